Context: an optimization exercise on an open-source flow, tuned for small area and a short achievable clock period. The choices shown serve that exercise and are no tape-out recipe. Only simulation tests tie the RTL to the original design; equivalence was not proved. Order is by start time. A run may have started before the one above it ended, and the first run may already hold edits. The series may have gaps, and a smaller design here may also do less where the tests do not look. No activity file was given, so power comes from the tool's default toggle rates.

File: flow/run.sh
#!/bin/bash
# synth_recipe.tcl (not shown) runs the flow's synth.tcl, then flattens the netlist and writes it again
# the make line also repeats each setting of config.mk as NAME=value (left out here)
make -C /OpenROAD-flow-scripts/flow DESIGN_CONFIG=/design/flow/config.mk WORK_HOME=/design/flow/orfs CLKGATE_MAP_FILE= SYNTH_SCRIPT=/design/flow/synth_recipe.tcl finish
File: flow/config.mk
export PLATFORM = sky130hd
export DESIGN_NAME = rv32i_top
export DESIGN_NICKNAME = rv32i_top
export VERILOG_FILES = /design/flow/design.v
export SDC_FILE = /design/flow/constraint.sdc
export NUM_CORES = 4
export LEC_CHECK = 0
export ABC_CLOCK_PERIOD_IN_PS = 9000
export CAP_MARGIN = 20
export CORE_MARGIN = 2
export CORE_UTILIZATION = 30
export PLACE_DENSITY = 0.5
export SETUP_SLACK_MARGIN = 0.3
export SLEW_MARGIN = 20
File: flow/constraint.sdc
create_clock -name core_clock -period 11.5 [get_ports {clk}]
set_input_delay 2.3000 -clock core_clock [delete_from_list [all_inputs] [get_ports {clk}]]
set_output_delay 2.3000 -clock core_clock [all_outputs]
set_load 0.01 [all_outputs]
File: flow/design.v
module alu #(parameter WIDTH=32) (
    input  logic [WIDTH-1:0] op1, op2,       
    input  logic [3:0] alu_ctrl,             
    output logic [WIDTH-1:0] alu_result,     
    output logic zero,  
    output logic lessSigend,
    output logic lessUnsigend                     
);
    always @(*) begin
        case (alu_ctrl)
            4'b0000: alu_result = op1 + op2;                 
            4'b1000: alu_result = op1 - op2;                 
            4'b0111: alu_result = op1 & op2;                 
            4'b0110: alu_result = op1 | op2;                 
            4'b0100: alu_result = op1 ^ op2;                 
            4'b0001: alu_result = op1 << op2[4:0];                
            4'b0101: alu_result = op1 >> op2[4:0];                
            4'b1101: alu_result = $signed(op1) >>> op2[4:0];      
            4'b0010: alu_result = ($signed(op1) < $signed(op2)) ? 1 : 0;  
            4'b0011: alu_result = (op1 < op2) ? 1 : 0;        
            default: alu_result = '0;                        
        endcase
        if ($unsigned(op1) < $unsigned(op2)) begin
            lessUnsigend = 1;
        end else begin
            lessUnsigend = 0;
        end
        if ($signed(op1) < $signed(op2))
            lessSigend = 1;
        else 
            lessSigend = 0;
        zero = (alu_result == 0) ? 1'b1 : 1'b0;
    end
endmodule
module alu_control (
    input  logic [1:0] alu_op,      
    input  logic func7,   
    input  logic [2:0] func3,     
    output logic [3:0] alu_ctrl   
);
always @(*) begin
    case (alu_op)
        2'b00: begin  
            alu_ctrl = 4'b0000;  
        end
        2'b01: begin  
            alu_ctrl = 4'b1000;  
        end
        2'b10: begin  
            case ({func7, func3})
                4'b0000: alu_ctrl = 4'b0000;  
                4'b1000: alu_ctrl = 4'b1000;  
                4'b0111: alu_ctrl = 4'b0111;  
                4'b0110: alu_ctrl = 4'b0110;  
                default: alu_ctrl = {((func3 == 3'b000) | (func3 == 3'b101)) & func7, func3};  
            endcase
        end
        2'b11: begin  
            case (func3)
                3'b000: alu_ctrl = 4'b0000;                    
                3'b010: alu_ctrl = 4'b0010;                    
                3'b011: alu_ctrl = 4'b0011;                    
                3'b100: alu_ctrl = 4'b0100;                    
                3'b110: alu_ctrl = 4'b0110;                    
                3'b111: alu_ctrl = 4'b0111;                    
                3'b001: alu_ctrl = 4'b0001;                    
                3'b101: alu_ctrl = func7 ? 4'b1101 : 4'b0101;  
                default: alu_ctrl = 4'b0000;
            endcase
        end
        default: alu_ctrl = 4'b0000;
    endcase
end
endmodule
module main_control(
    input logic [6:0] opcode,
    output logic reg_write,
    output logic mem_write,
    output logic mem_to_reg,
    output logic [1:0] alu_op,
    output logic alu_src,
    output logic branch
);
    always @(*) begin
        case (opcode)
            7'b0110011: begin  
                reg_write = 1'b1; 
                mem_write = 1'b0; 
                mem_to_reg = 1'b0;
                alu_op = 2'b10;
                alu_src = 1'b0;
                branch = 1'b0;
            end 
            7'b0010011: begin  
                reg_write = 1'b1; 
                mem_write = 1'b0; 
                mem_to_reg = 1'b0;
                alu_op = 2'b11;
                alu_src = 1'b1;
                branch = 1'b0;
            end 
            7'b0000011: begin  
                reg_write = 1'b1; 
                mem_write = 1'b0; 
                mem_to_reg = 1'b1;
                alu_op = 2'b00;
                alu_src = 1'b1;
                branch = 1'b0;
            end 
            7'b0100011: begin  
                reg_write = 1'b0; 
                mem_write = 1'b1; 
                mem_to_reg = 1'b0;
                alu_op = 2'b00;
                alu_src = 1'b1;
                branch = 1'b0;
            end 
            7'b1100011: begin  
                reg_write = 1'b0; 
                mem_write = 1'b0; 
                mem_to_reg = 1'b0;
                alu_op = 2'b01;
                alu_src = 1'b0;
                branch = 1'b1;
            end 
            7'b1101111: begin  
                reg_write = 1'b1; 
                mem_write = 1'b0; 
                mem_to_reg = 1'b0;
                alu_op = 2'b00;
                alu_src = 1'b1;
                branch = 1'b1;
            end 
            7'b1100111: begin  
                reg_write = 1'b1; 
                mem_write = 1'b0; 
                mem_to_reg = 1'b0;
                alu_op = 2'b00;
                alu_src = 1'b1;
                branch = 1'b0;
            end
            7'b0010111: begin  
                reg_write = 1'b1; 
                mem_write = 1'b0; 
                mem_to_reg = 1'b0;
                alu_op = 2'b00;
                alu_src = 1'b1;
                branch = 1'b0;
            end
            7'b0110111: begin  
                reg_write = 1'b1; 
                mem_write = 1'b0; 
                mem_to_reg = 1'b0;
                alu_op = 2'b00;
                alu_src = 1'b1;
                branch = 1'b0;
            end 
            default: begin      
                reg_write = 1'b0; 
                mem_write = 1'b0; 
                mem_to_reg = 1'b0;
                alu_op = 2'b00;
                alu_src = 1'b0;
                branch = 1'b0;
            end            
        endcase
    end
endmodule
module branch_controller #(parameter WIDTH=32) (
    input logic zero,
    input logic lessUnsigend,
    input logic lessSigend,
    input logic [2:0]func3,
    input logic branch,   
    output logic pc_sel                 
);
    always_comb begin
        case (func3)
            3'b000: pc_sel = (zero & branch) ? 1 : 0;    
            3'b001: pc_sel = (!zero & branch) ? 1 : 0;   
            3'b100: pc_sel = (lessSigend & branch) ? 1 : 0;    
            3'b101: pc_sel = (!lessSigend & branch) ? 1 : 0;   
            3'b110: pc_sel = (lessUnsigend & branch) ? 1 : 0;    
            3'b111: pc_sel = (!lessUnsigend & branch) ? 1 : 0;   
        default: pc_sel = 0 ; 
        endcase
    end
endmodule
module control_unit #(parameter WIDTH = 32)
    (
    input logic [ WIDTH - 1 : 0 ] inst,
    input logic zero,
    input logic lessUnsigend,
    input logic lessSigend,  
    output logic reg_write,
    output logic mem_write,
    output logic mem_to_reg,
    output logic alu_src,
    output logic [3:0] alu_ctrl,
    output logic pc_sel    
);
    logic [2:0]func3;
    logic [6:0]func7;
    logic branch;
    assign func3 = inst[14:12];
    assign func7 = inst[31:25];
    logic [1:0] alu_op;
    main_control mc(
                .opcode(inst[6:0]),
                .reg_write(reg_write),
                .mem_write(mem_write),
                .mem_to_reg(mem_to_reg),
                .alu_op(alu_op),
                .alu_src(alu_src),
                .branch(branch)
    );
    alu_control aluctrl(
                .func3(func3),
                .func7(func7[5]),
                .alu_op(alu_op),
                .alu_ctrl(alu_ctrl)
    );
    branch_controller #(WIDTH) bctrl(
        .zero(zero),
        .lessUnsigend(lessUnsigend),
        .lessSigend(lessSigend),
        .func3(func3),
        .branch(branch),   
        .pc_sel(pc_sel)                 
    );
endmodule
module imm_gen #(parameter WIDTH = 32)(
    input [ WIDTH - 1 : 0 ] inst,
    output logic [ WIDTH - 1 : 0 ] imm
    );
    logic [6:0] opcode;
    assign opcode = inst[6:0]; 
    always @ (*) begin
    case(opcode)
        7'b0010011 : imm = {{20{inst[31]}},inst[31:20]};  
        7'b0000011 : imm = {{20{inst[31]}},inst[31:20]};  
        7'b1100111 : imm = {{20{inst[31]}},inst[31:20]};  
        7'b0100011 : imm = {{20{inst[31]}},inst[31:25],inst[11:7]};  
        7'b1100011 : imm = {{20{inst[31]}},inst[7],inst[30:25],inst[11:8],1'b0};  
        7'b1101111 : imm = {{12{inst[31]}}, inst[19:12], inst[20], inst[30:21], 1'b0};  
        7'b0110111 : imm = {inst[31:12],{12{1'b0}}};  
        7'b0010111 : imm = {inst[31:12],{12{1'b0}}};  
    default  : imm = '0;
    endcase
    end
endmodule
module alignment_unit (
    input logic [2:0] fun3,
    input logic [1:0] addr,
    input logic [31:0] raw_data,
    output logic [31:0] aligned_data
);
    logic [7:0] byte_data;
    logic [15:0] halfword_data;
    assign byte_data = (addr == 2'b00) ? raw_data[7:0] :
                       (addr == 2'b01) ? raw_data[15:8] :
                       (addr == 2'b10) ? raw_data[23:16] : raw_data[31:24];
    assign halfword_data = (addr[1] == 1'b0) ? raw_data[15:0] : raw_data[31:16];
    always_comb begin
        case (fun3)
            3'b000: aligned_data = {{24{byte_data[7]}}, byte_data};           
            3'b001: aligned_data = {{16{halfword_data[15]}}, halfword_data};  
            3'b100: aligned_data = {{24{1'b0}}, byte_data};                   
            3'b101: aligned_data = {{16{1'b0}}, halfword_data};               
            default: aligned_data = raw_data;                                 
        endcase
    end
endmodule
module data_mem #(parameter WIDTH = 32) (
    input logic mem_write,
    input logic [2:0] fun3,
    input logic [WIDTH-1:0] addr, wdata,
    input logic [WIDTH-1:0] raw_data,
    output logic [3:0] wstrb,
    output logic [WIDTH-1:0] wdata_o,
    output logic [WIDTH-1:0] rdata
);
    logic [3:0] wsel;
    always_comb begin
        case (fun3[1:0])
            2'b00: wsel = (addr[1:0] == 2'b00) ? 4'b0001 :
                          (addr[1:0] == 2'b01) ? 4'b0010 :
                          (addr[1:0] == 2'b10) ? 4'b0100 : 4'b1000;
            2'b01: wsel = (addr[1] == 1'b0) ? 4'b0011 : 4'b1100;
            default: wsel = 4'b1111;
        endcase
    end
    assign wstrb = mem_write ? wsel : 4'b0000;
    always_comb begin
        case (fun3[1:0])
            2'b00: wdata_o = {4{wdata[7:0]}};
            2'b01: wdata_o = {2{wdata[15:0]}};
            default: wdata_o = wdata;
        endcase
    end
    alignment_unit align_unit (
        .fun3(fun3),
        .addr(addr[1:0]),
        .raw_data(raw_data),
        .aligned_data(rdata)
    );
endmodule
module reg_file#( parameter REGF_WIDTH = 32 )(
    input clk,
    input reset_n,
    input reg_write,
    input [4:0] raddr1,
    input [4:0] raddr2,
    input [4:0] waddr,
    input [REGF_WIDTH-1:0] wdata,
    output logic [REGF_WIDTH - 1 : 0] rdata1,
    output logic [REGF_WIDTH - 1 : 0] rdata2
);
    logic [REGF_WIDTH -1:0] register_file [31:1];
    integer i;
    always_ff @(posedge clk, negedge reset_n) begin
        if (!reset_n) begin 
           for(i = 3; i < 32; i = i + 1)
            register_file[i] <= 0;
            register_file[1] <= 0;
            register_file[2] <= 4096;
        end
        else if (reg_write & (waddr !=0)) begin
        register_file[waddr] <= wdata;
        end
    end
    assign rdata1 = (raddr1 == 0) ? '0 : register_file[raddr1];
    assign rdata2 = (raddr2 == 0) ? '0 : register_file[raddr2];
endmodule
module program_counter #(
                         parameter n = 32 
                        )(
                        input logic clk,
                        input logic reset_n,
                        input logic [n-1:0] data_in,
                        output logic [n-1:0] data_o
                        );
        always@(posedge clk, negedge reset_n) begin
            if(!reset_n) begin
                data_o <= 0;
            end
            else begin
                data_o <= data_in;
            end
        end
endmodule                        
module data_path#(parameter n = 32)
                (                    
                    input logic clk,
                    input logic reset_n,
                    input logic ALUsrc,
                    input logic memToReg,
                    input logic mem_write,
                    input logic reg_write,
                    input logic [3:0] alu_ctrl,
                    output logic [n-1:0] inst,
                    output logic zero,
                    output logic lessUnsigend,
                    output logic lessSigend,
                    input logic pc_sel,
                    output logic [n-1:0] imem_addr,
                    input logic [n-1:0] imem_rdata,
                    output logic [n-1:0] dmem_addr,
                    output logic dmem_re,
                    output logic [3:0] dmem_wstrb,
                    output logic [n-1:0] dmem_wdata,
                    input logic [n-1:0] dmem_rdata
                );
    logic [n-1:0] data_o;
    logic [n-1:0] rdata;
    logic [n-1:0] imm;
    logic [$clog2(n)-1:0] raddr1; 
    logic [$clog2(n)-1:0] raddr2; 
    logic [$clog2(n)-1:0] waddr;
    logic [n-1:0] rdata1;
    logic [n-1:0] rdata2;
    logic [n-1:0] alu_result;
    logic [n-1:0] mux_output1;
    logic [n-1:0] mux_output2;
    logic [n-1:0] mux_output3;   
    logic [n-1:0] mux_output4; 
    logic [n-1:0] mux_output5; 
    logic [n-1:0] mux_output6;           
    logic PC_jump_sel;            
    logic PC_jalr_sel;
    logic aupic_sel;
    logic lui_sel;
    logic [n-1:0] mux_output7;
    assign lui_sel =      (~inst[6] &  inst[5] & 
                            inst[4] & ~inst[3] & 
                            inst[2] & inst[1] & inst[0]);
    assign aupic_sel =    (~inst[6] &  ~inst[5] & 
                            inst[4] & ~inst[3] & 
                            inst[2] & inst[1] & inst[0]);
    assign PC_jalr_sel =    (inst[6] &  inst[5] & 
                            ~inst[4] & ~inst[3] & 
                            inst[2] & inst[1] & inst[0]);
    assign PC_jump_sel =  (inst[6] &  inst[5] & 
                            ~inst[4] & inst[3] & 
                            inst[2] & inst[1] & inst[0]) ;
    assign mux_output7 =  (lui_sel) ? 
    imm : mux_output6;
    assign mux_output6 =  (aupic_sel) ? 
    (data_o + imm) : mux_output5;
    assign mux_output5 = (PC_jalr_sel | PC_jump_sel) ? 
    data_o + 4 : mux_output2;
    assign mux_output4 = (PC_jalr_sel) ? 
    ((imm + rdata1) & ~32'd1) : mux_output3;
    assign raddr1 = inst[19:15];
    assign raddr2 = inst[24:20];
    assign waddr = inst[11:7];
    assign mux_output1 = (ALUsrc)? imm: rdata2;
    assign mux_output2 = (memToReg)? rdata: alu_result;
    assign mux_output3 = (pc_sel | PC_jump_sel)? data_o + imm: data_o + 4;
    assign inst = imem_rdata;
    assign imem_addr = data_o;
    assign dmem_addr = alu_result;
    assign dmem_re = memToReg;
    data_mem #(n) d(
    .mem_write(mem_write),
    .addr(alu_result),
    .fun3(inst [14:12]),
    .wdata(rdata2),
    .raw_data(dmem_rdata),
    .wstrb(dmem_wstrb),
    .wdata_o(dmem_wdata),
    .rdata(rdata)
    );
    imm_gen #(n) i(
     .inst(inst),
     .imm(imm)
    );
    reg_file #(n) f(
    .clk(clk),
    .reset_n(reset_n),
    .reg_write(reg_write),
    .raddr1(raddr1),
    .raddr2(raddr2),
    .waddr(waddr),
    .wdata(mux_output7),
    .rdata1(rdata1),
    .rdata2(rdata2)
    );
    alu #(n) u(
    .op1(rdata1),
    .op2(mux_output1),
    .alu_ctrl(alu_ctrl),
    .alu_result(alu_result),
    .zero(zero),
    .lessSigend(lessSigend),
    .lessUnsigend(lessUnsigend)
    );
    program_counter #(n) p(
    .clk(clk),
    .reset_n(reset_n),
    .data_in(mux_output4),
    .data_o(data_o)
    );
endmodule
module rv32i_top #(parameter n = 32)
                (
                input logic clk,
                input logic reset_n,
                output logic [n-1:0] imem_addr,
                input logic [n-1:0] imem_rdata,
                output logic [n-1:0] dmem_addr,
                output logic dmem_re,
                output logic [3:0] dmem_wstrb,
                output logic [n-1:0] dmem_wdata,
                input logic [n-1:0] dmem_rdata
                );
                 logic zero;
                 logic lessUnsigend;
                 logic lessSigend;     
                 logic pc_sel;    
                 logic ALUsrc;
                 logic memToReg;
                 logic mem_write;
                 logic reg_write;
                 logic [3:0] alu_ctrl;
                 logic [n-1:0] inst;
    data_path#(n)
                dp(
                    .clk(clk),
                    .reset_n(reset_n),
                    .ALUsrc(ALUsrc),
                    .memToReg(memToReg),
                    .mem_write(mem_write),
                    .reg_write(reg_write),
                    .alu_ctrl(alu_ctrl),
                    .inst(inst),
                    .pc_sel(pc_sel),
                    .zero(zero),
                    .lessUnsigend(lessUnsigend),
                    .lessSigend(lessSigend),
                    .imem_addr(imem_addr),
                    .imem_rdata(imem_rdata),
                    .dmem_addr(dmem_addr),
                    .dmem_re(dmem_re),
                    .dmem_wstrb(dmem_wstrb),
                    .dmem_wdata(dmem_wdata),
                    .dmem_rdata(dmem_rdata)
                );
    control_unit #( n )cu(
                .inst(inst),
                .reg_write(reg_write),
                .mem_write(mem_write),
                .mem_to_reg(memToReg),
                .alu_src(ALUsrc),                
                .alu_ctrl(alu_ctrl),
                .zero(zero),
                .lessUnsigend(lessUnsigend),
                .lessSigend(lessSigend),
                .pc_sel(pc_sel)
    );
endmodule
==> results of run 1 <==
[flip-flops by register name, summed over array words and instances (netlist names)]
signal,flops
dp.p.data_o,32
dp.f.register_file,992
[cell usage in the layout, fill, tap and decap left out, drive strengths merged, types with 32 or more instances in the layout]
cell,instances
nand2,1250
dfrtp,1023
o21ai,974
buf,837
a22oi,442
nand3,442
and3,376
nor2,376
a21oi,348
mux2,181
clkbuf,169
nand4,163
ha,161
clkdlybuf4s50,151
inv,147
nor3,129
a2111oi,125
a211oi,91
mux2i,88
a221oi,69
o211ai,67
xnor2,61
o31ai,51
a31oi,50
o22ai,48
a222oi,41
nand2b,40
a21o,38
o21a,38
nor4,35
clkinv,35
or3,34
nor2b,32
[critical path: stages]
cell,delay [ps]
buf_2,250
buf_6,290
nor2_4,200
buf_4,310
and3_1,210
a2111oi_0,510
nand4_1,160
o221a_2,320
buf_12,150
buf_4,180
ha_1,200
or3_1,400
o211ai_1,410
a2111oi_4,150
o31a_1,350
a41o_1,280
o41a_1,360
a41oi_2,220
buf_4,160
nand3_2,130
a2111oi_2,350
nor4b_1,120
a31oi_2,450
buf_4,200
dlygate4sd2_1,270
[repair_timing]
item	in CTS	in global routing
cloned	1	0
setup buffers	29	24
pin swaps	26	26
setup endpoints to repair	23	19
resized for setup	96	62
[worst max-delay path by stage]
stage                        start       endpoint  slack [ps]  cells after the start
floorplan            imem_rdata[5]  dmem_wstrb[0]         490                     30
global placement    imem_rdata[24]  dmem_addr[29]        -710                     28
detailed placement  imem_rdata[24]  dmem_addr[29]        -710                     28
CTS                 imem_rdata[24]  dmem_addr[23]         300                     30
global route        imem_rdata[24]  dmem_addr[29]         170                     31
finish              imem_rdata[15]  dmem_addr[29]         210                     25
[per-stage QoR]
stage / utilization [%] / std cells
after global placement: 34.77 / 11350
after detailed placement: 34.77 / 11350
after floorplan: - / 8202
after CTS: 37.05 / 11600
final: 37.29 / 11650
after global routing: 37.27 / 11630
[power groups by stage]
stage / logic [uW] / clock network, uW / registers (uW)
after floorplan: 932 / 0 / 3920
after global placement: 2020 / 0 / 3990
after detailed placement: 2020 / 0 / 3990
after CTS: 2050 / 4360 / 3930
after global routing: 2210 / 4490 / 3940
final: 2120 / 4330 / 3930
[metal layers]
metal	global-route usage, %	up-vias	wire [um]
met5	0	-	258
li1	-	31160	-
met2	54.63	5747	184100
met3	10.99	1602	50780
met1	47.74	37620	172100
met4	25.41	32	36920
[logic make-up (layout without fill, tap and decap cells)]
kind of cell    count (synthesis)  count (layout)
simple gates                 3034            3034
compound gates               2699            2699
flops                        1024            1024
buf+inv                       917            1369
mux                           274             274
fa+ha+maj                     165             165
xor+xnor                       89              89
other cells                     0              24
[final cells by class]
class                      instances  share of cell area [%]
inverter                         144                  0.6514
clock inverter                    63                   1.148
clock buffer                     165                   4.139
multi-input combinational       6261                   47.53
tap                             2975                   4.486
sequential                      1024                   30.88
timing repair buffer             997                   11.09
antenna                           24                 0.07238
==> impl_metrics.yaml, run 1 <==
cts:
  ctsRootBufferMaster: "clkbuf_16"
  cts_hold_buf: 0
  tritoncts: "built"
  clk_pin_slew_worst_paths_ps: 70
  cts_sinks: 1024
  insertion_delay_ps: 850
  cts.path.max_buffers: 3
  cts_buffers: 121
  htreeDepth: 3
floorplanning:
  die_width_um: 477.5
  die_h_um: 477.5
  io_pins: 167
  core.rowCount: 173
  start_util_pct: 30.22
  coreArea_um2: 222500
  dieArea_um2: 228000
synth:
  synth_cell_types: 103
  synth.most_common_cell: "nand2_1"
  synth_top_family_by_area: "compound AO/OA/AOI/OAI gates"
  synth_cells: 8202
  yosys-top-cells-area: "dfrtp_1, o21ai_0, nand2_1"
  synth_simple_gate_area_share_pct: 21.48
  synth_compound_area_share_pct: 26.35
  yosys_warnings: 10
  synth_adder_area_share_pct: 3.114
  syn_avg_cell_area_um2: 8.200
  synth.area.mux_share_pct: 4.508
  synth_xor_area_share_pct: 1.159
  synth_top_area_cell: "dfrtp_1"
  synth_edf_count: 0
  ys_top_cells_by_count: "nand2_1, dfrtp_1, o21ai_0, clkbuf_1, a22oi_1"
  yosys_register_bits: 1024
  ys_seq_area_share_pct: 38.10
  synthFlopType: "dfrtp_1"
  async_reset_ff_share_pct: 100.0
  syn_area_um2: 67260
  synth_top_cell_area_share_pct: 38.06
sta:
  timing.setup.tns_ps: 0
  finalHoldViolCount: 0
  tightest_slew_ps: 1259
  period_needed_ps: 11290
  setup-violations-final: 0
  setup_slack_ps: 213.7
  slew_violations: 0
  finalCritPeriodShare_pct: 98.14
  fmax_mhz: 88.60
  slew_headroom_pct: 15.94
  holdWs_ps: 504.8
  rsz0062_at_grt: "true"
  clock_skew_ps: 95.58
pwr:
  p_sw_uw: 3386
  switching_share_pct: 32.60
  pwr-share-comb_pct: 20.5
  power_uw: 10390
  p_seq_share_pct: 37.9
  internal-power_uw: 7001
  powerDensity_nw_per_um2: 125.2
  vdd_ir_drop_max_mv: 0.1330
  p_clk_share_pct: 41.7
  p_leak_uw: 0.03684
route:
  post_drt_via_cell_ratio: 6.535
  drtIter0Drc: 11800
  vias: 76150
  route.detailed.drc: 0
  wl_per_cell_um: 38.11
  drt_pass1_iterations: 10
  drt_wl_total_um: 444100
  ant_nets: 0
status:
  status: "no timing/DRC/antenna violations"
place:
  gp_congestion: 1.038
  place_ws_ps: -710.8
  placement.io_buffers: 166
  hpwl_um: 309300
  detailed_place.area_um2: 77370
worst_setup_path:
  rr_worst_depth: 36
  reg2reg_from: "dp.f.register_file[21][0]$_DFFE_PN0P_"
  cp.required_ps: 9200
  end_kind: "primary output"
  path_class: "input pin to primary output"
  worstSetupStartpointType: "input pin"
  worstPathArrival_ps: 8990
  cp_max_fo: 26
  r2r_setup_slack_ps: 3000
  r2r-end: "dp.f.register_file[8][23]$_DFFE_PN0P_"
min_path:
  hold_end: "dp.f.register_file[2][12]$_DFFE_PN1P_"
  min_from: "dp.f.register_file[2][12]$_DFFE_PN1P_"
  hold_path.class: "register to register"
  min_delay_path_depth: 2
global_route:
  grt_overflow_total: 0
  grt_pass1_vias: 71330
  grt_pass1_wl_um: 604800
  antenna_found_initial: 36
  grt_max_degree: 157
  grt.total_usage_pct: 37.51
final_layout:
  seqCellArea_um2: 25630
  design_area_um2: 82970
  fin_nets: 8780
  area_delta_synth_final_pct: 23.37
  fillCellCount: 22940
  multi_input_area_um2: 39440
  drive_above_1_share_pct: 17.84
run:
  maxCapViolCount: 0
==> run 2: too many edits to list; what changed since run 1 <==
flow/design.v: 521 -> 1966 lines; modules unchanged: 0
  dp_mux2i: new, 6 lines
  dp_shifter: new, 27 lines
  rf_ao222n: new, 6 lines
  rf_ao22n: new, 6 lines
  rf_nand3: new, 3 lines
  rf_nand2: new, 3 lines
  rf_nor2: new, 3 lines
  rf_and2p: new, 3 lines
  rf_and3p: new, 3 lines
  rf_decode: new, 22 lines
  rf_wmux: new, 6 lines
  rf_read: new, 35 lines
  ks_nand2: new, 3 lines
  ks_nor2: new, 3 lines
  ks_xor2: new, 3 lines
  ks_xnor2: new, 3 lines
  ks_inv: new, 3 lines
  ks_maj3: new, 3 lines
  ks_a21oi: new, 3 lines
  ks_o21ai: new, 3 lines
  ks_adder32: new, 694 lines, shown in part
  ks_addc32: new, 475 lines, not shown
  ks_adder32p: new, 472 lines, not shown
  rv32i_top: edited, 57 -> 178 lines
  removed: alu, alu_control, main_control, branch_controller, control_unit, imm_gen, alignment_unit, data_mem, reg_file, program_counter, data_path
==> module dp_mux2i as of run 2 <==
module dp_mux2i (
    input  logic a0, a1, s,
    output logic y
);
    assign y = ~(s ? a1 : a0);
endmodule
==> module dp_shifter as of run 2 <==
module dp_shifter (
    input  logic [31:0] a,
    input  logic [4:0]  sh_rs2,
    input  logic [4:0]  sh_imm,
    input  logic        use_rs2,
    input  logic        left,
    input  logic        fill,
    output logic [31:0] y
);
    logic [31:0] l0, l1, l2, l3, l4, l5;
    logic fill_n;
    logic [4:0] sh;
    assign sh = use_rs2 ? sh_rs2 : sh_imm;
    assign fill_n = ~fill;
    genvar i;
    generate
        for (i = 0; i < 32; i = i + 1) begin : g
            dp_mux2i ur (.a0(a[i]), .a1(a[31-i]), .s(left), .y(l0[i]));
            dp_mux2i u0 (.a0(l0[i]), .a1((i + 1 < 32) ? l0[i+1] : fill_n), .s(sh[0]), .y(l1[i]));
            dp_mux2i u1 (.a0(l1[i]), .a1((i + 2 < 32) ? l1[i+2] : fill), .s(sh[1]), .y(l2[i]));
            dp_mux2i u2 (.a0(l2[i]), .a1((i + 4 < 32) ? l2[i+4] : fill_n), .s(sh[2]), .y(l3[i]));
            dp_mux2i u3 (.a0(l3[i]), .a1((i + 8 < 32) ? l3[i+8] : fill), .s(sh[3]), .y(l4[i]));
            dp_mux2i u4 (.a0(l4[i]), .a1((i + 16 < 32) ? l4[i+16] : fill_n), .s(sh[4]), .y(l5[i]));
        end
    endgenerate
    assign y = l5;
endmodule
==> module rf_ao222n as of run 2 <==
module rf_ao222n (
    input  logic a1, a2, b1, b2, c1, c2,
    output logic y
);
    assign y = ~((a1 & a2) | (b1 & b2) | (c1 & c2));
endmodule
==> module rf_ao22n as of run 2 <==
module rf_ao22n (
    input  logic a1, a2, b1, b2,
    output logic y
);
    assign y = ~((a1 & a2) | (b1 & b2));
endmodule
==> module rf_nand3 as of run 2 <==
module rf_nand3 (input logic a, b, c, output logic y);
    assign y = ~(a & b & c);
endmodule
==> module rf_nand2 as of run 2 <==
module rf_nand2 (input logic a, b, output logic y);
    assign y = ~(a & b);
endmodule
==> module rf_nor2 as of run 2 <==
module rf_nor2 (input logic a, b, output logic y);
    assign y = ~(a | b);
endmodule
==> module rf_and2p as of run 2 <==
module rf_and2p #(parameter logic [1:0] INV = 2'b00) (input logic a, b, output logic y);
    assign y = (a ^ INV[0]) & (b ^ INV[1]);
endmodule
==> module rf_and3p as of run 2 <==
module rf_and3p #(parameter logic [2:0] INV = 3'b000) (input logic a, b, c, output logic y);
    assign y = (a ^ INV[0]) & (b ^ INV[1]) & (c ^ INV[2]);
endmodule
==> module rf_decode as of run 2 <==
module rf_decode (
    input  logic [4:0]  addr,
    input  logic [31:1] valid,
    output logic [31:1] sel,
    output logic        x2_rst
);
    logic [7:0] lo;
    logic [3:0] hi;
    genvar j, k;
    generate
        for (j = 0; j < 8; j = j + 1) begin : g_lo
            rf_and3p #(.INV(~j[2:0])) u (.a(addr[0]), .b(addr[1]), .c(addr[2]), .y(lo[j]));
        end
        for (j = 0; j < 4; j = j + 1) begin : g_hi
            rf_and2p #(.INV(~j[1:0])) u (.a(addr[3]), .b(addr[4]), .y(hi[j]));
        end
        for (k = 1; k < 32; k = k + 1) begin : g_sel
            rf_and3p #(.INV(3'b000)) u (.a(valid[k]), .b(lo[k % 8]), .c(hi[k / 8]), .y(sel[k]));
        end
    endgenerate
    rf_and3p #(.INV(3'b001)) ux2 (.a(valid[2]), .b(lo[2]), .c(hi[0]), .y(x2_rst));
endmodule
==> module rf_wmux as of run 2 <==
module rf_wmux (
    input  logic we, we_n, d, q,
    output logic y
);
    assign y = (we & d) | (we_n & q);
endmodule
==> module rf_read as of run 2 <==
module rf_read (
    input  logic [31:1]   sel,
    input  logic          x2_rst,
    input  logic [32*32-1:0] q,      
    output logic [31:0]   rdata
);
    genvar b, g;
    generate
        for (b = 0; b < 32; b = b + 1) begin : g_bit
            logic [10:0] y;
            for (g = 0; g < 10; g = g + 1) begin : g_grp
                rf_ao222n u (
                    .a1(sel[3*g+1]), .a2(q[32*(3*g+1) + b]),
                    .b1(sel[3*g+2]), .b2(q[32*(3*g+2) + b]),
                    .c1(sel[3*g+3]), .c2(q[32*(3*g+3) + b]),
                    .y(y[g])
                );
            end
            if (b == 12) begin : g_x2
                assign y[10] = ~((sel[31] & q[32*31 + b]) | x2_rst);
            end else begin : g_one
                assign y[10] = ~(sel[31] & q[32*31 + b]);
            end
            logic [3:0] t;
            logic [1:0] u;
            rf_nand3 n0 (.a(y[0]), .b(y[1]), .c(y[2]), .y(t[0]));
            rf_nand3 n1 (.a(y[3]), .b(y[4]), .c(y[5]), .y(t[1]));
            rf_nand3 n2 (.a(y[6]), .b(y[7]), .c(y[8]), .y(t[2]));
            rf_nand2 n3 (.a(y[9]), .b(y[10]), .y(t[3]));
            rf_nor2  o0 (.a(t[0]), .b(t[1]), .y(u[0]));
            rf_nor2  o1 (.a(t[2]), .b(t[3]), .y(u[1]));
            rf_nand2 f  (.a(u[0]), .b(u[1]), .y(rdata[b]));
        end
    endgenerate
endmodule
==> module ks_nand2 as of run 2 <==
module ks_nand2 (input logic a, b, output logic y);
    assign y = ~(a & b);
endmodule
==> module ks_nor2 as of run 2 <==
module ks_nor2 (input logic a, b, output logic y);
    assign y = ~(a | b);
endmodule
==> module ks_xor2 as of run 2 <==
module ks_xor2 (input logic a, b, output logic y);
    assign y = a ^ b;
endmodule
==> module ks_xnor2 as of run 2 <==
module ks_xnor2 (input logic a, b, output logic y);
    assign y = ~(a ^ b);
endmodule
==> module ks_inv as of run 2 <==
module ks_inv (input logic a, output logic y);
    assign y = ~a;
endmodule
==> module ks_maj3 as of run 2 <==
module ks_maj3 (input logic a, b, c, output logic y);
    assign y = (a & b) | (a & c) | (b & c);
endmodule
==> module ks_a21oi as of run 2 <==
module ks_a21oi (input logic a1, a2, b1, output logic y);
    assign y = ~((a1 & a2) | b1);
endmodule
==> module ks_o21ai as of run 2 <==
module ks_o21ai (input logic a1, a2, b1, output logic y);
    assign y = ~((a1 | a2) & b1);
endmodule
==> module ks_adder32 as of run 2, first 101 of 694 lines <==
module ks_adder32 (input logic [31:0] a, b, output logic [31:0] s);
    logic g0_0;
    logic pn0_0;
    logic g0_1;
    logic pn0_1;
    logic tn0_1;
    logic g0_2;
    logic pn0_2;
    logic tn0_2;
    logic g0_3;
    logic pn0_3;
    logic tn0_3;
    logic g0_4;
    logic pn0_4;
    logic tn0_4;
    logic g0_5;
    logic pn0_5;
    logic tn0_5;
    logic g0_6;
    logic pn0_6;
    logic tn0_6;
    logic g0_7;
    logic pn0_7;
    logic tn0_7;
    logic g0_8;
    logic pn0_8;
    logic tn0_8;
    logic g0_9;
    logic pn0_9;
    logic tn0_9;
    logic g0_10;
    logic pn0_10;
    logic tn0_10;
    logic g0_11;
    logic pn0_11;
    logic tn0_11;
    logic g0_12;
    logic pn0_12;
    logic tn0_12;
    logic g0_13;
    logic pn0_13;
    logic tn0_13;
    logic g0_14;
    logic pn0_14;
    logic tn0_14;
    logic g0_15;
    logic pn0_15;
    logic tn0_15;
    logic g0_16;
    logic pn0_16;
    logic tn0_16;
    logic g0_17;
    logic pn0_17;
    logic tn0_17;
    logic g0_18;
    logic pn0_18;
    logic tn0_18;
    logic g0_19;
    logic pn0_19;
    logic tn0_19;
    logic g0_20;
    logic pn0_20;
    logic tn0_20;
    logic g0_21;
    logic pn0_21;
    logic tn0_21;
    logic g0_22;
    logic pn0_22;
    logic tn0_22;
    logic g0_23;
    logic pn0_23;
    logic tn0_23;
    logic g0_24;
    logic pn0_24;
    logic tn0_24;
    logic g0_25;
    logic pn0_25;
    logic tn0_25;
    logic g0_26;
    logic pn0_26;
    logic tn0_26;
    logic g0_27;
    logic pn0_27;
    logic tn0_27;
    logic g0_28;
    logic pn0_28;
    logic tn0_28;
    logic g0_29;
    logic pn0_29;
    logic tn0_29;
    logic g0_30;
    logic pn0_30;
    logic tn0_30;
    logic g0_31;
    logic pn0_31;
    logic tn0_31;
    logic g1_1;
    logic g1_2;
    logic p1_2;
    logic g1_3;
    logic p1_3;
==> module rv32i_top as of run 2 <==
module rv32i_top #(parameter n = 32)
                (
                input  logic clk,
                input  logic reset_n,
                output logic [n-1:0] imem_addr,
                input  logic [n-1:0] imem_rdata,
                output logic [n-1:0] dmem_addr,
                output logic dmem_re,
                output logic [3:0] dmem_wstrb,
                output logic [n-1:0] dmem_wdata,
                input  logic [n-1:0] dmem_rdata
                );
    logic [31:0] inst;
    logic [31:0] pc;
    assign inst = imem_rdata;
    assign imem_addr = pc;
    logic [6:0] op;
    logic [2:0] f3;
    assign op = inst[6:0];
    assign f3 = inst[14:12];
    logic is_r, is_i, is_load, is_store, is_branch, is_jal, is_jalr, is_lui, is_auipc;
    assign is_r      = (op == 7'b0110011);
    assign is_i      = (op == 7'b0010011);
    assign is_load   = (op == 7'b0000011);
    assign is_store  = (op == 7'b0100011);
    assign is_branch = (op == 7'b1100011);
    assign is_jal    = (op == 7'b1101111);
    assign is_jalr   = (op == 7'b1100111);
    assign is_lui    = (op == 7'b0110111);
    assign is_auipc  = (op == 7'b0010111);
    logic reg_write;
    assign reg_write = is_r | is_i | is_load | is_jal | is_jalr | is_lui | is_auipc;
    logic [31:0] rs1v, rs2v, wdata;
    logic [4:0]  rs1, rs2, rd;
    assign rs1 = inst[19:15];
    assign rs2 = inst[24:20];
    assign rd  = inst[11:7];
    logic [32*32-1:0] rf_q, rf_d;
    logic [31:1] valid, wen, wen_n, sel1, sel2;
    assign rf_q[31:0] = '0;
    assign rf_d[31:0] = '0;
    genvar k, b;
    generate
        for (k = 1; k < 32; k = k + 1) begin : g_reg
            assign wen[k]   = reg_write & (rd == k);
            assign wen_n[k] = ~wen[k];
            for (b = 0; b < 32; b = b + 1) begin : g_bit
                rf_wmux u (.we(wen[k]), .we_n(wen_n[k]), .d(wdata[b]), .q(rf_q[32*k + b]), .y(rf_d[32*k + b]));
            end
            always_ff @(posedge clk)
                rf_q[32*k +: 32] <= rf_d[32*k +: 32];
            always_ff @(posedge clk, negedge reset_n)
                if (!reset_n) valid[k] <= 1'b0;
                else if (wen[k]) valid[k] <= 1'b1;
        end
    endgenerate
    logic x2_rst1, x2_rst2;
    rf_decode dec1 (.addr(rs1), .valid(valid), .sel(sel1), .x2_rst(x2_rst1));
    rf_decode dec2 (.addr(rs2), .valid(valid), .sel(sel2), .x2_rst(x2_rst2));
    rf_read rp1 (.sel(sel1), .x2_rst(x2_rst1), .q(rf_q), .rdata(rs1v));
    rf_read rp2 (.sel(sel2), .x2_rst(x2_rst2), .q(rf_q), .rdata(rs2v));
    logic [31:0] immI, immB, immU, immJ, imm_ls, imm_pc;
    assign immI = {{20{inst[31]}}, inst[31:20]};
    assign immB = {{20{inst[31]}}, inst[7], inst[30:25], inst[11:8], 1'b0};
    assign immU = {inst[31:12], 12'd0};
    assign immJ = {{12{inst[31]}}, inst[19:12], inst[20], inst[30:21], 1'b0};
    assign imm_ls = {{20{inst[31]}}, inst[31:25], (inst[5] & ~inst[2]) ? inst[11:7] : inst[24:20]};
    assign imm_pc = ~inst[2] ? immB : inst[3] ? immJ : immU;
    logic use_rs2, sub, cout, ltu, lts, eq;
    logic [31:0] opb, opbx, sum;
    assign use_rs2 = inst[5] & ~inst[2] & (inst[4] | inst[6]);
    assign sub  = (inst[4] & (f3[2:1] == 2'b01)) |
                  (use_rs2 & (~inst[4] | ((f3 == 3'b000) & inst[30])));
    assign opb  = use_rs2 ? rs2v : imm_ls;
    assign opbx = opb ^ {32{sub}};
    ks_addc32 alu_add (.ci(sub), .a(rs1v), .b(opbx), .s(sum), .co(cout));
    assign ltu  = ~cout;
    assign lts  = (rs1v[31] ^ opb[31]) ? rs1v[31] : ltu;
    assign eq   = (sum == 32'd0);
    logic [31:0] addr;
    ks_adder32 addr_add (.a(rs1v), .b(imm_ls), .s(addr));
    logic [31:0] op2;
    assign op2 = opb;
    logic [31:0] sh_r;
    dp_shifter shifter (
        .a(rs1v), .sh_rs2(rs2v[4:0]), .sh_imm(inst[24:20]), .use_rs2(use_rs2), .left(~f3[2]),
        .fill(inst[30] & rs1v[31] & f3[2]), .y(sh_r)
    );
    assign dmem_addr = addr;
    assign dmem_re   = is_load;
    always_comb begin
        case (f3[1:0])
            2'b00:   dmem_wstrb = {4{is_store}} & (4'b0001 << addr[1:0]);
            2'b01:   dmem_wstrb = {4{is_store}} & (addr[1] ? 4'b1100 : 4'b0011);
            default: dmem_wstrb = {4{is_store}};
        endcase
        case (f3[1:0])
            2'b00:   dmem_wdata = {4{rs2v[7:0]}};
            2'b01:   dmem_wdata = {2{rs2v[15:0]}};
            default: dmem_wdata = rs2v;
        endcase
    end
    logic [7:0]  ld_byte;
    logic [15:0] ld_half;
    logic [31:0] ld_data;
    always_comb begin
        case (addr[1:0])
            2'b00: ld_byte = dmem_rdata[7:0];
            2'b01: ld_byte = dmem_rdata[15:8];
            2'b10: ld_byte = dmem_rdata[23:16];
            default: ld_byte = dmem_rdata[31:24];
        endcase
        ld_half = addr[1] ? dmem_rdata[31:16] : dmem_rdata[15:0];
        case (f3)
            3'b000: ld_data = {{24{ld_byte[7]}}, ld_byte};
            3'b001: ld_data = {{16{ld_half[15]}}, ld_half};
            3'b100: ld_data = {24'd0, ld_byte};
            3'b101: ld_data = {16'd0, ld_half};
            default: ld_data = dmem_rdata;
        endcase
    end
    logic [31:0] pc4, pcimm, npc;
    logic taken;
    assign pc4   = pc + 32'd4;
    ks_adder32p pc_add (.a(pc), .b(imm_pc), .s(pcimm));
    always_comb begin
        case (f3)
            3'b000: taken = eq;
            3'b001: taken = ~eq;
            3'b100: taken = lts;
            3'b101: taken = ~lts;
            3'b110: taken = ltu;
            3'b111: taken = ~ltu;
            default: taken = 1'b0;
        endcase
    end
    assign npc = is_jalr ? {addr[31:1], 1'b0} :
                 ((is_branch & taken) | is_jal) ? pcimm : pc4;
    always_ff @(posedge clk, negedge reset_n)
        if (!reset_n) pc[31:1] <= 31'd0;
        else pc[31:1] <= npc[31:1];
    assign pc[0] = 1'b0;    
    logic alu_op, s_sum, s_shl, s_shr, s_and, s_xor, s_lt, s_ld, s_pc4, s_lui, s_auipc;
    assign alu_op  = inst[4] & ~inst[2];
    assign s_sum   = alu_op & (f3 == 3'b000);
    assign s_shl   = alu_op & (f3 == 3'b001);
    assign s_shr   = alu_op & (f3 == 3'b101);
    assign s_lt    = alu_op & (f3[2:1] == 2'b01);
    assign s_and   = alu_op & (f3[2:1] == 2'b11);                  
    assign s_xor   = alu_op & f3[2] & ~f3[0];                      
    assign s_ld    = ~inst[4] & ~inst[2];
    assign s_pc4   = ~inst[4] & inst[2];
    assign s_lui   = inst[4] & inst[2] & inst[5];
    assign s_auipc = inst[4] & inst[2] & ~inst[5];
    logic [31:0] t_and, t_xor, wb_y0, wb_y1, wb_y2;
    assign t_and = rs1v & op2;
    assign t_xor = rs1v ^ op2;
    genvar wb;
    generate
        for (wb = 0; wb < 32; wb = wb + 1) begin : g_wb
            rf_ao222n u0 (.a1(s_sum), .a2(sum[wb]), .b1(s_shl), .b2(sh_r[31-wb]),
                          .c1(s_shr), .c2(sh_r[wb]), .y(wb_y0[wb]));
            rf_ao222n u1 (.a1(s_and), .a2(t_and[wb]), .b1(s_xor), .b2(t_xor[wb]),
                          .c1(s_ld), .c2(ld_data[wb]), .y(wb_y1[wb]));
            if (wb >= 12) begin : g_u
                rf_ao222n u2 (.a1(s_pc4), .a2(pc4[wb]), .b1(s_auipc), .b2(pcimm[wb]),
                              .c1(s_lui), .c2(inst[wb]), .y(wb_y2[wb]));
            end else if (wb == 0) begin : g_lt
                rf_ao222n u2 (.a1(s_pc4), .a2(pc4[wb]), .b1(s_auipc), .b2(pcimm[wb]),
                              .c1(s_lt), .c2(f3[0] ? ltu : lts), .y(wb_y2[wb]));
            end else begin : g_l
                rf_ao22n u2 (.a1(s_pc4), .a2(pc4[wb]), .b1(s_auipc), .b2(pcimm[wb]),
                             .y(wb_y2[wb]));
            end
            assign wdata[wb] = ~(wb_y0[wb] & wb_y1[wb] & wb_y2[wb]);
        end
    endgenerate
endmodule
==> flow/config.mk (replaced) <==
export PLATFORM = sky130hd
export DESIGN_NAME = rv32i_top
export DESIGN_NICKNAME = rv32i_top
export VERILOG_FILES = /design/flow/design.v
export SDC_FILE = /design/flow/constraint.sdc
export NUM_CORES = 4
export LEC_CHECK = 0
export CAP_MARGIN = 20
export CORE_MARGIN = 2
export CORE_UTILIZATION = 50
export CTS_BUF_LIST = sky130_fd_sc_hd__clkbuf_16
export CTS_CLUSTER_DIAMETER = 100
export CTS_CLUSTER_SIZE = 24
export PLACE_DENSITY = 0.65
export SETUP_SLACK_MARGIN = 3.6
export SLEW_MARGIN = 20
export SYNTH_HIERARCHICAL = 1
export TNS_END_PERCENT = 5
==> run 2 against run 1 <==
Worst setup slack better by 3100 ps. Cell count is 39% lower. Count of clock-buffer cells in the layout is 113 lower. First-iteration DRC count is 8.3% higher. Design area is 25% lower. Combinational power is 8% lower. Register-to-register slack better by 2200 ps. Area after synthesis is 23% lower. Synthesized cell count is 36% lower. Fmax is 39% higher. Critical path type unchanged. Largest cell class unchanged.
==> impl_metrics.yaml, run 2 <==
worst_setup_path:
  path_class: "input pin to primary output"
  cp.required_ps: 9200
  cp_max_fo: 11
  crit_family: "simple AND/OR/NAND/NOR gates"
  path_cells: "buf_4 -> nor2b_4 -> and3_4 -> buf_4 -> a222oi_1 -> nand3_1 -> nor2_4 -> nand2_4 -> nor2_2 -> nor2_2 -> a21oi_2 -> o21ai_1 -> a21oi_2 -> o21ai_1 -> xnor2_2 -> clkdlybuf4s15_2"
  end_kind: "primary output"
  worst-path-buf-inv: 3
  worstPathArrival_ps: 5840
  slowest_delay_ps: 660
  worstSetupStartpointType: "input pin"
  cp_slowest_cell: "a222oi_1"
pwr:
  vdd_ir_drop_max_mv: 0.1501
  switching_share_pct: 34.55
  powerDensity_nw_per_um2: 130.9
  p_seq_share_pct: 50.4
  pwr-share-comb_pct: 24.1
  p_sw_uw: 2818
  p_leak_uw: 0.02451
  p_clk_share_pct: 25.5
  internal-power_uw: 5338
sta:
  clock_skew_ps: 35.22
  holdWs_ps: 486.2
  rsz0062_at_grt: "true"
  slew_headroom_pct: 11.50
  period_needed_ps: 8137
  slew_violations: 0
  finalHoldViolCount: 0
  tightest_slew_ps: 1327
  finalCritPeriodShare_pct: 70.75
  setup-violations-final: 0
  fmax_mhz: 122.9
  timing.setup.tns_ps: 0
floorplanning:
  start_util_pct: 50.36
  core.rowCount: 118
  dieArea_um2: 106800
  die_h_um: 326.9
  coreArea_um2: 103500
  io_pins: 167
  die_width_um: 326.9
final_layout:
  drive_above_1_share_pct: 18.41
  area_delta_synth_final_pct: 19.51
  fillCellCount: 8961
  top_register: "rf_q"
  fin_nets: 5863
  largest_reg_flops: 992
  top_regs: "rf_q: 992 flops, pc: 31 flops, valid: 31 flops"
  final_cell_mix: "a22o_1, dfxtp_1, a222oi_1"
route:
  vias: 56100
  wl_per_cell_um: 37.53
  drtIter0Drc: 12790
  post_drt_via_cell_ratio: 7.834
  ant_nets: 0
  drt_wl_total_um: 268800
  drt_pass1_iterations: 14
  route.detailed.drc: 0
cts:
  cts_sinks: 1054
  ctsRootBufferMaster: "clkbuf_16"
  tritoncts: "built"
  insertion_delay_ps: 720
  cts.path.max_buffers: 3
  clk_pin_slew_worst_paths_ps: 120
  cts_hold_buf: 0
  cts_buffers: 50
  htreeDepth: 2
synth:
  syn_area_um2: 52120
  synth_edf_count: 0
  synth_cell_types: 60
  ys_seq_area_share_pct: 41.08
  async_reset_ff_share_pct: 5.882
  ys_top_cells_by_count: "a22o_1, dfxtp_1, a222oi_1, nand2_1, nor2_1"
  syn_avg_cell_area_um2: 9.960
  synth_cells: 5233
  yosys_register_bits: 1054
  synth_top_cell_area_share_pct: 38.10
  yosys_warnings: 8
  yosys-top-cells-area: "dfxtp_1, a22o_1, a222oi_1"
  synthFlopType: "dfxtp_1"
  synth_top_area_cell: "dfxtp_1"
global_route:
  grt_pass1_wl_um: 375700
  grt_overflow_total: 0
  grt_max_degree: 63
  grt_pass1_vias: 50910
  grt.total_usage_pct: 47.68
  antenna_found_initial: 15
place:
  placement.io_buffers: 165
  hpwl_um: 178600
  gp_congestion: 1.084
status:
  status: "no timing/DRC/antenna violations"
min_path:
  hold_path.class: "register to register"
run:
  maxCapViolCount: 0
==> run 2: changes by cell type in the layout (fill, tap and decap cells not counted), sizes merged, moves of 684 or more <==
cell / change
dfxtp: +992
a22o: +964
dfrtp: -961
o21ai: -756
nand2: -718
a222oi: +684
==> run 2: final cells by class <==
cell class	count	area [um^2]	area share, %
repair buffers	543	5020	8.059
flip-flops and latches	1054	21410	34.37
multi-input cells	4034	32420	52.05
clock inverters	10	83.83	0.1346
well taps	1380	1727	2.772
inverters	81	307.8	0.4941
clock buffers	52	1301	2.089
diodes	7	17.52	0.02812
==> run 2: power groups by stage <==
stage / Clock, uW / Sequential (uW) / Combinational, uW
final: 2080 / 4110 / 1960
after global routing: 2190 / 4130 / 2020
after CTS: 2070 / 4100 / 1860
after detailed placement: 0 / 4170 / 1820
after global placement: 0 / 4170 / 1800
after floorplan: 0 / 4110 / 1050
==> run 2: layer usage <==
metal  track usage [%]  part of all wire [%]
met5                 0                  0.13
met4             34.24                   9.0
met3             17.82                    15
met2             67.41                    40
met1             59.41                    36
==> run 2: logic make-up after synthesis <==
| group | count (synthesis) | share of synthesized area, % |
|---|---|---|
| AO/OA/AOI/OAI | 2211 | 36.92 |
| AND/OR/NAND/NOR | 1298 | 11.12 |
| flip-flops | 1054 | 41.08 |
| adder cells (fa/ha/maj) | 34 | 0.8138 |
| XOR/XNOR | 251 | 4.218 |
| other | 1 | 0.007195 |
| multiplexers | 233 | 4.573 |
| buffers and inverters | 151 | 1.265 |
==> run 2: repair_timing <==
item / in CTS / in global routing
buffers inserted: 97 / 16
gates cloned: 10 / 1
setup endpoints to repair: 1091 / 611
pin swaps: 158 / 71
resized for setup: 610 / 110
==> run 2: worst paths after layout <==
kind                                  startpoint                    end  slack, ps  cells past startpoint
setup / recovery                  imem_rdata[19]          dmem_addr[20]       3360                     16
hold reg to reg            valid[31]$_DFFE_PN0P_  valid[31]$_DFFE_PN0P_        490                      1
min in group asynchronous                reset_n       pc[22]$_DFF_PN0_       1800                      2
max in group asynchronous                reset_n  valid[15]$_DFFE_PN0P_       9030                      2
hold / removal             valid[31]$_DFFE_PN0P_  valid[31]$_DFFE_PN0P_        490                      1
setup reg to reg           valid[18]$_DFFE_PN0P_      rf_q[749]$_DFF_P_       5210                     17
==> run 2: through the flow <==
| stage | util, % | instances | total power [uW] | setup WS [ps] | instance area (um^2) |
|---|---|---|---|---|---|
| floorplan | - | 5238 | 5163 | 4077 | 52140 |
| global placement | 55.50 | 6964 | 5975 | 1038 | 57440 |
| detailed placement | 55.50 | 6964 | 5991 | 1072 | 57440 |
| CTS | 59.55 | 7133 | 8026 | 3396 | 61630 |
| global route | 60.17 | 7154 | 8343 | 3372 | 62270 |
| finish | 60.18 | 7161 | 8156 | 3363 | 62290 |
==> run 2: Yosys stat by module, one instance, submodules excluded, a selection <==
module	cells inside	flip-flops and latches	copies in the design	area, um^2
ks_maj3	1	0	1	11.26
rf_read	35	0	2	155.1
rf_nand3	1	0	192	5.005
rv32i_top	1857	1054	1	26280
dp_shifter	6	0	1	60.06
rf_ao222n	1	0	725	10.01
ks_a21oi	1	0	114	8.758
ks_inv	1	0	63	3.754
==> run 3: changes to the inputs <==
--- a/flow/design.v
+++ b/flow/design.v
@@ -90,7 +90,9 @@
     input  logic [31:1]   sel,
     input  logic          x2_rst,
     input  logic [32*32-1:0] q,      
-    output logic [31:0]   rdata
+    output logic [31:0]   rdata,
+    output logic [31:0]   u0,        
+    output logic [31:0]   u1
 );
     genvar b, g;
     generate
@@ -118,6 +120,8 @@
             rf_nor2  o0 (.a(t[0]), .b(t[1]), .y(u[0]));
             rf_nor2  o1 (.a(t[2]), .b(t[3]), .y(u[1]));
             rf_nand2 f  (.a(u[0]), .b(u[1]), .y(rdata[b]));
+            assign u0[b] = u[0];
+            assign u1[b] = u[1];
         end
     endgenerate
 endmodule
@@ -139,13 +143,19 @@
 module ks_maj3 (input logic a, b, c, output logic y);
     assign y = (a & b) | (a & c) | (b & c);
 endmodule
+module ks_a21o (input logic a1, a2, b1, output logic y);
+    assign y = (a1 & a2) | b1;
+endmodule
+module ks_and3 (input logic a, b, c, output logic y);
+    assign y = a & b & c;
+endmodule
 module ks_a21oi (input logic a1, a2, b1, output logic y);
     assign y = ~((a1 & a2) | b1);
 endmodule
 module ks_o21ai (input logic a1, a2, b1, output logic y);
     assign y = ~((a1 | a2) & b1);
 endmodule
-module ks_adder32 (input logic [31:0] a, b, output logic [31:0] s);
+module ks_adder32 (input logic [31:0] au0, au1, bn, input logic [31:0] a, b, output logic [31:0] s);
     logic g0_0;
     logic pn0_0;
     logic g0_1;
@@ -477,100 +487,100 @@
     logic g5_30;
     logic g5_31;
     ks_xnor2 u1 (.a(a[0]), .b(b[0]), .y(pn0_0));
-    ks_nand2 u2 (.a(a[0]), .b(b[0]), .y(g0_0));
+    ks_a21o u2 (.a1(au0[0]), .a2(au1[0]), .b1(bn[0]), .y(g0_0));
     ks_xnor2 u3 (.a(a[1]), .b(b[1]), .y(pn0_1));
-    ks_nand2 u4 (.a(a[1]), .b(b[1]), .y(g0_1));
-    ks_nor2 u5 (.a(a[1]), .b(b[1]), .y(tn0_1));
+    ks_a21o u4 (.a1(au0[1]), .a2(au1[1]), .b1(bn[1]), .y(g0_1));
+    ks_and3 u5 (.a(au0[1]), .b(au1[1]), .c(bn[1]), .y(tn0_1));
     ks_xnor2 u6 (.a(a[2]), .b(b[2]), .y(pn0_2));
-    ks_nand2 u7 (.a(a[2]), .b(b[2]), .y(g0_2));
-    ks_nor2 u8 (.a(a[2]), .b(b[2]), .y(tn0_2));
+    ks_a21o u7 (.a1(au0[2]), .a2(au1[2]), .b1(bn[2]), .y(g0_2));
+    ks_and3 u8 (.a(au0[2]), .b(au1[2]), .c(bn[2]), .y(tn0_2));
     ks_xnor2 u9 (.a(a[3]), .b(b[3]), .y(pn0_3));
-    ks_nand2 u10 (.a(a[3]), .b(b[3]), .y(g0_3));
-    ks_nor2 u11 (.a(a[3]), .b(b[3]), .y(tn0_3));
+    ks_a21o u10 (.a1(au0[3]), .a2(au1[3]), .b1(bn[3]), .y(g0_3));
+    ks_and3 u11 (.a(au0[3]), .b(au1[3]), .c(bn[3]), .y(tn0_3));
     ks_xnor2 u12 (.a(a[4]), .b(b[4]), .y(pn0_4));
-    ks_nand2 u13 (.a(a[4]), .b(b[4]), .y(g0_4));
-    ks_nor2 u14 (.a(a[4]), .b(b[4]), .y(tn0_4));
+    ks_a21o u13 (.a1(au0[4]), .a2(au1[4]), .b1(bn[4]), .y(g0_4));
+    ks_and3 u14 (.a(au0[4]), .b(au1[4]), .c(bn[4]), .y(tn0_4));
     ks_xnor2 u15 (.a(a[5]), .b(b[5]), .y(pn0_5));
-    ks_nand2 u16 (.a(a[5]), .b(b[5]), .y(g0_5));
-    ks_nor2 u17 (.a(a[5]), .b(b[5]), .y(tn0_5));
+    ks_a21o u16 (.a1(au0[5]), .a2(au1[5]), .b1(bn[5]), .y(g0_5));
+    ks_and3 u17 (.a(au0[5]), .b(au1[5]), .c(bn[5]), .y(tn0_5));
     ks_xnor2 u18 (.a(a[6]), .b(b[6]), .y(pn0_6));
-    ks_nand2 u19 (.a(a[6]), .b(b[6]), .y(g0_6));
-    ks_nor2 u20 (.a(a[6]), .b(b[6]), .y(tn0_6));
+    ks_a21o u19 (.a1(au0[6]), .a2(au1[6]), .b1(bn[6]), .y(g0_6));
+    ks_and3 u20 (.a(au0[6]), .b(au1[6]), .c(bn[6]), .y(tn0_6));
     ks_xnor2 u21 (.a(a[7]), .b(b[7]), .y(pn0_7));
-    ks_nand2 u22 (.a(a[7]), .b(b[7]), .y(g0_7));
-    ks_nor2 u23 (.a(a[7]), .b(b[7]), .y(tn0_7));
+    ks_a21o u22 (.a1(au0[7]), .a2(au1[7]), .b1(bn[7]), .y(g0_7));
+    ks_and3 u23 (.a(au0[7]), .b(au1[7]), .c(bn[7]), .y(tn0_7));
     ks_xnor2 u24 (.a(a[8]), .b(b[8]), .y(pn0_8));
-    ks_nand2 u25 (.a(a[8]), .b(b[8]), .y(g0_8));
-    ks_nor2 u26 (.a(a[8]), .b(b[8]), .y(tn0_8));
+    ks_a21o u25 (.a1(au0[8]), .a2(au1[8]), .b1(bn[8]), .y(g0_8));
+    ks_and3 u26 (.a(au0[8]), .b(au1[8]), .c(bn[8]), .y(tn0_8));
     ks_xnor2 u27 (.a(a[9]), .b(b[9]), .y(pn0_9));
-    ks_nand2 u28 (.a(a[9]), .b(b[9]), .y(g0_9));
-    ks_nor2 u29 (.a(a[9]), .b(b[9]), .y(tn0_9));
+    ks_a21o u28 (.a1(au0[9]), .a2(au1[9]), .b1(bn[9]), .y(g0_9));
+    ks_and3 u29 (.a(au0[9]), .b(au1[9]), .c(bn[9]), .y(tn0_9));
     ks_xnor2 u30 (.a(a[10]), .b(b[10]), .y(pn0_10));
-    ks_nand2 u31 (.a(a[10]), .b(b[10]), .y(g0_10));
-    ks_nor2 u32 (.a(a[10]), .b(b[10]), .y(tn0_10));
+    ks_a21o u31 (.a1(au0[10]), .a2(au1[10]), .b1(bn[10]), .y(g0_10));
+    ks_and3 u32 (.a(au0[10]), .b(au1[10]), .c(bn[10]), .y(tn0_10));
     ks_xnor2 u33 (.a(a[11]), .b(b[11]), .y(pn0_11));
-    ks_nand2 u34 (.a(a[11]), .b(b[11]), .y(g0_11));
-    ks_nor2 u35 (.a(a[11]), .b(b[11]), .y(tn0_11));
+    ks_a21o u34 (.a1(au0[11]), .a2(au1[11]), .b1(bn[11]), .y(g0_11));
+    ks_and3 u35 (.a(au0[11]), .b(au1[11]), .c(bn[11]), .y(tn0_11));
     ks_xnor2 u36 (.a(a[12]), .b(b[12]), .y(pn0_12));
-    ks_nand2 u37 (.a(a[12]), .b(b[12]), .y(g0_12));
-    ks_nor2 u38 (.a(a[12]), .b(b[12]), .y(tn0_12));
+    ks_a21o u37 (.a1(au0[12]), .a2(au1[12]), .b1(bn[12]), .y(g0_12));
+    ks_and3 u38 (.a(au0[12]), .b(au1[12]), .c(bn[12]), .y(tn0_12));
     ks_xnor2 u39 (.a(a[13]), .b(b[13]), .y(pn0_13));
-    ks_nand2 u40 (.a(a[13]), .b(b[13]), .y(g0_13));
-    ks_nor2 u41 (.a(a[13]), .b(b[13]), .y(tn0_13));
+    ks_a21o u40 (.a1(au0[13]), .a2(au1[13]), .b1(bn[13]), .y(g0_13));
+    ks_and3 u41 (.a(au0[13]), .b(au1[13]), .c(bn[13]), .y(tn0_13));
     ks_xnor2 u42 (.a(a[14]), .b(b[14]), .y(pn0_14));
-    ks_nand2 u43 (.a(a[14]), .b(b[14]), .y(g0_14));
-    ks_nor2 u44 (.a(a[14]), .b(b[14]), .y(tn0_14));
+    ks_a21o u43 (.a1(au0[14]), .a2(au1[14]), .b1(bn[14]), .y(g0_14));
+    ks_and3 u44 (.a(au0[14]), .b(au1[14]), .c(bn[14]), .y(tn0_14));
     ks_xnor2 u45 (.a(a[15]), .b(b[15]), .y(pn0_15));
-    ks_nand2 u46 (.a(a[15]), .b(b[15]), .y(g0_15));
-    ks_nor2 u47 (.a(a[15]), .b(b[15]), .y(tn0_15));
+    ks_a21o u46 (.a1(au0[15]), .a2(au1[15]), .b1(bn[15]), .y(g0_15));
+    ks_and3 u47 (.a(au0[15]), .b(au1[15]), .c(bn[15]), .y(tn0_15));
     ks_xnor2 u48 (.a(a[16]), .b(b[16]), .y(pn0_16));
-    ks_nand2 u49 (.a(a[16]), .b(b[16]), .y(g0_16));
-    ks_nor2 u50 (.a(a[16]), .b(b[16]), .y(tn0_16));
+    ks_a21o u49 (.a1(au0[16]), .a2(au1[16]), .b1(bn[16]), .y(g0_16));
+    ks_and3 u50 (.a(au0[16]), .b(au1[16]), .c(bn[16]), .y(tn0_16));
     ks_xnor2 u51 (.a(a[17]), .b(b[17]), .y(pn0_17));
-    ks_nand2 u52 (.a(a[17]), .b(b[17]), .y(g0_17));
-    ks_nor2 u53 (.a(a[17]), .b(b[17]), .y(tn0_17));
+    ks_a21o u52 (.a1(au0[17]), .a2(au1[17]), .b1(bn[17]), .y(g0_17));
+    ks_and3 u53 (.a(au0[17]), .b(au1[17]), .c(bn[17]), .y(tn0_17));
     ks_xnor2 u54 (.a(a[18]), .b(b[18]), .y(pn0_18));
-    ks_nand2 u55 (.a(a[18]), .b(b[18]), .y(g0_18));
-    ks_nor2 u56 (.a(a[18]), .b(b[18]), .y(tn0_18));
+    ks_a21o u55 (.a1(au0[18]), .a2(au1[18]), .b1(bn[18]), .y(g0_18));
+    ks_and3 u56 (.a(au0[18]), .b(au1[18]), .c(bn[18]), .y(tn0_18));
     ks_xnor2 u57 (.a(a[19]), .b(b[19]), .y(pn0_19));
-    ks_nand2 u58 (.a(a[19]), .b(b[19]), .y(g0_19));
-    ks_nor2 u59 (.a(a[19]), .b(b[19]), .y(tn0_19));
+    ks_a21o u58 (.a1(au0[19]), .a2(au1[19]), .b1(bn[19]), .y(g0_19));
+    ks_and3 u59 (.a(au0[19]), .b(au1[19]), .c(bn[19]), .y(tn0_19));
     ks_xnor2 u60 (.a(a[20]), .b(b[20]), .y(pn0_20));
-    ks_nand2 u61 (.a(a[20]), .b(b[20]), .y(g0_20));
-    ks_nor2 u62 (.a(a[20]), .b(b[20]), .y(tn0_20));
+    ks_a21o u61 (.a1(au0[20]), .a2(au1[20]), .b1(bn[20]), .y(g0_20));
+    ks_and3 u62 (.a(au0[20]), .b(au1[20]), .c(bn[20]), .y(tn0_20));
     ks_xnor2 u63 (.a(a[21]), .b(b[21]), .y(pn0_21));
-    ks_nand2 u64 (.a(a[21]), .b(b[21]), .y(g0_21));
-    ks_nor2 u65 (.a(a[21]), .b(b[21]), .y(tn0_21));
+    ks_a21o u64 (.a1(au0[21]), .a2(au1[21]), .b1(bn[21]), .y(g0_21));
+    ks_and3 u65 (.a(au0[21]), .b(au1[21]), .c(bn[21]), .y(tn0_21));
     ks_xnor2 u66 (.a(a[22]), .b(b[22]), .y(pn0_22));
-    ks_nand2 u67 (.a(a[22]), .b(b[22]), .y(g0_22));
-    ks_nor2 u68 (.a(a[22]), .b(b[22]), .y(tn0_22));
+    ks_a21o u67 (.a1(au0[22]), .a2(au1[22]), .b1(bn[22]), .y(g0_22));
+    ks_and3 u68 (.a(au0[22]), .b(au1[22]), .c(bn[22]), .y(tn0_22));
     ks_xnor2 u69 (.a(a[23]), .b(b[23]), .y(pn0_23));
-    ks_nand2 u70 (.a(a[23]), .b(b[23]), .y(g0_23));
-    ks_nor2 u71 (.a(a[23]), .b(b[23]), .y(tn0_23));
+    ks_a21o u70 (.a1(au0[23]), .a2(au1[23]), .b1(bn[23]), .y(g0_23));
+    ks_and3 u71 (.a(au0[23]), .b(au1[23]), .c(bn[23]), .y(tn0_23));
     ks_xnor2 u72 (.a(a[24]), .b(b[24]), .y(pn0_24));
-    ks_nand2 u73 (.a(a[24]), .b(b[24]), .y(g0_24));
-    ks_nor2 u74 (.a(a[24]), .b(b[24]), .y(tn0_24));
+    ks_a21o u73 (.a1(au0[24]), .a2(au1[24]), .b1(bn[24]), .y(g0_24));
+    ks_and3 u74 (.a(au0[24]), .b(au1[24]), .c(bn[24]), .y(tn0_24));
     ks_xnor2 u75 (.a(a[25]), .b(b[25]), .y(pn0_25));
-    ks_nand2 u76 (.a(a[25]), .b(b[25]), .y(g0_25));
-    ks_nor2 u77 (.a(a[25]), .b(b[25]), .y(tn0_25));
+    ks_a21o u76 (.a1(au0[25]), .a2(au1[25]), .b1(bn[25]), .y(g0_25));
+    ks_and3 u77 (.a(au0[25]), .b(au1[25]), .c(bn[25]), .y(tn0_25));
     ks_xnor2 u78 (.a(a[26]), .b(b[26]), .y(pn0_26));
-    ks_nand2 u79 (.a(a[26]), .b(b[26]), .y(g0_26));
-    ks_nor2 u80 (.a(a[26]), .b(b[26]), .y(tn0_26));
+    ks_a21o u79 (.a1(au0[26]), .a2(au1[26]), .b1(bn[26]), .y(g0_26));
+    ks_and3 u80 (.a(au0[26]), .b(au1[26]), .c(bn[26]), .y(tn0_26));
     ks_xnor2 u81 (.a(a[27]), .b(b[27]), .y(pn0_27));
-    ks_nand2 u82 (.a(a[27]), .b(b[27]), .y(g0_27));
-    ks_nor2 u83 (.a(a[27]), .b(b[27]), .y(tn0_27));
+    ks_a21o u82 (.a1(au0[27]), .a2(au1[27]), .b1(bn[27]), .y(g0_27));
+    ks_and3 u83 (.a(au0[27]), .b(au1[27]), .c(bn[27]), .y(tn0_27));
     ks_xnor2 u84 (.a(a[28]), .b(b[28]), .y(pn0_28));
-    ks_nand2 u85 (.a(a[28]), .b(b[28]), .y(g0_28));
-    ks_nor2 u86 (.a(a[28]), .b(b[28]), .y(tn0_28));
+    ks_a21o u85 (.a1(au0[28]), .a2(au1[28]), .b1(bn[28]), .y(g0_28));
+    ks_and3 u86 (.a(au0[28]), .b(au1[28]), .c(bn[28]), .y(tn0_28));
     ks_xnor2 u87 (.a(a[29]), .b(b[29]), .y(pn0_29));
-    ks_nand2 u88 (.a(a[29]), .b(b[29]), .y(g0_29));
-    ks_nor2 u89 (.a(a[29]), .b(b[29]), .y(tn0_29));
+    ks_a21o u88 (.a1(au0[29]), .a2(au1[29]), .b1(bn[29]), .y(g0_29));
+    ks_and3 u89 (.a(au0[29]), .b(au1[29]), .c(bn[29]), .y(tn0_29));
     ks_xnor2 u90 (.a(a[30]), .b(b[30]), .y(pn0_30));
-    ks_nand2 u91 (.a(a[30]), .b(b[30]), .y(g0_30));
-    ks_nor2 u92 (.a(a[30]), .b(b[30]), .y(tn0_30));
+    ks_a21o u91 (.a1(au0[30]), .a2(au1[30]), .b1(bn[30]), .y(g0_30));
+    ks_and3 u92 (.a(au0[30]), .b(au1[30]), .c(bn[30]), .y(tn0_30));
     ks_xnor2 u93 (.a(a[31]), .b(b[31]), .y(pn0_31));
-    ks_nand2 u94 (.a(a[31]), .b(b[31]), .y(g0_31));
-    ks_nor2 u95 (.a(a[31]), .b(b[31]), .y(tn0_31));
+    ks_a21o u94 (.a1(au0[31]), .a2(au1[31]), .b1(bn[31]), .y(g0_31));
+    ks_and3 u95 (.a(au0[31]), .b(au1[31]), .c(bn[31]), .y(tn0_31));
     ks_o21ai u96 (.a1(tn0_1), .a2(g0_0), .b1(g0_1), .y(g1_1));
     ks_o21ai u97 (.a1(tn0_2), .a2(g0_1), .b1(g0_2), .y(g1_2));
     ks_nor2 u98 (.a(tn0_2), .b(tn0_1), .y(p1_2));
@@ -1845,8 +1855,9 @@
     logic x2_rst1, x2_rst2;
     rf_decode dec1 (.addr(rs1), .valid(valid), .sel(sel1), .x2_rst(x2_rst1));
     rf_decode dec2 (.addr(rs2), .valid(valid), .sel(sel2), .x2_rst(x2_rst2));
-    rf_read rp1 (.sel(sel1), .x2_rst(x2_rst1), .q(rf_q), .rdata(rs1v));
-    rf_read rp2 (.sel(sel2), .x2_rst(x2_rst2), .q(rf_q), .rdata(rs2v));
+    logic [31:0] rs1_u0, rs1_u1;
+    rf_read rp1 (.sel(sel1), .x2_rst(x2_rst1), .q(rf_q), .rdata(rs1v), .u0(rs1_u0), .u1(rs1_u1));
+    rf_read rp2 (.sel(sel2), .x2_rst(x2_rst2), .q(rf_q), .rdata(rs2v), .u0(), .u1());
     logic [31:0] immI, immB, immU, immJ, imm_ls, imm_pc;
     assign immI = {{20{inst[31]}}, inst[31:20]};
     assign immB = {{20{inst[31]}}, inst[7], inst[30:25], inst[11:8], 1'b0};
@@ -1866,7 +1877,7 @@
     assign lts  = (rs1v[31] ^ opb[31]) ? rs1v[31] : ltu;
     assign eq   = (sum == 32'd0);
     logic [31:0] addr;
-    ks_adder32 addr_add (.a(rs1v), .b(imm_ls), .s(addr));
+    ks_adder32 addr_add (.au0(rs1_u0), .au1(rs1_u1), .bn(~imm_ls), .a(rs1v), .b(imm_ls), .s(addr));
     logic [31:0] op2;
     assign op2 = opb;
     logic [31:0] sh_r;
==> flow/flow/run.sh (new file) <==
#!/bin/bash
# Layout flow: the standard flow (standard.sh, unchanged synthesis and
# steps), except that buffer_ports gives every input and output port a
# sky130_fd_sc_hd__buf_2 instead of its default pick (clkdlybuf4s50_1, a slow
# delay buffer). The full make output goes to standard.log in the work folder;
# ORFS keeps its per-step logs under orfs/logs.
set -euo pipefail
export BUFFER_PORTS_ARGS="-buffer_cell sky130_fd_sc_hd__buf_2"
bash standard.sh > standard.log 2>&1
==> flow/standard.sh (new file) <==
#!/bin/bash
# synth_recipe.tcl (not shown) runs the flow's synth.tcl, then flattens the netlist and writes it again
# the make line also repeats each setting of config.mk as NAME=value (left out here)
make -C /OpenROAD-flow-scripts/flow DESIGN_CONFIG=/design/flow/config.mk WORK_HOME=/design/flow/orfs CLKGATE_MAP_FILE= SYNTH_SCRIPT=/design/flow/synth_recipe.tcl "${@:-finish}"
removed: flow/run.sh
==> run 3 against run 2 <==
Combinational power decreased by 4%. Critical path depth decreased by 4. Core utilization decreased by 1.8 points. Register-to-register slack got worse by 210 ps. Global-route usage decreased by 0.72 points. First-iteration DRC count increased by 6.2%. Clock power about the same. Sequential power about the same. Area after synthesis increased by 0.45%. Fmax decreased by 0.27%. Hold slack got worse by 6.2 ps. Worst setup slack got worse by 22 ps. Largest cell class unchanged. Highest routed layer unchanged.
==> impl_metrics.yaml, run 3 <==
floorplanning:
  io_pins: 167
  coreArea_um2: 103600
  die_h_um: 327.6
  dieArea_um2: 107300
  die_width_um: 327.6
  core.rowCount: 118
  start_util_pct: 50.51
cts:
  cts_sinks: 1054
  clk_pin_slew_worst_paths_ps: 120
  cts.path.max_buffers: 3
  ctsRootBufferMaster: "clkbuf_16"
  cts_hold_buf: 0
  cts_buffers: 52
  tritoncts: "built"
  insertion_delay_ps: 710
  htreeDepth: 2
worst_setup_path:
  r2r-end: "rf_q[736]$_DFF_P_"
  path_class: "input pin to primary output"
  reg2reg_from: "valid[13]$_DFFE_PN0P_"
  end_kind: "primary output"
  r2r_setup_slack_ps: 5000
  worst-path-buf-inv: 4
  crit_family: "simple AND/OR/NAND/NOR gates"
  slowest_delay_ps: 550
  cp_max_fo: 32
  rr_worst_depth: 18
  cp_common_cell: "buf_6"
  path_cells: "buf_6 -> and3b_2 -> buf_4 -> and3_1 -> buf_6 -> a222oi_1 -> nand3_2 -> nor2_4 -> nand2_1 -> xnor2_1 -> xor2_4 -> buf_2"
  worstPathArrival_ps: 5860
  cp.required_ps: 9200
  worstSetupStartpointType: "input pin"
  cp_slowest_cell: "xnor2_1"
pwr:
  p_leak_uw: 0.02415
  vdd_ir_drop_max_mv: 0.1555
  powerDensity_nw_per_um2: 133.9
  power_uw: 8106
route:
  vias: 55830
  ant_nets: 0
  wl_per_cell_um: 37.83
  drtIter0Drc: 13580
  route.detailed.drc: 0
  drt_pass1_iterations: 17
  drt_wl_total_um: 266400
  post_drt_via_cell_ratio: 7.928
min_path:
  min_from: "valid[31]$_DFFE_PN0P_"
  min_delay_path_depth: 1
  hold_path.class: "register to register"
  hold_end: "valid[31]$_DFFE_PN0P_"
sta:
  period_needed_ps: 8159
  holdWs_ps: 480.0
  finalHoldViolCount: 0
  fmax_mhz: 122.6
  slew_headroom_pct: 18.19
  setup_slack_ps: 3341
  setup-violations-final: 0
  timing.setup.tns_ps: 0
  slew_violations: 0
  rsz0062_at_grt: "true"
  clock_skew_ps: 57.75
  tightest_slew_ps: 1224
  finalCritPeriodShare_pct: 70.95
synth:
  synth_cell_types: 66
  synth_edf_count: 0
  synth_top_area_cell: "dfxtp_1"
  syn_avg_cell_area_um2: 9.991
  syn_area_um2: 52350
  synthFlopType: "dfxtp_1"
  async_reset_ff_share_pct: 5.882
  synth_top_cell_area_share_pct: 37.93
  synth_cells: 5240
  ys_seq_area_share_pct: 40.90
  yosys-top-cells-area: "dfxtp_1, a22o_1, a222oi_1"
  yosys_warnings: 8
  ys_top_cells_by_count: "a22o_1, dfxtp_1, a222oi_1, nand2_1, nor2_1"
  yosys_register_bits: 1054
final_layout:
  fin_nets: 5747
  fin_util_pct: 58.39
  top_register: "rf_q"
  area_delta_synth_final_pct: 15.60
  seqCellArea_um2: 21410
  largest_reg_flops: 992
  fillCellCount: 9202
  top_regs: "rf_q: 992 flops, pc: 31 flops, valid: 31 flops"
  final_cell_mix: "a22o_1, dfxtp_1, a222oi_1"
  drive_above_1_share_pct: 18.13
  multi_input_area_um2: 32360
global_route:
  grt_overflow_total: 0
  grt_max_degree: 68
  grt_pass1_vias: 49580
  antenna_found_initial: 14
  grt.total_usage_pct: 46.96
  grt_pass1_wl_um: 370700
status:
  status: "no timing/DRC/antenna violations"
place:
  place_ws_ps: 1379
  hpwl_um: 173600
  gp_congestion: 1.102
  placement.io_buffers: 165
run:
  maxCapViolCount: 0
## run 3: changes by cell type after synthesis, sizes merged, moves of 25 or more
cell and delta:
a21oi -25, and3 +29, nand2 -28, nor2 -44, a21o +31, inv +26
## run 3: metrics by stage
stage | instances | cell area (um^2)
2_1_floorplan | 5245 | 52370
6_report | 7042 | 60520
5_1_grt | 7039 | 60510
4_1_cts | 7012 | 59860
3_5_place_dp | 6907 | 56460
3_3_place_gp | 6906 | 56430
## run 3: cell families after synthesis
family,after synthesis,synth area share (%)
adders and majority gates,34,0.8102
AOI/OAI and AO/OA,2226,37.28
other,1,0.007163
muxes,232,4.522
and+or+nand+nor,1263,10.88
xor gates and xnor gates,250,4.182
buffers and inverters,180,1.420
DFF,1054,40.90
## run 3: how the worst max path moves through the flow
stage	start	to	slack [ps]	cells after the start
3_5_place_dp	imem_rdata[22]	pc[19]$_DFF_PN0_	1380	26
2_1_floorplan	imem_rdata[3]	rf_q[100]$_DFF_P_	3930	8
4_1_cts	imem_rdata[17]	dmem_addr[12]	3560	15
3_3_place_gp	imem_rdata[22]	pc[18]$_DFF_PN0_	1440	26
6_report	imem_rdata[17]	dmem_addr[15]	3340	12
5_1_grt	imem_rdata[23]	pc[18]$_DFF_PN0_	3380	24
## run 3: cell type report
| class | count | area share [%] |
|---|---|---|
| clock inverter | 12 | 0.2295 |
| tap | 1380 | 2.853 |
| antenna | 4 | 0.01654 |
| clock buffer | 52 | 2.150 |
| inverter | 108 | 0.6823 |
| sequential | 1054 | 35.38 |
| multi-input combinational | 4013 | 53.47 |
| timing repair buffer | 419 | 5.218 |
## run 3: repair_timing
action	in CTS	in global routing
resized for setup	410	79
setup endpoints to repair	958	563
buffers inserted	38	21
pin swaps	102	55
cloned	3	1
## run 3: modules after synthesis, one instance, submodules excluded, a selection
module	cells	area [um^2]
dp_shifter	6	60.06
ks_a21o	1	7.507
ks_and3	1	6.256
ks_inv	1	3.754
ks_maj3	1	11.26
ks_xnor2	1	8.758
ks_xor2	1	8.758
rf_ao222n	1	10.01
rf_nand2	1	3.754
rf_nand3	1	5.005
rf_nor2	1	3.754
rf_read	35	155.1
rf_wmux	1	8.758
rv32i_top	1864	26320
## run 3: power breakdown
group | internal (uW) | leakage, uW | total [uW] | switching, uW
sequential | 3860 | 0.00882 | 4120 | 264
combinational | 585 | 0.0146 | 1890 | 1300
clock | 833 | 0.000722 | 2100 | 1270
## run 3: metal layers
| metal | vias to the layer above | GRT usage, % | wire length [um] |
|---|---|---|---|
| met5 | - | 0 | 287 |
| met4 | 14 | 32.36 | 23730 |
| met3 | 978 | 13.75 | 38820 |
| met2 | 4853 | 66.88 | 107200 |
| met1 | 27190 | 61.04 | 96370 |
| li1 | 22790 | - | - |
==> run 4: changes to the inputs <==
--- a/flow/config.mk
+++ b/flow/config.mk
@@ -9,10 +9,10 @@
 export CORE_MARGIN = 2
 export CORE_UTILIZATION = 50
 export CTS_BUF_LIST = sky130_fd_sc_hd__clkbuf_16
-export CTS_CLUSTER_DIAMETER = 100
-export CTS_CLUSTER_SIZE = 24
-export PLACE_DENSITY = 0.65
-export SETUP_SLACK_MARGIN = 3.6
+export CTS_CLUSTER_DIAMETER = 80
+export CTS_CLUSTER_SIZE = 20
+export PLACE_DENSITY = 0.75
+export SETUP_SLACK_MARGIN = 3.8
 export SLEW_MARGIN = 20
 export SYNTH_HIERARCHICAL = 1
 export TNS_END_PERCENT = 5
==> run 4 against run 3 <==
Sequential share of layout area shrank 1.2 points. Non-clock buffer count up 90. Combinational power is 2% higher. Fmax is 0.50% higher. Largest cell class unchanged. Register-to-register slack improved by 120 ps. Hold slack better by 11 ps. Routed wire length up 0.62%. Largest power group unchanged. Flip-flop and latch count is the same. Global-route usage about the same. Cell count is 1.5% higher. Die area unchanged.
==> impl_metrics.yaml, run 4 <==
status:
  status: "no timing/DRC/antenna violations"
sta:
  clock_skew_ps: 45.07
  setup-violations-final: 0
  rsz0062_at_grt: "true"
  period_needed_ps: 8118
  finalHoldViolCount: 0
  slew_headroom_pct: 19.65
  fmax_mhz: 123.2
  finalCritPeriodShare_pct: 70.59
  slew_violations: 0
  holdWs_ps: 490.9
  tightest_slew_ps: 1202
  timing.setup.tns_ps: 0
global_route:
  grt_pass1_vias: 51440
  grt.total_usage_pct: 47.01
  grt_max_degree: 69
  grt_overflow_total: 0
  grt_pass1_wl_um: 372700
  antenna_found_initial: 14
synth:
  ys_seq_area_share_pct: 40.90
  async_reset_ff_share_pct: 5.882
  yosys_warnings: 8
  yosys_register_bits: 1054
  syn_avg_cell_area_um2: 9.991
  synth_cells: 5240
  syn_area_um2: 52350
  synthFlopType: "dfxtp_1"
  synth_edf_count: 0
  yosys-top-cells-area: "dfxtp_1, a22o_1, a222oi_1"
  synth_top_cell_area_share_pct: 37.93
  synth_cell_types: 66
  synth_top_area_cell: "dfxtp_1"
  ys_top_cells_by_count: "a22o_1, dfxtp_1, a222oi_1, nand2_1, nor2_1"
min_path:
  hold_end: "valid[28]$_DFFE_PN0P_"
  hold_path.class: "register to register"
  min_from: "valid[28]$_DFFE_PN0P_"
  min_delay_path_depth: 1
route:
  drt_pass1_iterations: 22
  ant_nets: 0
  vias: 57110
  wl_per_cell_um: 37.49
  drtIter0Drc: 14200
  drt_wl_total_um: 268100
  route.detailed.drc: 0
  post_drt_via_cell_ratio: 7.987
worst_setup_path:
  reg2reg_from: "valid[16]$_DFFE_PN0P_"
  worstSetupStartpointType: "input pin"
  r2r_setup_slack_ps: 5120
  end_kind: "primary output"
  rr_worst_depth: 19
  worstPathArrival_ps: 5820
  cp.required_ps: 9200
  r2r-end: "rf_q[74]$_DFF_P_"
  cp_max_fo: 10
  path_class: "input pin to primary output"
floorplanning:
  io_pins: 167
  start_util_pct: 50.51
  die_h_um: 327.6
  core.rowCount: 118
  die_width_um: 327.6
  coreArea_um2: 103600
  dieArea_um2: 107300
place:
  detailed_place.area_um2: 56370
  placement.io_buffers: 165
  dp_cells: 6921
  hpwl_um: 170500
  gp_congestion: 1.092
final_layout:
  drive_above_1_share_pct: 21.22
  final_cell_mix: "a22o_1, dfxtp_1, a222oi_1"
  area_delta_synth_final_pct: 19.58
  fin_nets: 5850
  top_register: "rf_q"
  largest_reg_flops: 992
  design_area_um2: 62610
  top_regs: "rf_q: 992 flops, pc: 31 flops, valid: 31 flops"
  fin_cells: 7150
run:
  maxCapViolCount: 0
pwr:
  powerDensity_nw_per_um2: 132.8
  power_uw: 8316
  p_leak_uw: 0.02505
  vdd_ir_drop_max_mv: 0.1302
cts:
  insertion_delay_ps: 750
  htreeDepth: 2
  clk_pin_slew_worst_paths_ps: 80
  ctsRootBufferMaster: "clkbuf_16"
  cts.path.max_buffers: 3
  tritoncts: "built"
  cts_buffers: 61
  cts_sinks: 1054
## run 4: cell counts after synthesis
No cell type changed its count.
## run 4: cell families after synthesis
family | Yosys count | share of synthesized area [%]
DFF | 1054 | 40.90
buffers and inverters | 180 | 1.420
xor gates and xnor gates | 250 | 4.182
adders and majority gates | 34 | 0.8102
AOI/OAI and AO/OA | 2226 | 37.28
muxes | 232 | 4.522
other | 1 | 0.007163
and+or+nand+nor | 1263 | 10.88
## run 4: repair_timing
item,CTS,global route
pin swaps,189,151
setup buffers,78,43
endpoints found under the setup margin,1081,812
gates resized for setup,533,194
cloned,15,8
hold buffers,0,0
## run 4: power breakdown
| part | switching, uW | internal [uW] |
|---|---|---|
| clock network | 1300 | 960 |
| registers | 275 | 3860 |
| logic | 1300 | 622 |
## run 4: how the worst max path moves through the flow
stage	from	to	depth (start not counted)
after floorplan	imem_rdata[3]	rf_q[100]$_DFF_P_	8
after global placement	imem_rdata[21]	pc[20]$_DFF_PN0_	26
after detailed placement	imem_rdata[20]	pc[20]$_DFF_PN0_	26
after CTS	imem_rdata[16]	dmem_addr[31]	17
after global routing	imem_rdata[16]	dmem_addr[18]	17
final	imem_rdata[16]	dmem_addr[18]	17
## run 4: worst max-delay path: stages
cell and delay, ps:
buf_12 130, nor3b_4 150, buf_6 130, and3_4 190, buf_12 140, buf_16 140
a222oi_1 630, nand3_1 250, nor2_4 260, and3_4 260, nor2_2 60, a21oi_2 190
o21ai_2 130, a21oi_2 120, o21ai_1 150, xnor2_2 340, buf_2 210
## run 4: per-module statistics from Yosys, one instance, submodules excluded, excerpt
module	flip-flops and latches	times used	area (um^2)	cells
dp_mux2i	0	192	10.01	1
ks_inv	0	63	3.754	1
ks_maj3	0	1	11.26	1
ks_o21ai	0	165	5.005	1
ks_xnor2	0	138	8.758	1
rf_ao222n	0	725	10.01	1
rf_nor2	0	128	3.754	1
rv32i_top	1054	1	26320	1864
## run 4: final cells by class
type                       instances  area [um^2]
fill                            8888        41040
multi-input combinational       4017        33020
sequential                      1054        21410
timing repair buffer             509         4373
tap                             1380         1727
clock buffer                      61         1526
inverter                         108        412.9
clock inverter                    15        122.6
antenna                            6        15.01
## run 4: routing by layer
metal | global-route usage [%] | wire, um | vias up
li1 | - | - | 23030
met1 | 58.25 | 91190 | 27270
met2 | 66.16 | 106000 | 5482
met3 | 17.41 | 43150 | 1313
met4 | 35.20 | 27500 | 10
met5 | 1.642 | 263 | -
## run 4: per-stage QoR
step	worst slack (ps)	util, %
global placement	1379	54.36
floorplan	3926	-
finish	3382	60.40
global route	3439	60.39
detailed placement	1393	54.38
CTS	3658	59.03
==> run 5: changes to the inputs <==
--- a/flow/config.mk
+++ b/flow/config.mk
@@ -7,7 +7,7 @@
 export LEC_CHECK = 0
 export CAP_MARGIN = 20
 export CORE_MARGIN = 2
-export CORE_UTILIZATION = 50
+export CORE_UTILIZATION = 55
 export CTS_BUF_LIST = sky130_fd_sc_hd__clkbuf_16
 export CTS_CLUSTER_DIAMETER = 80
 export CTS_CLUSTER_SIZE = 20
==> run 5 against run 4 <==
Still clean. Non-clock buffer count is 36 lower. Sequential share of layout area grew 0.54 points. Core utilization is 4.7 points higher.
==> impl_metrics.yaml, run 5 <==
sta:
  timing.setup.tns_ps: 0
  setup-violations-final: 0
  fmax_mhz: 123.6
  tightest_slew_ps: 1210
  slew_headroom_pct: 19.16
  finalHoldViolCount: 0
  rsz0062_at_grt: "true"
  slew_violations: 0
  finalCritPeriodShare_pct: 70.36
  clock_skew_ps: 43.53
  period_needed_ps: 8092
synth:
  synth_xor_area_share_pct: 4.182
  syn_avg_cell_area_um2: 9.991
  synthFlopType: "dfxtp_1"
  synth_top_area_cell: "dfxtp_1"
  synth_compound_area_share_pct: 37.28
  ys_seq_area_share_pct: 40.90
  async_reset_ff_share_pct: 5.882
  yosys_warnings: 8
  yosys_register_bits: 1054
  syn_area_um2: 52350
  synth_top_family_by_area: "compound AO/OA/AOI/OAI gates"
  synth_adder_area_share_pct: 0.8102
  synth_simple_gate_area_share_pct: 10.88
  synth_cell_types: 66
  synth_edf_count: 0
  synth_top_cell_area_share_pct: 37.93
  yosys-top-cells-area: "dfxtp_1, a22o_1, a222oi_1"
  synth_cells: 5240
  ys_top_cells_by_count: "a22o_1, dfxtp_1, a222oi_1, nand2_1, nor2_1"
  synth.area.mux_share_pct: 4.522
status:
  status: "no timing/DRC/antenna violations"
worst_setup_path:
  r2r_setup_slack_ps: 5100
  cp_max_fo: 17
  end_kind: "primary output"
  r2r-end: "pc[21]$_DFF_PN0_"
  rr_worst_depth: 24
  path_class: "input pin to primary output"
  worstSetupStartpointType: "input pin"
  reg2reg_from: "valid[12]$_DFFE_PN0P_"
  startpoint: "imem_rdata[17]"
  cp.required_ps: 9200
  worstPathArrival_ps: 5790
min_path:
  hold_end: "valid[11]$_DFFE_PN0P_"
  min_delay_path_depth: 1
  min_from: "valid[11]$_DFFE_PN0P_"
  hold_path.class: "register to register"
global_route:
  grt.total_usage_pct: 51.03
  antenna_found_initial: 10
  grt_pass1_wl_um: 370000
  grt_pass1_vias: 50910
  grt_overflow_total: 0
  grt_max_degree: 71
floorplanning:
  io_pins: 167
  start_util_pct: 55.27
  coreArea_um2: 94730
  die_width_um: 312.5
  core.rowCount: 113
  die_h_um: 312.5
  dieArea_um2: 97670
final_layout:
  area_delta_synth_final_pct: 17.74
  fin_cells: 6991
  fin_util_pct: 65.07
  largest_reg_flops: 992
  final_cell_mix: "a22o_1, dfxtp_1, a222oi_1"
  fin_nets: 5808
  top_regs: "rf_q: 992 flops, pc: 31 flops, valid: 31 flops"
  top_register: "rf_q"
  drive_above_1_share_pct: 19.84
route:
  drt_wl_total_um: 264500
  ant_nets: 0
  drt_pass1_iterations: 14
  drtIter0Drc: 14150
  post_drt_via_cell_ratio: 8.135
  route.detailed.drc: 0
  wl_per_cell_um: 37.83
  vias: 56870
place:
  placement.io_buffers: 165
  hpwl_um: 170500
  gp_congestion: 1.104
  dp_cells: 6796
cts:
  tritoncts: "built"
  cts.path.max_buffers: 3
  cts_buffers: 59
  clk_pin_slew_worst_paths_ps: 90
  htreeDepth: 2
  cts_sinks: 1054
  cts_hold_buf: 0
  insertion_delay_ps: 740
  ctsRootBufferMaster: "clkbuf_16"
run:
  maxCapViolCount: 0
pwr:
  powerDensity_nw_per_um2: 134.4
  vdd_ir_drop_max_mv: 0.1486
  p_leak_uw: 0.02474
run 5: routing by layer:
layer / track usage, % / share of wire [%]
met1: 63.92 / 34
met2: 71.42 / 39
met3: 18.92 / 16
met4: 37.83 / 10
met5: 0.2418 / 0.028
run 5: what timing repair did:
action / in CTS / in global routing
gates resized for setup: 528 / 89
setup endpoints to repair: 849 / 257
gates cloned: 7 / 6
pin swaps: 183 / 85
setup buffers: 80 / 22
run 5: worst max-delay path, stage by stage:
cell and delay (ps):
buf_12 110, buf_4 120, nor3_4 40, buf_12 130, and3_4 210, buf_8 170, a222oi_1 530, nand3_2 270
nor2_4 320, and3_4 290, o21ai_4 100, a21oi_4 200, o21ai_2 100, a21oi_2 190, o21ai_2 140, xnor2_2 330
buf_2 200
run 5: per-module statistics from Yosys, one instance, submodules excluded, a selection:
| module | times used | area, um^2 |
|---|---|---|
| dp_shifter | 1 | 60.06 |
| ks_a21oi | 114 | 8.758 |
| ks_inv | 63 | 3.754 |
| ks_o21ai | 165 | 5.005 |
| ks_xnor2 | 138 | 8.758 |
| rf_nand2 | 128 | 3.754 |
| rf_nor2 | 128 | 3.754 |
| rf_wmux | 992 | 8.758 |
run 5: final cells by class:
cell class / instances / area (um^2)
antenna: 6 / 15.01
clock buffer: 63 / 1577
clock inverter: 9 / 67.56
fill: 7864 / 33090
inverter: 108 / 412.9
multi-input combinational: 4013 / 32740
sequential: 1054 / 21410
tap: 1265 / 1583
timing repair buffer: 473 / 3837
run 5: where the power goes:
group / total [uW] / switching [uW] / leakage (uW) / internal, uW
clock network: 2250 / 1270 / 0.000829 / 975
logic: 1910 / 1310 / 0.0151 / 599
registers: 4130 / 271 / 0.00882 / 3860
total: 8290 / 2850 / 0.0247 / 5430
run 5: cell families after synthesis:
group           Yosys count
compound gates         2226
xor+xnor                250
fa+ha+maj                34
buf+inv                 180
flops                  1054
mux                     232
other cells               1
simple gates           1263
run 5: worst max-delay path by stage:
stage / cells past startpoint / to
detailed placement: 26 / pc[20]$_DFF_PN0_
global route: 27 / pc[20]$_DFF_PN0_
global placement: 26 / pc[20]$_DFF_PN0_
CTS: 15 / dmem_addr[30]
finish: 17 / dmem_addr[29]
floorplan: 8 / rf_q[100]$_DFF_P_
run 5: metrics by stage:
step                      area [um^2]  setup WS (ps)  total power, uW  hold slack [ps]
after CTS                       60840           3624             8110            479.4
after global routing            61620           3395             8447            493.2
after detailed placement        56180           1297             5913            454.0
after floorplan                 52370           3926             5171            434.1
after global placement          56180           1403             5893            445.4
final                           61640           3408             8285            482.9
==> run 6: changes to the inputs <==
--- a/flow/design.v
+++ b/flow/design.v
@@ -1877,7 +1877,14 @@
     assign lts  = (rs1v[31] ^ opb[31]) ? rs1v[31] : ltu;
     assign eq   = (sum == 32'd0);
     logic [31:0] addr;
-    ks_adder32 addr_add (.au0(rs1_u0), .au1(rs1_u1), .bn(~imm_ls), .a(rs1v), .b(imm_ls), .s(addr));
+    logic [31:0] rs1a;
+    genvar ra;
+    generate
+        for (ra = 0; ra < 32; ra = ra + 1) begin : g_rs1a
+            rf_nand2 u (.a(rs1_u0[ra]), .b(rs1_u1[ra]), .y(rs1a[ra]));
+        end
+    endgenerate
+    ks_adder32 addr_add (.au0(rs1_u0), .au1(rs1_u1), .bn(~imm_ls), .a(rs1a), .b(imm_ls), .s(addr));
     logic [31:0] op2;
     assign op2 = opb;
     logic [31:0] sh_r;
==> flow/config.mk (replaced) <==
export PLATFORM = sky130hd
export DESIGN_NAME = rv32i_top
export DESIGN_NICKNAME = rv32i_top
export VERILOG_FILES = /design/flow/design.v
export SDC_FILE = /design/flow/constraint.sdc
export NUM_CORES = 4
export LEC_CHECK = 0
export CAP_MARGIN = 20
export CORE_MARGIN = 2
export CORE_UTILIZATION = 50
export CTS_BUF_LIST = sky130_fd_sc_hd__clkbuf_16
export CTS_CLUSTER_DIAMETER = 100
export CTS_CLUSTER_SIZE = 24
export PLACE_DENSITY = 0.65
export SETUP_SLACK_MARGIN = 3.6
export SLEW_MARGIN = 20
export SYNTH_HIERARCHICAL = 1
export TNS_END_PERCENT = 5
==> run 6 against run 5 <==
Routed wire length rose by 0.42%. Count of clock-buffer cells in the layout fell by 11. Critical path depth fell by 1. Area after synthesis rose by 0.23%.
==> impl_metrics.yaml, run 6 <==
status:
  status: "no timing/DRC/antenna violations"
route:
  drt_wl_total_um: 265600
  drtIter0Drc: 13660
  route.detailed.drc: 0
  drt_pass1_iterations: 12
  ant_nets: 0
  vias: 56230
  wl_per_cell_um: 37.36
  post_drt_via_cell_ratio: 7.910
sta:
  fmax_mhz: 121.5
  rsz0062_at_grt: "true"
  timing.setup.tns_ps: 0
  period_needed_ps: 8233
  finalCritPeriodShare_pct: 71.59
  slew_violations: 0
  setup-violations-final: 0
  slew_headroom_pct: 15.01
  clock_skew_ps: 40.87
  finalHoldViolCount: 0
  tightest_slew_ps: 1275
final_layout:
  top_register: "rf_q"
  fillCellCount: 9109
  fin_cells: 7109
  top_regs: "rf_q: 992 flops, pc: 31 flops, valid: 31 flops"
  design_area_um2: 60820
  fin_util_pct: 58.60
  drive_above_1_share_pct: 18.18
  final_cell_mix: "a22o_1, dfxtp_1, a222oi_1"
  area_delta_synth_final_pct: 15.90
  fin_nets: 5813
  largest_reg_flops: 992
global_route:
  grt_pass1_vias: 50130
  grt_max_degree: 63
  antenna_found_initial: 10
  grt_pass1_wl_um: 370600
  grt_overflow_total: 0
  grt.total_usage_pct: 46.71
cts:
  ctsRootBufferMaster: "clkbuf_16"
  clk_pin_slew_worst_paths_ps: 100
  cts.path.max_buffers: 3
  htreeDepth: 2
  cts_buffers: 51
  cts_sinks: 1054
  tritoncts: "built"
  insertion_delay_ps: 730
  cts_hold_buf: 0
synth:
  synth_cells: 5272
  synth_edf_count: 0
  yosys_warnings: 8
  ys_top_cells_by_count: "a22o_1, dfxtp_1, a222oi_1, nand2_1, nor2_1"
  ys_seq_area_share_pct: 40.80
  syn_avg_cell_area_um2: 9.953
  yosys-top-cells-area: "dfxtp_1, a22o_1, a222oi_1"
  synth_top_area_cell: "dfxtp_1"
  synthFlopType: "dfxtp_1"
  async_reset_ff_share_pct: 5.882
  syn_area_um2: 52470
  yosys_register_bits: 1054
  synth_top_cell_area_share_pct: 37.85
  synth_cell_types: 66
place:
  placement.io_buffers: 165
  detailed_place.area_um2: 56570
  hpwl_um: 174200
  gp_congestion: 1.073
  dp_cells: 6942
run:
  maxCapViolCount: 0
worst_setup_path:
  reg2reg_from: "valid[13]$_DFFE_PN0P_"
  end_kind: "primary output"
  worstSetupStartpointType: "input pin"
  worstPathArrival_ps: 5930
  r2r_setup_slack_ps: 4870
  endpoint: "dmem_addr[14]"
  cp.required_ps: 9200
  path_class: "input pin to primary output"
  r2r-end: "rf_q[449]$_DFF_P_"
  cp_max_fo: 32
  startpoint: "imem_rdata[18]"
  rr_worst_depth: 16
pwr:
  vdd_ir_drop_max_mv: 0.1534
  p_leak_uw: 0.02463
  powerDensity_nw_per_um2: 133.6
floorplanning:
  io_pins: 167
  coreArea_um2: 103800
  dieArea_um2: 107600
  die_h_um: 328.0
  start_util_pct: 50.56
  core.rowCount: 118
  die_width_um: 328.0
min_path:
  hold_path.class: "register to register"
run 6: cell count changes in the layout (fill, tap and decap cells not counted), moves of 9 or more:
cell | before | now
o21ai_1 | 111 | 157
clkbuf_16 | 68 | 52
nor2_1 | 155 | 182
and3_1 | 50 | 67
buf_4 | 255 | 246
buf_12 | 24 | 13
nand3_1 | 174 | 160
nand2_1 | 490 | 524
nor2_2 | 54 | 39
and3_4 | 51 | 30
o21ai_2 | 49 | 12
nor2_4 | 104 | 92
run 6: layer usage:
metal	wire (um)	vias to the layer above	global-route usage, %	part of all wire [%]
li1	-	22950	-	-
met3	39190	1048	14.24	15
met2	108000	4987	67.78	41
met5	65	-	0.08873	0.024
met4	23060	10	30.71	8.7
met1	95290	27240	59.82	36
run 6: cell type report:
type | count | area [um^2] | share of cell area, %
antenna | 4 | 10.01 | 0.01646
timing repair buffer | 451 | 3347 | 5.503
sequential | 1054 | 21410 | 35.20
tap | 1380 | 1727 | 2.839
clock buffer | 52 | 1301 | 2.140
inverter | 108 | 412.9 | 0.6789
multi-input combinational | 4048 | 32500 | 53.44
clock inverter | 12 | 111.4 | 0.1831
run 6: Yosys stat by module (local to each module, per instance), excerpt:
| module | times used | flip-flops and latches | area, um^2 |
|---|---|---|---|
| ks_and3 | 30 | 0 | 6.256 |
| ks_xnor2 | 138 | 0 | 8.758 |
| ks_xor2 | 52 | 0 | 8.758 |
| rf_nand3 | 192 | 0 | 5.005 |
| ks_nand2 | 136 | 0 | 3.754 |
| ks_inv | 63 | 0 | 3.754 |
| rf_nor2 | 128 | 0 | 3.754 |
| ks_a21o | 31 | 0 | 7.507 |
| rf_nand2 | 160 | 0 | 3.754 |
| dp_shifter | 1 | 0 | 60.06 |
| rf_wmux | 992 | 0 | 8.758 |
| dp_mux2i | 192 | 0 | 10.01 |
run 6: worst min path at each step:
| stage | slack, ps | cells past startpoint | start | end |
|---|---|---|---|---|
| after floorplan | 430 | 1 | valid[10]$_DFFE_PN0P_ | valid[10]$_DFFE_PN0P_ |
| after global placement | 450 | 1 | valid[12]$_DFFE_PN0P_ | valid[12]$_DFFE_PN0P_ |
| after detailed placement | 450 | 1 | valid[9]$_DFFE_PN0P_ | valid[9]$_DFFE_PN0P_ |
| after CTS | 480 | 1 | valid[28]$_DFFE_PN0P_ | valid[28]$_DFFE_PN0P_ |
| after global routing | 510 | 1 | valid[31]$_DFFE_PN0P_ | valid[31]$_DFFE_PN0P_ |
| final | 480 | 1 | valid[16]$_DFFE_PN0P_ | valid[16]$_DFFE_PN0P_ |
run 6: per-stage QoR:
stage / total power, uW / hold WS [ps] / setup WS [ps]
2_1_floorplan: 5171 / 434.1 / 3926
3_3_place_gp: 5925 / 446.8 / 992.7
3_5_place_dp: 5935 / 452.8 / 926.1
4_1_cts: 7973 / 478.4 / 3511
5_1_grt: 8321 / 506.8 / 3308
6_report: 8125 / 483.5 / 3267
run 6: cell families after synthesis:
| logic type | Yosys count | share of synthesized area (%) |
|---|---|---|
| xor gates and xnor gates | 250 | 4.173 |
| buffers and inverters | 180 | 1.416 |
| adders and majority gates | 34 | 0.8083 |
| AOI/OAI and AO/OA | 2226 | 37.20 |
| muxes | 232 | 4.511 |
| DFF | 1054 | 40.80 |
| and+or+nand+nor | 1295 | 11.09 |
| other | 1 | 0.007146 |
run 6: power by group:
| group | switching (uW) | internal [uW] | total (uW) |
|---|---|---|---|
| sequential | 267 | 3860 | 4120 |
| combinational | 1320 | 593 | 1910 |
| clock | 1260 | 827 | 2090 |
| total | 2850 | 5280 | 8130 |
run 6: repair_timing:
action | CTS | global route
gates cloned | 3 | 2
resized for setup | 301 | 146
endpoints found under the setup margin | 1064 | 501
pin swaps | 73 | 73
setup buffers | 63 | 24
hold endpoints to repair | 0 | 0
run 6: critical path, stage by stage:
cell      delay (ps)
buf_2            200
and2_2           280
and3_1           210
buf_6            220
a222oi_1         560
nand3_2          260
nor2_4           180
buf_12           140
and3_1           210
o21ai_1          120
a21oi_2          200
o21ai_1          150
a21oi_2          220
buf_4            170
xor2_2           260
buf_2            200
==> run 7: changes to the inputs <==
==> flow/config.mk (replaced) <==
export PLATFORM = sky130hd
export DESIGN_NAME = rv32i_top
export DESIGN_NICKNAME = rv32i_top
export VERILOG_FILES = /design/flow/design.v
export SDC_FILE = /design/flow/constraint.sdc
export NUM_CORES = 4
export LEC_CHECK = 0
export CAP_MARGIN = 20
export CORE_MARGIN = 2
export CORE_UTILIZATION = 55
export CTS_BUF_LIST = sky130_fd_sc_hd__clkbuf_16
export CTS_CLUSTER_DIAMETER = 80
export CTS_CLUSTER_SIZE = 20
export PLACE_DENSITY = 0.75
export SETUP_SLACK_MARGIN = 3.8
export SLEW_MARGIN = 20
export SYNTH_HIERARCHICAL = 1
export TNS_END_PERCENT = 5
==> run 7 against run 6 <==
Now fails the layout checks on slew limit. Die area down 9.0%. Via count up 2.7%. Register-to-register slack better by 200 ps. Area after synthesis unchanged. Clock power up 15%. First-iteration DRC count up 6.6%. Combinational power up 3%. Sequential share of layout area down 1.3 points. Largest power group unchanged.
==> impl_metrics.yaml, run 7 <==
run:
  maxCapViolCount: 0
route:
  wl_per_cell_um: 37.43
  met1Wirelength_um: 91160
  top_layer: "met5"
  ant_nets: 0
  vias: 57750
  wl_met3_um: 44340
  route.detailed.drc: 0
  drt_wl_total_um: 266400
  route.met2.wl_um: 103300
  drtIter0Drc: 14570
  post_drt_via_cell_ratio: 8.113
  drt_pass1_iterations: 15
floorplanning:
  die_width_um: 312.9
  dieArea_um2: 97890
  coreArea_um2: 94730
  start_util_pct: 55.39
  core.rowCount: 113
  die_h_um: 312.9
  io_pins: 167
pwr:
  p_sw_uw: 2935
  switching_share_pct: 34.59
  p_clk_share_pct: 28.3
  internal-power_uw: 5551
  vdd_ir_drop_max_mv: 0.1386
  pwr-share-comb_pct: 23.0
  p_seq_share_pct: 48.6
  p_leak_uw: 0.02578
  powerDensity_nw_per_um2: 134.2
sta:
  timing.setup.tns_ps: 0
  finalHoldViolCount: 0
  period_needed_ps: 8003
  tightest_slew_ps: 1950
  clock_skew_ps: 59.83
  setup-violations-final: 0
  finalCritPeriodShare_pct: 69.59
  slew_violations: 4
  fmax_mhz: 125.0
  rsz0062_at_grt: "true"
  slew_headroom_pct: -30.00
synth:
  syn_avg_cell_area_um2: 9.953
  synth_edf_count: 0
  async_reset_ff_share_pct: 5.882
  ys_seq_area_share_pct: 40.80
  synth_cells: 5272
  yosys_warnings: 8
  yosys-top-cells-area: "dfxtp_1, a22o_1, a222oi_1"
  synth_top_cell_area_share_pct: 37.85
  yosys_register_bits: 1054
  synth_cell_types: 66
  ys_top_cells_by_count: "a22o_1, dfxtp_1, a222oi_1, nand2_1, nor2_1"
  synthFlopType: "dfxtp_1"
  syn_area_um2: 52470
  synth_top_area_cell: "dfxtp_1"
cts:
  htreeDepth: 3
  tritoncts: "built"
  insertion_delay_ps: 700
  cts_hold_buf: 0
  ctsRootBufferMaster: "clkbuf_16"
  cts.path.max_buffers: 3
  cts_buffers: 66
  clk_pin_slew_worst_paths_ps: 80
  cts_sinks: 1054
global_route:
  grt_pass1_vias: 51400
  grt_overflow_total: 0
  grt_pass1_wl_um: 367500
  grt_max_degree: 63
  antenna_found_initial: 16
  grt.total_usage_pct: 50.42
place:
  hpwl_um: 169000
  gp_congestion: 1.089
  detailed_place.area_um2: 56380
  placement.io_buffers: 165
status:
  failed_checks: "slew limit"
  status: "failed layout checks"
final_layout:
  design_area_um2: 63230
  drive_above_1_share_pct: 22.17
  top_regs: "rf_q: 992 flops, pc: 31 flops, valid: 31 flops"
  area_delta_synth_final_pct: 20.51
  fin_nets: 5932
  largest_reg_flops: 992
  top_register: "rf_q"
  final_cell_mix: "a22o_1, dfxtp_1, a222oi_1"
  fillCellCount: 7649
worst_setup_path:
  worstSetupStartpointType: "input pin"
  end_kind: "primary output"
  worstPathArrival_ps: 5700
  cp.required_ps: 9200
  endpoint: "dmem_addr[3]"
  cp_num_cells: 12
  cp_slowest_cell: "xor2_1"
  cp_common_cell: "clkbuf_16"
  worst-path-buf-inv: 3
  r2r_setup_slack_ps: 5070
  startpoint: "imem_rdata[16]"
  reg2reg_from: "valid[17]$_DFFE_PN0P_"
  rr_worst_depth: 18
  slowest_delay_ps: 680
  r2r-end: "rf_q[811]$_DFF_P_"
  cp_max_fo: 16
  path_cells: "clkbuf_16 -> and3b_2 -> and3_4 -> clkbuf_16 -> a222oi_1 -> nand3_2 -> nor2_2 -> and3_1 -> nor2_1 -> a21oi_4 -> xor2_1 -> buf_2"
  path_class: "input pin to primary output"
  crit_family: "simple AND/OR/NAND/NOR gates"
min_path:
  hold_path.class: "register to register"
-- run 7: cell counts after synthesis --
No cell type changed its count.
-- run 7: layer usage --
metal  track usage [%]  vias up
met2             69.84     5706
met1             63.86    27450
met5                 0        -
met4             37.05       24
met3             18.76     1341
li1                  -    23230
-- run 7: modules after synthesis, one instance, submodules excluded, a selection --
| module | cell area (um^2) | cells |
|---|---|---|
| rv32i_top | 26320 | 1864 |
| rf_read | 155.1 | 35 |
| dp_shifter | 60.06 | 6 |
| rf_ao22n | 12.51 | 1 |
| ks_maj3 | 11.26 | 1 |
| rf_ao222n | 10.01 | 1 |
| ks_a21oi | 8.758 | 1 |
| rf_wmux | 8.758 | 1 |
| ks_xor2 | 8.758 | 1 |
| ks_a21o | 7.507 | 1 |
| ks_and3 | 6.256 | 1 |
| rf_nand3 | 5.005 | 1 |
| ks_nor2 | 3.754 | 1 |
-- run 7: how the worst min path moves through the flow --
stage	cells after the start	startpoint	endpoint
floorplan	1	valid[10]$_DFFE_PN0P_	valid[10]$_DFFE_PN0P_
global placement	1	valid[16]$_DFFE_PN0P_	valid[16]$_DFFE_PN0P_
detailed placement	1	valid[15]$_DFFE_PN0P_	valid[15]$_DFFE_PN0P_
CTS	1	valid[28]$_DFFE_PN0P_	valid[28]$_DFFE_PN0P_
global route	1	valid[29]$_DFFE_PN0P_	valid[29]$_DFFE_PN0P_
finish	1	valid[28]$_DFFE_PN0P_	valid[28]$_DFFE_PN0P_
-- run 7: layout make-up --
cell class | instances | area [um^2] | share of cell area [%]
Antenna cell | 3 | 7.507 | 0.01187
Tap cell | 1265 | 1583 | 2.503
Sequential cell | 1054 | 21410 | 33.86
Inverter | 108 | 410.4 | 0.6490
Clock buffer | 66 | 1652 | 2.612
Timing Repair Buffer | 551 | 4667 | 7.380
Multi-Input combinational cell | 4052 | 33300 | 52.66
Clock inverter | 19 | 203.9 | 0.3225
-- run 7: power groups by stage --
| stage | Sequential [uW] | Combinational [uW] | Clock [uW] |
|---|---|---|---|
| 2_1_floorplan | 4120 | 1050 | 0 |
| 3_3_place_gp | 4180 | 1700 | 0 |
| 3_5_place_dp | 4180 | 1720 | 0 |
| 4_1_cts | 4100 | 1780 | 2400 |
| 5_1_grt | 4140 | 2010 | 2520 |
| 6_report | 4120 | 1960 | 2410 |
-- run 7: stage by stage --
stage                     hold slack (ps)  std cells  worst slack (ps)  utilization (%)  power (uW)
final                               481.9       7118              3497            66.75        8486
after global routing                483.7       7115              3560            66.75        8668
after CTS                           475.0       7018              3744            64.63        8274
after detailed placement            455.3       6836              1020            59.52        5907
after global placement              446.6       6836              1214            59.51        5884
after floorplan                     434.1       5277              3926                -        5171
-- run 7: what timing repair did --
action                                  in CTS  in global routing
endpoints found under the hold margin        0                  0
setup buffers                               88                 80
cloned                                       9                 14
endpoints found under the setup margin    1086                456
pin swaps                                  186                215
gates resized for setup                    508                234
-- run 7: kinds of logic (layout without fill, tap and decap cells) --
logic type / after synthesis / after routing / synth area share [%]
muxes: 232 / 232 / 4.511
and+or+nand+nor: 1295 / 1304 / 11.09
adders and majority gates: 34 / 34 / 0.8083
xor gates and xnor gates: 250 / 250 / 4.173
other: 1 / 9 / 0.007146
AOI/OAI and AO/OA: 2226 / 2226 / 37.20
DFF: 1054 / 1054 / 40.80
buffers and inverters: 180 / 744 / 1.416

## port drivers added, routing unchanged
How much do the figures lean on ideal ports? The routed layouts below were timed once more, with nothing changed but the port constraints.
Step 1 (the two cells are an assumption about what drives the block):
set clk [get_ports {clk}]
set_driving_cell -lib_cell sky130_fd_sc_hd__clkbuf_16 $clk
set_driving_cell -lib_cell sky130_fd_sc_hd__buf_2 [delete_from_list [all_inputs] $clk]
Step 2 also shifts input and output timing later by t, the mid clock arrival at the registers, as if the neighbouring blocks saw the same clock.
Three values: no drivers, after step 1, after step 2; two values: the first two.
run	t, ns	slack for setup (ns)	worst register clock-pin slew, ns
run 1	0.900	0.214 / 0.022 / 0.022	0.09 / 0.09
run 2	0.776	3.363 / 3.169 / 2.829	0.12 / 0.12
run 3	0.767	3.341 / 3.273 / 2.613	0.12 / 0.12
run 4	0.799	3.382 / 3.298 / 2.753	0.09 / 0.09
run 5	0.797	3.408 / 3.258 / 2.730	0.10 / 0.10
run 6	0.782	3.267 / 3.231 / 2.609	0.11 / 0.11
run 7	0.744	3.497 / 3.279 / 2.681	0.09 / 0.09
The setup slack of run 7, which loses most, moves by -0.218 ns with the drivers and by -0.816 ns with both steps.
